This is an optimization exercise on Yosys and OpenROAD, whose aim is a short achievable clock period and few clock cycles, not a production implementation.
In this exercise RTL edits were held to simulation tests only and were not proved equivalent to the original.
The runs stand in the order in which they began. Some may have run side by side, so a run need not build on the results above it, and the first need not be the original design.
Not every run is shown, and edits may drop behaviour that the tests do not exercise.
Power and IR drop assume default switching activity.

<file path="flow/run.sh">
#!/bin/bash
set -euo pipefail
bash standard.sh SETUP_SLACK_MARGIN=9.5 finish > standard_flow.log 2>&1
</file>
<file path="standard.sh">
#!/bin/bash
# synth_recipe.tcl (not shown) runs the flow's synth.tcl, then flattens the netlist and writes it again
# the make line also repeats each setting of config.mk as NAME=value (left out here)
make -C /OpenROAD-flow-scripts/flow DESIGN_CONFIG=/design/flow/config.mk WORK_HOME=/design/flow/orfs CLKGATE_MAP_FILE= SYNTH_SCRIPT=/design/flow/synth_recipe.tcl "${@:-finish}"
</file>
<file path="config.mk">
export PLATFORM = sky130hd
export DESIGN_NAME = CPU
export DESIGN_NICKNAME = CPU
export VERILOG_FILES = /design/flow/design.v
export SDC_FILE = /design/flow/constraint.sdc
export NUM_CORES = 4
export LEC_CHECK = 0
export CAP_MARGIN = 20
export CORE_MARGIN = 2
export CORE_UTILIZATION = 30
export PLACE_DENSITY = 0.45
export SLEW_MARGIN = 20
</file>
<file path="constraint.sdc">
create_clock -name core_clock -period 14.0 [get_ports {clk}]
set_input_delay 2.8000 -clock core_clock [delete_from_list [all_inputs] [get_ports {clk}]]
set_output_delay 2.8000 -clock core_clock [all_outputs]
set_load 0.01 [all_outputs]
</file>
<file path="design.v">
module CPU (
    input clk, reset,
    output wire [31:0] mem_addr,
    output wire        mem_wr,
    output wire [31:0] mem_wdata,
    input  wire [31:0] mem_rdata
);
    localparam RB = 4;       
    localparam BN = 16;      
    localparam K_NO = 3'd0, K_F = 3'd1, K_LD = 3'd2, K_SR = 3'd3, K_DM = 3'd4, K_EX = 3'd5;
    localparam PD_W = 14;
    localparam P_RS = 0, P_RT = 1, P_WD = 2, P_MEM = 3, P_SRAM = 4, P_DVC = 5, P_DIV = 6;
    function [PD_W-1:0] predec;
        input [31:0] w;
        reg [5:0] op, fn;
        reg isR, r_add, r_sub, r_and, r_slt, r_jr, r_brk, r_rte, r_sll, r_srl, r_sra, r_sllv, r_srav;
        reg r_div, r_mfhi, r_mflo, r_mult, r_divm, r_bad, i_known;
        reg i_load, i_st, wr_rd, wr_rt, i_br;
        begin
            op = w[31:26]; fn = w[5:0];
            isR    = op == 6'h00;
            r_add  = isR && fn == 6'h20;
            r_sub  = isR && fn == 6'h22;
            r_and  = isR && fn == 6'h24;
            r_slt  = isR && fn == 6'h2a;
            r_jr   = isR && fn == 6'h08;
            r_brk  = isR && fn == 6'h0d;
            r_rte  = isR && fn == 6'h13;
            r_sll  = isR && fn == 6'h00;
            r_srl  = isR && fn == 6'h02;
            r_sra  = isR && fn == 6'h03;
            r_sllv = isR && fn == 6'h04;
            r_srav = isR && fn == 6'h07;
            r_div  = isR && fn == 6'h1a;
            r_mfhi = isR && fn == 6'h10;
            r_mflo = isR && fn == 6'h12;
            r_mult = isR && fn == 6'h18;
            r_divm = isR && fn == 6'h05;
            i_load = op == 6'h20 || op == 6'h21 || op == 6'h23;
            i_st   = op == 6'h28 || op == 6'h29 || op == 6'h2b;
            i_br   = op == 6'h04 || op == 6'h05 || op == 6'h06 || op == 6'h07;
            i_known = isR || op == 6'h01 || op == 6'h02 || op == 6'h03 || i_br || op == 6'h08 ||
                      op == 6'h09 || op == 6'h0a || op == 6'h0f || i_load || i_st;
            wr_rd = r_add | r_sub | r_and | r_slt | r_sll | r_srl | r_sra | r_sllv | r_srav | r_mfhi | r_mflo;
            wr_rt = op == 6'h08 || op == 6'h09 || op == 6'h0a || op == 6'h0f || op == 6'h01 || i_load;
            predec[P_RS]   = r_add | r_sub | r_and | r_slt | r_sllv | r_srav | r_div | r_jr |
                             op == 6'h08 || op == 6'h09 || op == 6'h0a || i_br || i_load || i_st;
            predec[P_RT]   = r_add | r_sub | r_and | r_slt | r_sll | r_srl | r_sra | r_sllv | r_srav |
                             r_div | r_divm | i_br | i_st | op == 6'h01;
            predec[P_WD]   = wr_rd | wr_rt | op == 6'h03;
            predec[P_MEM]  = i_load | i_st | r_divm;
            predec[P_SRAM] = op == 6'h01;
            predec[P_DVC]  = r_div | r_divm | r_mfhi | r_mflo;
            predec[P_DIV]  = r_div;
            predec[11:7]   = (op == 6'h03) ? 5'd31 : wr_rt ? w[20:16] : w[15:11];
            predec[12]     = !i_known;
            predec[13]     = i_br || op == 6'h02 || op == 6'h03;
        end
    endfunction
    reg [31:0] ba, bwd;
    reg        bwr;
    assign mem_addr  = ba;
    assign mem_wr    = bwr;
    assign mem_wdata = bwd;
    reg [2:0]  k0, k1, k2;
    reg [1:0]  e0, e1, e2;       
    reg [31:0] p1, p2;           
    reg [4:0]  d0, d1, d2;       
    reg [1:0]  y0, y1, y2;       
    reg        u0, u1, u2;       
    reg        t0, t1, t2;       
    reg [31:0]     rb_i [0:RB-1];
    reg [31:0]     rb_p [0:RB-1];
    reg            rb_t [0:RB-1];
    reg [PD_W-1:0] rb_d [0:RB-1];
    reg [1:0]      rh, rtl;
    reg [2:0]      rn;
    reg            ofv, of_t;
    reg [31:0]     of_i, of_p;
    reg [PD_W-1:0] of_d;
    reg        bt_v [0:BN-1];
    reg [31:0] bt_pc [0:BN-1];
    reg [31:0] bt_tg [0:BN-1];
    reg [1:0]  epoch;            
    reg [31:0] fpc;
    reg        halted;
    reg        exc_req, exc_wait;
    reg [1:0]  exc_vec;          
    reg [31:0] HI, LO, EPC, MDR;
    reg        dctl;             
    reg [31:0] mu_addr, mu_data;
    reg        mu_byte;
    reg        dm_busy, dm_chk;
    reg [31:0] dm_pc;
    reg        dv_busy;
    reg [4:0]  dv_cnt;
    reg [31:0] dv_rem, dv_res, dv_by;
    reg        xv;
    reg [31:0] x_pc, x_A, x_B, x_Bop, x_k, x_tgt, x_rtg;
    reg        x_cin;
    reg [31:0] x_dsel;           
    reg [4:0]  x_dst;
    reg [4:0]  x_sha;
    reg [31:0] x_shv;
    reg        x_wr, x_ovw, x_ovx;
    reg        s_sum, s_and, s_lt, s_shl, s_shr, s_hi, s_lo, s_k;
    reg        x_ar, x_sram;
    reg        x_beq, x_bne, x_ble, x_bgt, x_jmp;
    reg        x_brk, x_bad, x_div, x_nz, x_divm;
    reg        x_ld, x_sw, x_smw, x_sb;
    reg [1:0]  x_lty;
    reg        x_wdv;            
    reg        x_pt, x_bt;       
    reg        bw_v, bw_tk;
    reg [31:0] bw_pc, bw_tg;
    reg        w_en;
    reg [31:0] w_dsel, w_res;
    reg [4:0]  w_dst;
    wire [31:0] rv [0:31];
    wire        we1, we2;
    wire [4:0]  wa2;
    wire [31:0] wd1, wd2;
    genvar gi;
    generate
        for (gi = 0; gi < 32; gi = gi + 1) begin : RF
            reg [31:0] q;
            assign rv[gi] = q;
            always @(posedge clk or posedge reset) begin
                if (reset)
                    q <= (gi == 29) ? 32'd227 : 32'd0;
                else if (we2 && wa2 == gi)
                    q <= wd2;
                else if (w_en && w_dsel[gi])
                    q <= w_res;
            end
        end
    endgenerate
    wire [31:0] I  = of_i;
    wire [31:0] pc = of_p;
    wire [5:0]  op = I[31:26];
    wire [4:0]  rs = I[25:21];
    wire [4:0]  rt = I[20:16];
    wire [4:0]  sa = I[10:6];
    wire [5:0]  fn = I[5:0];
    wire [15:0] imm = I[15:0];
    wire [31:0] simm = {{16{imm[15]}}, imm};
    wire isR    = (op == 6'h00);
    wire r_add  = isR && fn == 6'h20;
    wire r_sub  = isR && fn == 6'h22;
    wire r_and  = isR && fn == 6'h24;
    wire r_slt  = isR && fn == 6'h2a;
    wire r_jr   = isR && fn == 6'h08;
    wire r_brk  = isR && fn == 6'h0d;
    wire r_rte  = isR && fn == 6'h13;
    wire r_sll  = isR && fn == 6'h00;
    wire r_srl  = isR && fn == 6'h02;
    wire r_sra  = isR && fn == 6'h03;
    wire r_sllv = isR && fn == 6'h04;
    wire r_srav = isR && fn == 6'h07;
    wire r_div  = isR && fn == 6'h1a;
    wire r_mfhi = isR && fn == 6'h10;
    wire r_mflo = isR && fn == 6'h12;
    wire r_mult = isR && fn == 6'h18;
    wire r_divm = isR && fn == 6'h05;
    wire r_bad  = isR && !(r_add | r_sub | r_and | r_slt | r_jr | r_brk | r_rte | r_sll | r_srl |
                           r_sra | r_sllv | r_srav | r_div | r_mfhi | r_mflo | r_mult | r_divm);
    wire i_sram  = op == 6'h01;
    wire i_j     = op == 6'h02;
    wire i_jal   = op == 6'h03;
    wire i_beq   = op == 6'h04;
    wire i_bne   = op == 6'h05;
    wire i_ble   = op == 6'h06;
    wire i_bgt   = op == 6'h07;
    wire i_addi  = op == 6'h08;
    wire i_addiu = op == 6'h09;
    wire i_slti  = op == 6'h0a;
    wire i_lui   = op == 6'h0f;
    wire i_lb    = op == 6'h20;
    wire i_lh    = op == 6'h21;
    wire i_lw    = op == 6'h23;
    wire i_sb    = op == 6'h28;
    wire i_sh    = op == 6'h29;
    wire i_sw    = op == 6'h2b;
    wire i_load  = i_lb | i_lh | i_lw;
    wire i_smw   = i_sb | i_sh;
    wire i_br    = i_beq | i_bne | i_ble | i_bgt;
    wire [31:0] A, B;
    wire       wr_rd = r_add | r_sub | r_and | r_slt | r_sll | r_srl | r_sra | r_sllv | r_srav | r_mfhi | r_mflo;
    wire [4:0] dst = of_d[11:7];
    wire pl0 = (k0 == K_LD), pl1 = (k1 == K_LD), pl2 = (k2 == K_LD);
    wire xw  = xv && x_wdv;
    wire xl  = xv && x_ld;
    function pend_r;
        input [4:0] r;
        pend_r = (pl0 && d0 == r) || (pl1 && d1 == r) || (xl && x_dst == r);
    endfunction
    function pend_w;
        input [4:0] r;
        pend_w = (pl0 && d0 == r) || (xl && x_dst == r);
    endfunction
    wire hazard = (of_d[P_RS] && pend_r(rs)) || (of_d[P_RT] && pend_r(rt)) || (of_d[P_WD] && pend_w(dst));
    wire sr_01   = (k0 == K_SR) || (k1 == K_SR);
    wire mem_ok  = !sr_01 && !(xv && x_smw);
    wire mdr_ok  = !((pl0 && u0) || (pl1 && u1) || sr_01 || (xv && (x_ld || x_smw)));
    wire dv_last = dv_cnt == 5'd31;
    wire dv_ok   = !(dv_busy && !dv_last) && !(xv && x_div);
    wire dctl_e  = (xv && x_div) ? 1'b0 : dctl;
    wire hv = ofv && !exc_req && !exc_wait && !halted && !dm_busy && !dm_chk && !(xv && x_divm);
    wire ok = !hazard &&
              (!of_d[P_MEM] || mem_ok) &&
              (!of_d[P_SRAM] || mdr_ok) &&
              (!of_d[P_DVC] || dv_ok) &&
              (!of_d[P_DIV] || !dctl_e || rn != 3'd0);
    wire [31:0] sum = x_A + x_Bop + {31'd0, x_cin};
    wire ovf  = (x_A[31] == x_Bop[31]) && (sum[31] != x_A[31]);
    wire lt   = sum[31] ^ ovf;
    wire eq   = (x_A == x_B);
    wire gt   = !lt && !eq;
    wire [4:0]  sha = x_sram ? MDR[4:0] : x_sha;
    wire [31:0] shl = x_shv << sha;
    wire signed [32:0] shx = {x_ar & x_shv[31], x_shv};
    wire [32:0] shr_full = shx >>> sha;
    wire [31:0] shr = shr_full[31:0];
    wire [31:0] res = ({32{s_sum}} & sum) | ({32{s_and}} & (x_A & x_B)) | ({32{s_lt}} & {31'd0, lt}) |
                      ({32{s_shl}} & shl) | ({32{s_shr}} & shr) | ({32{s_hi}} & HI) |
                      ({32{s_lo}} & LO) | ({32{s_k}} & x_k);
    wire div0  = x_div && ((x_B == 32'd0) || x_nz);
    wire exc   = xv && ((x_ovx && ovf) || div0 || x_bad);
    wire [1:0] exc_v = x_bad ? 2'd0 : (x_div ? 2'd2 : 2'd1);
    wire tk    = (x_beq && eq) || (x_bne && !eq) || (x_ble && !gt) || (x_bgt && gt) || x_jmp;
    wire taken = xv && (tk != x_pt);         
    wire halt  = xv && x_brk;
    wire dm_exc = dm_chk && (MDR == 32'd0);
    wire flip  = taken || halt || exc || dm_exc;
    assign we1 = xv && x_wr && !(x_ovw && ovf);
    function [31:0] opnd;
        input [4:0] r;
        opnd = (xv && x_wr && x_dst == r) ? res :
               (w_en && w_dst == r)       ? w_res :
               (pl2 && d2 == r)           ? wd2 : rv[r];
    endfunction
    assign A = opnd(rs);
    assign B = opnd(rt);
    assign wd1 = res;
    wire go    = hv && ok;           
    wire issue = go && !flip;
    wire ld_ret = (k2 == K_LD);
    assign we2 = ld_ret;
    assign wa2 = d2;
    assign wd2 = (y2 == 2'd0) ? mem_rdata : (y2 == 2'd1) ? {16'd0, mem_rdata[15:0]} : {24'd0, mem_rdata[7:0]};
    wire push = (k2 == K_F) && (e2 == epoch);
    wire in_j = push && (mem_rdata[31:27] == 5'b00001) && !t2;
    wire [31:0] p2_4 = p2 + 32'd4;
    wire [31:0] jt_a = {p2_4[31:28], mem_rdata[25:0], 2'b00};
    wire [31:0] jt_a4 = jt_a + 32'd4;
    wire [PD_W-1:0] in_d = predec(mem_rdata);
    wire [2:0] fly_f = {2'd0, k0 == K_F} + {2'd0, k1 == K_F} + {2'd0, k2 == K_F};
    wire [3:0] held  = {1'b0, rn} + {3'd0, ofv} + {1'b0, fly_f};
    wire fetch_ok = !halted && !exc_req && !exc_wait && (held < RB + 1);
    wire take = go || !ofv;                   
    wire rb_any = rn != 3'd0;
    wire mv = take && (rb_any || push);       
    integer i;
    always @(posedge clk or posedge reset) begin
        if (reset) begin
            rh <= 2'd0; rtl <= 2'd0; rn <= 3'd0;
            ofv <= 1'b0; of_t <= 1'b0; of_i <= 32'd0; of_p <= 32'd0; of_d <= {PD_W{1'b0}};
            for (i = 0; i < RB; i = i + 1) begin
                rb_i[i] <= 32'd0; rb_p[i] <= 32'd0; rb_t[i] <= 1'b0; rb_d[i] <= {PD_W{1'b0}};
            end
        end else begin
            if (push) begin
                rb_i[rtl] <= mem_rdata; rb_p[rtl] <= p2; rb_t[rtl] <= t2 | in_j; rb_d[rtl] <= in_d;
            end
            if (take) begin
                if (rb_any) begin
                    of_i <= rb_i[rh]; of_p <= rb_p[rh]; of_t <= rb_t[rh]; of_d <= rb_d[rh];
                end else begin
                    of_i <= mem_rdata; of_p <= p2; of_t <= t2 | in_j; of_d <= in_d;
                end
            end
            if (flip) begin
                ofv <= 1'b0;
                rn <= 3'd0;
                rh <= 2'd0; rtl <= 2'd0;
            end else begin
                if (take) ofv <= rb_any || push;
                rtl <= rtl + {1'b0, push};
                rh  <= rh + {1'b0, mv};
                rn  <= rn + {2'd0, push} - {2'd0, mv};
            end
        end
    end
    wire [31:0] pc4  = pc + 32'd4;
    wire [31:0] btgt = pc4 + {simm[29:0], 2'b00};
    wire [31:0] jtgt = {pc4[31:28], I[25:0], 2'b00};
    wire [31:0] tgt  = r_jr ? A : r_rte ? EPC : (i_j | i_jal) ? jtgt : btgt;
    wire [31:0] nxt  = rb_i[rh];      
    always @(posedge clk or posedge reset) begin
        if (reset) begin
            xv <= 1'b0;
            x_pc <= 32'd0; x_A <= 32'd0; x_B <= 32'd0; x_Bop <= 32'd0; x_k <= 32'd0;
            x_tgt <= 32'd0; x_rtg <= 32'd0;
            x_cin <= 1'b0; x_dsel <= 32'd0; x_dst <= 5'd0; x_sha <= 5'd0; x_shv <= 32'd0;
            x_wr <= 1'b0; x_ovw <= 1'b0; x_ovx <= 1'b0;
            s_sum <= 1'b0; s_and <= 1'b0; s_lt <= 1'b0; s_shl <= 1'b0; s_shr <= 1'b0;
            s_hi <= 1'b0; s_lo <= 1'b0; s_k <= 1'b0;
            x_ar <= 1'b0; x_sram <= 1'b0;
            x_beq <= 1'b0; x_bne <= 1'b0; x_ble <= 1'b0; x_bgt <= 1'b0; x_jmp <= 1'b0;
            x_brk <= 1'b0; x_bad <= 1'b0; x_div <= 1'b0; x_nz <= 1'b0; x_divm <= 1'b0;
            x_ld <= 1'b0; x_sw <= 1'b0; x_smw <= 1'b0; x_sb <= 1'b0; x_lty <= 2'd0; x_wdv <= 1'b0;
            x_pt <= 1'b0; x_bt <= 1'b0;
        end else begin
            xv <= issue;
            x_pc <= pc;
            x_A <= A;
            x_B <= B;
            if (r_sub | r_slt | i_ble | i_bgt)
                x_Bop <= ~B;
            else if (i_slti)
                x_Bop <= ~simm;
            else if (r_add)
                x_Bop <= B;
            else
                x_Bop <= simm;
            x_cin <= r_sub | r_slt | i_slti | i_ble | i_bgt;
            x_k <= i_jal ? pc4 : {imm, 16'd0};
            x_tgt <= tgt;
            x_rtg <= of_t ? pc4 : tgt;       
            x_dsel <= 32'd1 << dst;
            x_dst <= dst;
            x_sha <= (r_sllv | r_srav) ? B[4:0] : sa;
            x_shv <= (r_sllv | r_srav) ? A : B;
            x_wr  <= wr_rd | i_addi | i_addiu | i_slti | i_lui | i_sram | i_jal;
            x_ovw <= r_sub | i_addi;
            x_ovx <= r_add | r_sub | i_addi;
            s_sum <= r_add | r_sub | i_addi | i_addiu;
            s_and <= r_and;
            s_lt  <= r_slt | i_slti;
            s_shl <= r_sll | r_sllv;
            s_shr <= r_srl | r_sra | r_srav | i_sram;
            s_hi  <= r_mfhi;
            s_lo  <= r_mflo;
            s_k   <= i_lui | i_jal;
            x_ar  <= r_sra | r_srav | i_sram;
            x_sram <= i_sram;
            x_beq <= i_beq; x_bne <= i_bne; x_ble <= i_ble; x_bgt <= i_bgt;
            x_jmp <= i_j | i_jal | r_jr | r_rte;
            x_brk <= r_brk | r_bad;
            x_bad <= of_d[12];
            x_div <= r_div;
            x_nz  <= dctl_e && (nxt == 32'd0);
            x_divm <= r_divm;
            x_ld  <= i_load;
            x_sw  <= i_sw;
            x_smw <= i_smw;
            x_sb  <= i_sb;
            x_lty <= i_lw ? 2'd0 : i_lh ? 2'd1 : 2'd2;
            x_wdv <= of_d[P_WD];
            x_pt  <= of_t;
            x_bt  <= of_d[13];
        end
    end
    wire sr_ret = (k2 == K_SR);
    wire [31:0] merged = mu_byte ? {mem_rdata[31:8], mu_data[7:0]} : {mem_rdata[31:16], mu_data[15:0]};
    wire x_mem = xv && (x_ld || x_sw || x_smw || x_divm);
    wire bhit = bt_v[fpc[5:2]] && (bt_pc[fpc[5:2]] == fpc);
    wire [31:0] btgt_f = bt_tg[fpc[5:2]];
    wire [31:0] dv_a = dm_chk ? MDR : x_A;
    wire [31:0] dv_b = dm_chk ? MDR : x_B;
    wire dv_start = (xv && x_div && !div0) || (dm_chk && !dm_exc);
    reg [4:0] dv_z;
    integer z;
    always @(*) begin
        dv_z = 5'd31;
        for (z = 0; z < 32; z = z + 1)
            if (dv_a[z]) dv_z = 5'd31 - z[4:0];
    end
    wire [32:0] dsub = {1'b0, dv_rem[30:0], dv_res[31]} - {1'b0, dv_by};
    wire [31:0] nrem = dsub[32] ? {dv_rem[30:0], dv_res[31]} : dsub[31:0];
    wire [31:0] nres = {dv_res[30:0], !dsub[32]};
    always @(posedge clk or posedge reset) begin
        if (reset) begin
            w_en <= 1'b0; w_dsel <= 32'd0; w_res <= 32'd0; w_dst <= 5'd0;
        end else begin
            w_en <= we1; w_dsel <= x_dsel; w_res <= wd1; w_dst <= x_dst;
        end
    end
    integer j;
    always @(posedge clk or posedge reset) begin
        if (reset) begin
            ba <= 32'd0; bwr <= 1'b0; bwd <= 32'd0;
            k0 <= K_F; k1 <= K_NO; k2 <= K_NO;
            e0 <= 2'd0; e1 <= 2'd0; e2 <= 2'd0;
            p1 <= 32'd0; p2 <= 32'd0;
            d0 <= 5'd0; d1 <= 5'd0; d2 <= 5'd0;
            y0 <= 2'd0; y1 <= 2'd0; y2 <= 2'd0;
            u0 <= 1'b0; u1 <= 1'b0; u2 <= 1'b0;
            t0 <= 1'b0; t1 <= 1'b0; t2 <= 1'b0;
            bw_v <= 1'b0; bw_tk <= 1'b0; bw_pc <= 32'd0; bw_tg <= 32'd0;
            for (j = 0; j < BN; j = j + 1) begin
                bt_v[j] <= 1'b0; bt_pc[j] <= 32'd0; bt_tg[j] <= 32'd0;
            end
            epoch <= 2'd0;
            fpc <= 32'd4;
            halted <= 1'b0;
            exc_req <= 1'b0; exc_wait <= 1'b0; exc_vec <= 2'd0;
            HI <= 32'd0; LO <= 32'd0; EPC <= 32'd0; MDR <= 32'd0;
            dctl <= 1'b0;
            mu_addr <= 32'd0; mu_data <= 32'd0; mu_byte <= 1'b0;
            dm_busy <= 1'b0; dm_chk <= 1'b0; dm_pc <= 32'd0;
            dv_busy <= 1'b0; dv_cnt <= 5'd0; dv_rem <= 32'd0; dv_res <= 32'd0; dv_by <= 32'd0;
        end else begin
            k1 <= k0; k2 <= k1;
            e1 <= e0; e2 <= e1;
            p1 <= ba; p2 <= p1;
            d1 <= d0; d2 <= d1;
            y1 <= y0; y2 <= y1;
            u1 <= u0; u2 <= u1;
            t1 <= t0; t2 <= t1;
            epoch <= epoch + {1'b0, flip | in_j};
            bwr <= 1'b0;
            k0 <= K_NO;
            u0 <= 1'b0;
            t0 <= 1'b0;
            if (sr_ret) begin
                ba <= mu_addr; bwr <= 1'b1; bwd <= merged;
                if (taken) fpc <= x_rtg;
                else if (in_j) fpc <= jt_a;
            end else if (exc_req) begin
                ba <= (exc_vec == 2'd0) ? 32'd253 : (exc_vec == 2'd1) ? 32'd254 : 32'd255;
                k0 <= K_EX;
                exc_req <= 1'b0;
                exc_wait <= 1'b1;
            end else if (x_mem) begin
                if (x_divm) begin
                    ba <= x_B; k0 <= K_DM;
                end else if (x_sw) begin
                    ba <= sum; bwr <= 1'b1; bwd <= x_B;
                end else if (x_smw) begin
                    ba <= sum; k0 <= K_SR;
                end else begin
                    ba <= sum; k0 <= K_LD; d0 <= x_dst; y0 <= x_lty; u0 <= 1'b1;
                end
                if (in_j) fpc <= jt_a;
            end else if (taken) begin
                ba <= x_rtg; k0 <= K_F; e0 <= epoch + 2'd1; fpc <= x_rtg + 32'd4;
            end else if (in_j && fetch_ok) begin
                ba <= jt_a; k0 <= K_F; e0 <= epoch + {1'b0, !flip}; fpc <= jt_a4;
            end else if (in_j) begin
                fpc <= jt_a;         
            end else if (fetch_ok) begin
                ba <= fpc; k0 <= K_F; e0 <= epoch; t0 <= bhit;
                fpc <= bhit ? btgt_f : fpc + 32'd4;
            end
            bw_v  <= xv && x_bt && (tk || x_pt);
            bw_tk <= tk;
            bw_pc <= x_pc;
            bw_tg <= x_tgt;
            if (bw_v) begin
                bt_v[bw_pc[5:2]] <= bw_tk; bt_pc[bw_pc[5:2]] <= bw_pc; bt_tg[bw_pc[5:2]] <= bw_tg;
            end
            if (xv && x_smw) begin
                mu_addr <= sum; mu_data <= x_B; mu_byte <= x_sb;
            end
            if (xv && x_sw) begin
                MDR <= x_B;
                u1 <= 1'b0; u2 <= 1'b0;
            end else if ((ld_ret && u2) || sr_ret || k2 == K_DM || k2 == K_EX) begin
                MDR <= mem_rdata;
            end
            if (exc) begin
                exc_req <= 1'b1; exc_vec <= exc_v; EPC <= x_pc;
            end
            if (k2 == K_EX) begin
                exc_wait <= 1'b0;
                fpc <= {24'd0, mem_rdata[7:0]};
            end
            if (halt) halted <= 1'b1;
            if (xv && x_divm) begin
                dm_busy <= 1'b1; dm_pc <= x_pc; dctl <= 1'b1;
            end
            if (k2 == K_DM) begin
                dm_busy <= 1'b0; dm_chk <= 1'b1;
            end
            if (dm_chk) begin
                dm_chk <= 1'b0;
                if (dm_exc) begin
                    exc_req <= 1'b1; exc_vec <= 2'd2; EPC <= dm_pc;
                end
            end
            if (xv && x_div) dctl <= 1'b0;
            if (dv_start) begin
                dv_busy <= 1'b1; dv_cnt <= dv_z;
                dv_rem <= 32'd0; dv_res <= dv_a << dv_z; dv_by <= dv_b;
            end else if (dv_busy) begin
                dv_rem <= nrem; dv_res <= nres;
                dv_cnt <= dv_cnt + 5'd1;
                if (dv_last) begin
                    dv_busy <= 1'b0;
                    HI <= nrem; LO <= nres;
                end
            end
        end
    end
endmodule
</file>
==> impl_metrics.csv, run 1 <==
group,metric,value,unit
power,p_leak,102,nW
floorplan,dieArea,606000,um^2
sta,setup_viol,0,
power,ir_drop,0.143,mV
sta,fmax,210,MHz
yosys,yosysUniqueCellTypes,95,
placement,hpwl,620000,um
sta,fin_crit,4.77,ns
yosys,netlist.area_leader.share,48.0,%
yosys,netlist_area,180000,um^2
yosys,synth.most_common_cell,"dfrtp_1",
sta,finalCritPeriodShare,34.1,%
yosys,ys_seq_elements,3457,
sta,tightestPinTransition,1.32,ns
floorplan,io_pins,99,
clock_network,cts_buffers,406,
clock_network,root_buffer,"clkbuf_16",
route,wl_per_cell,38.4,um
job,max-cap-violations,0,
yosys,yosysSeqAreaShare,48.1,%
sta,fin_worst_skew,0.0966,ns
yosys,avgSynthCellArea,10.1,um^2
status,outcome,"finished clean",
yosys,ys_warn_count,8,
yosys,synth_nets,17900,
final_layout,area_delta_synth_final,18.4,%
placement,port_buffers,98,
global_route,first_global_vias,150000,
route,ant_nets,0,
worst_setup_path,slowest_delay,0.48,ns
floorplan,die_height,778,um
worst_setup_path,worstPathCellList,"fa_2 -> a211oi_2 -> o21ai_2 -> nand3_2 -> a21oi_4 -> o21ai_4 -> a211oi_4 -> o31ai_2 -> mux2_4 -> nor3_4 -> a21oi_4 -> nor2_4 -> ha_4 -> and2_4 -> buf_12 -> or2_4 -> or3_4 -> buf_12 -> buf_16 -> nor2_4 -> a21oi_1",
global_route,grt.total_usage,31.6,%
worst_setup_path,cp-start-kind,"register",
yosys,synth_top_area_cell,"dfrtp_1",
clock_network,clkTransAtPathRegs,0.06,ns
worst_setup_path,worstSetupPathType,"register to register",
global_route,antenna_found_initial,110,
floorplan,core,598000,um^2
route,routed-via-count,159000,
final_layout,multi_input_area,91000,um^2
route,vias_per_cell,6.13,
final_layout,nets,17700,
worst_setup_path,critPathSlowestCell,"or3_4",
global_route,grt_pass1_wl,1340000,um
worst_setup_path,r2r_cells,21,
clock_network,cts_tree,"done",
floorplan,rows,284,
yosys,syn_inst,17700,
hold_path,hold_class,"register to register",
floorplan,die_x,778,um
power,powerDensity,238,nW/um^2
sta,tns,0,ns
yosys,netlist_top_cells_count,"dfrtp_1 (3450), mux2i_1 (1570), nor2_1 (1570)",
placement,gp_congestion,0.979,
yosys,ys.flop_type,"dfrtp_1",
clock_network,clock_latency,1.08,ns
worst_setup_path,r2r_slack,9.23,ns
yosys,synth-edff-count,0,
worst_setup_path,end_kind,"register",
worst_setup_path,cp_max_fo,7,
final_layout,fillCellCount,60300,
yosys,synthTopCellsByArea,"dfrtp_1 (48%), mux2i_1 (8.7%), mux2_2 (8.1%), a21oi_1 (3.9%), a22oi_1 (3.8%)",
global_route,grt-ovfl-total,0,
clock_network,clkSinkCount,3457,
hold_path,holdPathStages,0,
floorplan,start_util,30.1,%
yosys,ys_async_sr_fraction,100,%
clock_network,h-tree-depth,5,
route,drc,0,
route,drt_iter0_markers,20700,
route,drtPass1Iterations,8,
global_route,grt_max_degree,144,
sta,finalMaxSlewViolations,0,
worst_setup_path,required,14.94,ns
sta,whs,0.339,ns
route,routed_wl,994000,um
sta,rsz0062_at_grt,"true",
clock_network,clk_path_buf_depth,4,
sta,final-hold-violation-count,0,
final_layout,seq_area,86700,um^2
final_layout,drive_above_1_share,21.8,%
worst_setup_path,crit_arrival,5.71,ns
sta,max_slew_margin,12.2,%
[layer usage]
metal,wire length (um),global-route usage (%),vias to the layer above
li1,-,-,64000
met1,386000,40.1,81000
met2,422000,46.8,10400
met3,99000,8.27,3375
met4,86900,21.9,30
met5,210,0.141,-
[kinds of logic (layout without fill, tap and decap cells)]
family                   count (synthesis)  after routing  synth area share (%)
AO/OA/AOI/OAI                         4450           4451                  16.0
XOR/XNOR                               281            281                  1.37
adder cells (fa/ha/maj)                151            151                  1.08
buffers and inverters                 1856           1935                  3.97
flip-flops                            3457           3457                  48.1
multiplexers                          2975           2975                  18.2
other                                    0             89                     0
AND/OR/NAND/NOR                       4568           4573                  11.3
[registers in the layout, summed over array words and instances, names as in the netlist, 56 cells and up]
| name | cells |
|---|---|
| RF.q | 1024 |
| bt_pc | 512 |
| bt_tg | 512 |
| rb_d | 56 |
| rb_i | 128 |
| rb_p | 128 |
[cells in the final DEF, fill, tap and decap left out, types with 141 or more instances in the layout]
cell       instances
o21ai_0          751
mux2_2          1294
nand4_1          152
a21oi_1         1345
inv_1            172
mux2i_1         1550
a221oi_1         191
a22oi_1          905
nand2_1         1476
xnor2_1          141
nor2_1          1471
and3_1           231
a22o_1           170
clkbuf_16        423
dfrtp_1         3373
buf_4            640
nand3_1          323
[layout make-up]
type | instances | area share, %
repair buffers | 1010 | 5.01
clock buffers | 618 | 5.73
inverters | 187 | 0.341
diodes | 89 | 0.105
flip-flops and latches | 3457 | 40.7
repair inverters | 1 | 0.00235
clock inverters | 119 | 0.685
multi-input cells | 12400 | 42.7
well taps | 8008 | 4.70
[where the power goes]
part | internal (W) | switching, W
logic | 0.00810 | 0.0153
registers | 0.0125 | 0.00375
clock network | 0.00642 | 0.00474
[metrics by stage]
stage | area [um^2] | std cells | power, W | utilization (%) | worst slack (ns)
3_5_place_dp | 190000 | 24700 | 0.0360 | 31.8 | 6.61
6_report | 213000 | 25900 | 0.0508 | 35.6 | 9.23
5_1_grt | 213000 | 25800 | 0.0521 | 35.6 | 9.16
4_1_cts | 210000 | 25700 | 0.0492 | 35.2 | 9.20
3_3_place_gp | 190000 | 24700 | 0.0359 | 31.8 | 6.56
2_1_floorplan | 180000 | 17700 | 0.0259 | - | -36.94
[path summary, 6_finish.rpt]
check | endpoint | from
max | ba[2] | x_cin
min | w_dsel[16] | x_dsel[16]
min reg2reg | w_dsel[16] | x_dsel[16]
min in group asynchronous | bt_tg[13][21] | reset
max in group asynchronous | of_p[15] | reset
max reg2reg | ba[2] | x_cin
[worst max-delay path, delay by kind of cell (launching register included)]
family                     cells  cell delay (ns)
and+or+nand+nor                7             1.40
AOI/OAI and AO/OA              8             1.34
adders and majority gates      2             0.66
buffers and inverters          3             0.48
DFF                            1             0.40
muxes                          1             0.34
[timing repair]
item | in CTS | in global routing
hold buffers | 0 | 0
gates resized for setup | 1108 | 301
setup endpoints to repair | 2257 | 1035
buffers inserted | 215 | 93
pin swaps | 129 | 101
cloned | 46 | 7
Testbench counts, summed over its fixed seeds: cycles 51,523.
==> run 2: changes to the inputs <==
--- a/design.v
+++ b/design.v
@@ -250,6 +250,11 @@
     assign wd2 = (y2 == 2'd0) ? mem_rdata : (y2 == 2'd1) ? {16'd0, mem_rdata[15:0]} : {24'd0, mem_rdata[7:0]};
     wire push = (k2 == K_F) && (e2 == epoch);
     wire in_j = push && (mem_rdata[31:27] == 5'b00001) && !t2;
+    wire in_bk = push && (mem_rdata[31:28] == 4'b0001) && mem_rdata[15] && !t2;
+    reg        bk_p;
+    reg [31:0] bk_pc;
+    reg [15:0] bk_off;
+    wire [31:0] bk_tgt = bk_pc + 32'd4 + {{14{bk_off[15]}}, bk_off, 2'b00};
     wire [31:0] p2_4 = p2 + 32'd4;
     wire [31:0] jt_a = {p2_4[31:28], mem_rdata[25:0], 2'b00};
     wire [31:0] jt_a4 = jt_a + 32'd4;
@@ -270,13 +275,13 @@
             end
         end else begin
             if (push) begin
-                rb_i[rtl] <= mem_rdata; rb_p[rtl] <= p2; rb_t[rtl] <= t2 | in_j; rb_d[rtl] <= in_d;
+                rb_i[rtl] <= mem_rdata; rb_p[rtl] <= p2; rb_t[rtl] <= t2 | in_j | in_bk; rb_d[rtl] <= in_d;
             end
             if (take) begin
                 if (rb_any) begin
                     of_i <= rb_i[rh]; of_p <= rb_p[rh]; of_t <= rb_t[rh]; of_d <= rb_d[rh];
                 end else begin
-                    of_i <= mem_rdata; of_p <= p2; of_t <= t2 | in_j; of_d <= in_d;
+                    of_i <= mem_rdata; of_p <= p2; of_t <= t2 | in_j | in_bk; of_d <= in_d;
                 end
             end
             if (flip) begin
@@ -386,6 +391,23 @@
             w_en <= we1; w_dsel <= x_dsel; w_res <= wd1; w_dst <= x_dst;
         end
     end
+    wire redir = taken && !sr_ret && !exc_req && !x_mem;
+    wire [31:0] x_rtg4 = x_rtg + 32'd4;
+    reg [31:0] ba_o;
+    always @(*) begin
+        if (sr_ret)
+            ba_o = mu_addr;
+        else if (exc_req)
+            ba_o = (exc_vec == 2'd0) ? 32'd253 : (exc_vec == 2'd1) ? 32'd254 : 32'd255;
+        else if (x_mem)
+            ba_o = x_divm ? x_B : sum;
+        else if (in_j)
+            ba_o = jt_a;
+        else if (bk_p)
+            ba_o = bk_tgt;
+        else
+            ba_o = fpc;
+    end
     integer j;
     always @(posedge clk or posedge reset) begin
         if (reset) begin
@@ -402,6 +424,7 @@
                 bt_v[j] <= 1'b0; bt_pc[j] <= 32'd0; bt_tg[j] <= 32'd0;
             end
             epoch <= 2'd0;
+            bk_p <= 1'b0; bk_pc <= 32'd0; bk_off <= 16'd0;
             fpc <= 32'd4;
             halted <= 1'b0;
             exc_req <= 1'b0; exc_wait <= 1'b0; exc_vec <= 2'd0;
@@ -418,41 +441,50 @@
             y1 <= y0; y2 <= y1;
             u1 <= u0; u2 <= u1;
             t1 <= t0; t2 <= t1;
-            epoch <= epoch + {1'b0, flip | in_j};
+            epoch <= epoch + {1'b0, flip | in_j | in_bk};
+            bk_p <= in_bk && !flip;
+            bk_pc <= p2;
+            bk_off <= mem_rdata[15:0];
             bwr <= 1'b0;
             k0 <= K_NO;
             u0 <= 1'b0;
             t0 <= 1'b0;
+            ba <= redir ? x_rtg : ba_o;
             if (sr_ret) begin
-                ba <= mu_addr; bwr <= 1'b1; bwd <= merged;
-                if (taken) fpc <= x_rtg;
-                else if (in_j) fpc <= jt_a;
+                bwr <= 1'b1; bwd <= merged;
+                if (in_j) fpc <= jt_a;
+                else if (bk_p) fpc <= bk_tgt;
             end else if (exc_req) begin
-                ba <= (exc_vec == 2'd0) ? 32'd253 : (exc_vec == 2'd1) ? 32'd254 : 32'd255;
                 k0 <= K_EX;
                 exc_req <= 1'b0;
                 exc_wait <= 1'b1;
             end else if (x_mem) begin
                 if (x_divm) begin
-                    ba <= x_B; k0 <= K_DM;
+                    k0 <= K_DM;
                 end else if (x_sw) begin
-                    ba <= sum; bwr <= 1'b1; bwd <= x_B;
+                    bwr <= 1'b1; bwd <= x_B;
                 end else if (x_smw) begin
-                    ba <= sum; k0 <= K_SR;
+                    k0 <= K_SR;
                 end else begin
-                    ba <= sum; k0 <= K_LD; d0 <= x_dst; y0 <= x_lty; u0 <= 1'b1;
+                    k0 <= K_LD; d0 <= x_dst; y0 <= x_lty; u0 <= 1'b1;
                 end
                 if (in_j) fpc <= jt_a;
+                else if (bk_p) fpc <= bk_tgt;
             end else if (taken) begin
-                ba <= x_rtg; k0 <= K_F; e0 <= epoch + 2'd1; fpc <= x_rtg + 32'd4;
+                k0 <= K_F; e0 <= epoch + 2'd1;
             end else if (in_j && fetch_ok) begin
-                ba <= jt_a; k0 <= K_F; e0 <= epoch + {1'b0, !flip}; fpc <= jt_a4;
+                k0 <= K_F; e0 <= epoch + {1'b0, !flip}; fpc <= jt_a4;
             end else if (in_j) begin
                 fpc <= jt_a;         
+            end else if (bk_p && fetch_ok) begin
+                k0 <= K_F; e0 <= epoch; fpc <= bk_tgt + 32'd4;
+            end else if (bk_p) begin
+                fpc <= bk_tgt;
             end else if (fetch_ok) begin
-                ba <= fpc; k0 <= K_F; e0 <= epoch; t0 <= bhit;
+                k0 <= K_F; e0 <= epoch; t0 <= bhit;
                 fpc <= bhit ? btgt_f : fpc + 32'd4;
             end
+            if (taken) fpc <= sr_ret ? x_rtg : x_rtg4;
             bw_v  <= xv && x_bt && (tk || x_pt);
             bw_tk <= tk;
             bw_pc <= x_pc;
==> run 2 against run 1 <==
Net effect: combinational power barely moved; synthesized cell count grew 1.9%; die area increased by 2.2%; area after synthesis up 2.2%; sequential cell count is 49 higher; global-route usage shrank 1.2 points; cell area is 1.2% higher; maximum frequency increased by 0.15%.
==> impl_metrics.csv, run 2 <==
group,metric,value,unit
power,p_sw_share,47.3,%
sta,max_slew_margin,13.9,%
yosys,ys.flop_type,"dfrtp_1",
final_layout,fin_util,35.3,%
job,max-cap-violations,0,
final_layout,fillCellCount,61300,
worst_setup_path,required,14.90,ns
worst_setup_path,cp_max_fo,7,
power,ir_drop,0.388,mV
worst_setup_path,crit_arrival,5.66,ns
yosys,synth_top_area_cell,"dfrtp_1",
route,vias_per_cell,6.10,
sta,finalCritPeriodShare,34.0,%
yosys,synth.most_common_cell,"dfrtp_1",
final_layout,area_delta_synth_final,17.2,%
clock_network,clkSinkCount,3506,
final_layout,largestRegisters,"RF.q x1024, bt_pc x512, bt_tg x512",
clock_network,cts_tree,"done",
floorplan,die_x,787,um
yosys,synthTopCellsByArea,"dfrtp_1 (48%), mux2i_1 (8.8%), mux2_2 (7.7%), a21oi_1 (3.8%), a22oi_1 (3.6%)",
power,total_power,0.0513,W
yosys,ys_async_sr_fraction,100,%
clock_network,cts_buffers,409,
yosys,netlist.area_leader.share,47.6,%
power,p_leak,103,nW
floorplan,dieArea,619000,um^2
worst_setup_path,cp-start-kind,"register",
clock_network,clk_path_buf_depth,4,
worst_setup_path,end_kind,"register",
yosys,netlist_area,184000,um^2
clock_network,h-tree-depth,5,
yosys,ys_seq_elements,3506,
yosys,ys_warn_count,8,
worst_setup_path,slowest_delay,0.54,ns
sta,final-hold-violation-count,0,
worst_setup_path,r2r_slack,9.24,ns
clock_network,root_buffer,"clkbuf_16",
hold_path,hold_class,"register to register",
hold_path,holdPathStages,0,
sta,fin_worst_skew,0.112,ns
floorplan,die_height,787,um
final_layout,final_common_cell,"dfrtp_1",
placement,port_buffers,98,
sta,setup_viol,0,
floorplan,io_pins,99,
route,wl_per_cell,37.6,um
worst_setup_path,worstReg2RegStart,"x_A[14]",
global_route,grt-ovfl-total,0,
final_layout,largest_register_ffs,1024,
clock_network,hold_buffers,0,
route,drtPass1Iterations,9,
worst_setup_path,critPathSlowestCell,"ha_1",
global_route,grt_max_degree,167,
placement,gp_congestion,0.970,
worst_setup_path,crit_start,"x_A[14]",
final_layout,layout_common_cells,"dfrtp_1 (3427), nand2_1 (1581), mux2i_1 (1580)",
global_route,grt_pass1_wl,1330000,um
power,internal_power,0.0270,W
route,routed-via-count,160000,
yosys,syn_inst,18100,
yosys,yosysSeqAreaShare,47.7,%
sta,rsz0062_at_grt,"true",
sta,fin_ws,9.24,ns
clock_network,clock_latency,1.08,ns
final_layout,regMostFlops,"RF.q",
yosys,netlist_top_cells_count,"dfrtp_1 (3499), nand2_1 (1654), mux2i_1 (1620)",
floorplan,rows,287,
sta,fmax,210,MHz
global_route,grt.total_usage,30.4,%
power,share_seq_of_total_power,32.0,%
power,powerDensity,238,nW/um^2
clock_network,clkTransAtPathRegs,0.06,ns
global_route,antenna_found_initial,92,
yosys,synth-edff-count,0,
power,pwr-share-comb,46.2,%
placement,hpwl,620000,um
sta,finalMaxSlewViolations,0,
sta,whs,0.305,ns
final_layout,drive_above_1_share,20.7,%
floorplan,start_util,30.1,%
yosys,synth_nets,18300,
worst_setup_path,r2r_cells,18,
sta,fin_crit,4.76,ns
route,ant_nets,0,
power,p_switching,0.0243,W
route,drt_iter0_markers,22800,
power,clkPwrFrac,21.8,%
sta,tns,0,ns
worst_setup_path,worstSetupPathType,"register to register",
worst_setup_path,timing.rr.end,"fpc[8]",
final_layout,seq_area,87900,um^2
route,drc,0,
yosys,yosysUniqueCellTypes,102,
placement,dpl_worst_slack,6.70,ns
floorplan,core,611000,um^2
route,routed_wl,986000,um
status,outcome,"finished clean",
final_layout,multi_input_area,93400,um^2
global_route,first_global_vias,150000,
worst_setup_path,crit_end,"fpc[8]",
worst_setup_path,worstPathCellList,"ha_1 -> and4_1 -> and4_4 -> o21ai_4 -> a31o_4 -> o31ai_4 -> mux2i_2 -> nor4_2 -> mux2_4 -> ha_4 -> and2_4 -> buf_12 -> or3_4 -> nor2_4 -> buf_6 -> buf_16 -> a222oi_1 -> o21ai_1",
final_layout,nets,18000,
yosys,avgSynthCellArea,10.2,um^2
sta,tightestPinTransition,1.29,ns
[run 2: layout make-up]
| cell class | instances | share of cell area, % |
|---|---|---|
| Inverter | 227 | 0.406 |
| Clock buffer | 606 | 5.65 |
| Timing Repair Buffer | 944 | 4.34 |
| Antenna cell | 44 | 0.0511 |
| Multi-Input combinational cell | 12700 | 43.4 |
| Clock inverter | 141 | 0.728 |
| Tap cell | 8092 | 4.70 |
| Sequential cell | 3506 | 40.8 |
[run 2: timing repair]
action | in CTS | in global routing
hold endpoints to repair | 0 | 0
cloned | 15 | 13
resized for setup | 981 | 288
buffers inserted | 148 | 81
setup endpoints to repair | 1566 | 1766
pin swaps | 100 | 99
[run 2: power by group through the flow]
stage          Sequential, W  Combinational [W]  Clock (W)
6_report              0.0164             0.0237     0.0112
5_1_grt               0.0166             0.0243     0.0117
4_1_cts               0.0163             0.0223     0.0113
3_5_place_dp          0.0164             0.0207          0
3_3_place_gp          0.0164             0.0206          0
2_1_floorplan         0.0145             0.0120          0
[run 2: kinds of logic (layout without fill, tap and decap cells)]
kind of cell / count (synthesis) / after routing / synth area share, %
xor gates and xnor gates: 310 / 310 / 1.48
adders and majority gates: 211 / 211 / 1.47
and+or+nand+nor: 4616 / 4622 / 11.2
other: 0 / 44 / 0
DFF: 3506 / 3506 / 47.7
muxes: 3002 / 3002 / 18.0
buffers and inverters: 1881 / 1918 / 3.95
AOI/OAI and AO/OA: 4544 / 4544 / 16.1
[run 2: worst max-delay path, delay by kind of cell, from the launching register on]
| kind | cells | cell delay [ns] |
|---|---|---|
| AO/OA/AOI/OAI | 5 | 1.25 |
| adder cells (fa/ha/maj) | 2 | 0.83 |
| buffers and inverters | 3 | 0.41 |
| flip-flops | 1 | 0.46 |
| multiplexers | 2 | 0.60 |
| AND/OR/NAND/NOR | 6 | 1.05 |
[run 2: worst min path at each step]
stage                     startpoint    endpoint  slack [ns]
after detailed placement       p1[0]       p2[0]        0.33
after global routing      x_dsel[18]  w_dsel[18]        0.34
after floorplan             x_tgt[0]    bw_tg[0]        0.33
after CTS                 x_dsel[18]  w_dsel[18]        0.33
after global placement        p1[15]      p2[15]        0.33
final                     x_dsel[18]  w_dsel[18]        0.30
[run 2: metal layers]
layer,wire (um),vias to the layer above,GRT usage (%)
met5,344,-,0
met4,72400,52,17.4
met3,98200,2907,7.50
met2,408000,9894,43.8
met1,407000,82100,41.4
li1,-,65200,-
[run 2: through the flow]
| step | std cells | cell area (um^2) |
|---|---|---|
| after floorplan | 18100 | 184000 |
| after global placement | 25200 | 194000 |
| after detailed placement | 25200 | 195000 |
| after CTS | 26100 | 213000 |
| after global routing | 26200 | 215000 |
| final | 26200 | 215000 |
Testbench counts for the RTL of run 2, summed over its fixed seeds: cycles 51,108.
==> run 3: changes to the inputs <==
--- a/design.v
+++ b/design.v
@@ -82,6 +82,7 @@
     reg [31:0] bt_pc [0:BN-1];
     reg [31:0] bt_tg [0:BN-1];
     reg [1:0]  epoch;            
+    reg        flip_r;           
     reg [31:0] fpc;
     reg        halted;
     reg        exc_req, exc_wait;
@@ -111,6 +112,7 @@
     reg [1:0]  x_lty;
     reg        x_wdv;            
     reg        x_pt, x_bt;       
+    reg        x_ph2, x_gt;      
     reg        bw_v, bw_tk;
     reg [31:0] bw_pc, bw_tg;
     reg        w_en;
@@ -198,20 +200,23 @@
         input [4:0] r;
         pend_w = (pl0 && d0 == r) || (xl && x_dst == r);
     endfunction
-    wire hazard = (of_d[P_RS] && pend_r(rs)) || (of_d[P_RT] && pend_r(rt)) || (of_d[P_WD] && pend_w(dst));
+    wire jr_wait = r_jr && ((xv && x_wr && x_dst == rs) || (pl2 && d2 == rs));
+    wire hazard = (of_d[P_RS] && pend_r(rs)) || (of_d[P_RT] && pend_r(rt)) || (of_d[P_WD] && pend_w(dst)) ||
+                  jr_wait;
     wire sr_01   = (k0 == K_SR) || (k1 == K_SR);
     wire mem_ok  = !sr_01 && !(xv && x_smw);
     wire mdr_ok  = !((pl0 && u0) || (pl1 && u1) || sr_01 || (xv && (x_ld || x_smw)));
     wire dv_last = dv_cnt == 5'd31;
     wire dv_ok   = !(dv_busy && !dv_last) && !(xv && x_div);
     wire dctl_e  = (xv && x_div) ? 1'b0 : dctl;
-    wire hv = ofv && !exc_req && !exc_wait && !halted && !dm_busy && !dm_chk && !(xv && x_divm);
+    wire hv = ofv && !flip_r && !exc_req && !exc_wait && !halted && !dm_busy && !dm_chk && !(xv && x_divm);
     wire ok = !hazard &&
               (!of_d[P_MEM] || mem_ok) &&
               (!of_d[P_SRAM] || mdr_ok) &&
               (!of_d[P_DVC] || dv_ok) &&
               (!of_d[P_DIV] || !dctl_e || rn != 3'd0);
-    wire [31:0] sum = x_A + x_Bop + {31'd0, x_cin};
+    wire [32:0] sum_c = {x_A, 1'b1} + {x_Bop, x_cin};
+    wire [31:0] sum = sum_c[32:1];
     wire ovf  = (x_A[31] == x_Bop[31]) && (sum[31] != x_A[31]);
     wire lt   = sum[31] ^ ovf;
     wire eq   = (x_A == x_B);
@@ -227,8 +232,9 @@
     wire div0  = x_div && ((x_B == 32'd0) || x_nz);
     wire exc   = xv && ((x_ovx && ovf) || div0 || x_bad);
     wire [1:0] exc_v = x_bad ? 2'd0 : (x_div ? 2'd2 : 2'd1);
-    wire tk    = (x_beq && eq) || (x_bne && !eq) || (x_ble && !gt) || (x_bgt && gt) || x_jmp;
-    wire taken = xv && (tk != x_pt);         
+    wire hold  = xv && (x_ble || x_bgt) && !x_ph2;
+    wire tk    = (x_beq && eq) || (x_bne && !eq) || (x_ble && !x_gt) || (x_bgt && x_gt) || x_jmp;
+    wire taken = xv && !hold && (tk != x_pt);    
     wire halt  = xv && x_brk;
     wire dm_exc = dm_chk && (MDR == 32'd0);
     wire flip  = taken || halt || exc || dm_exc;
@@ -242,26 +248,34 @@
     assign A = opnd(rs);
     assign B = opnd(rt);
     assign wd1 = res;
-    wire go    = hv && ok;           
+    wire go    = hv && ok && !hold;  
     wire issue = go && !flip;
     wire ld_ret = (k2 == K_LD);
     assign we2 = ld_ret;
     assign wa2 = d2;
     assign wd2 = (y2 == 2'd0) ? mem_rdata : (y2 == 2'd1) ? {16'd0, mem_rdata[15:0]} : {24'd0, mem_rdata[7:0]};
-    wire push = (k2 == K_F) && (e2 == epoch);
+    wire push = (k2 == K_F) && (e2 == epoch) && !flip_r;
     wire in_j = push && (mem_rdata[31:27] == 5'b00001) && !t2;
     wire in_bk = push && (mem_rdata[31:28] == 4'b0001) && mem_rdata[15] && !t2;
-    reg        bk_p;
     reg [31:0] bk_pc;
     reg [15:0] bk_off;
-    wire [31:0] bk_tgt = bk_pc + 32'd4 + {{14{bk_off[15]}}, bk_off, 2'b00};
+    reg        pr_p, pr_j;
+    reg [31:0] pr_jt;
+    wire prv = pr_p && !flip_r;
+    wire [30:0] bk_s = {bk_pc[31:2], 1'b1} + {{14{bk_off[15]}}, bk_off, 1'b1};
+    wire [31:0] bk_tgt = {bk_s[30:1], bk_pc[1:0]};
+    wire [31:0] pr_tgt = pr_j ? pr_jt : bk_tgt;
     wire [31:0] p2_4 = p2 + 32'd4;
     wire [31:0] jt_a = {p2_4[31:28], mem_rdata[25:0], 2'b00};
-    wire [31:0] jt_a4 = jt_a + 32'd4;
     wire [PD_W-1:0] in_d = predec(mem_rdata);
-    wire [2:0] fly_f = {2'd0, k0 == K_F} + {2'd0, k1 == K_F} + {2'd0, k2 == K_F};
-    wire [3:0] held  = {1'b0, rn} + {3'd0, ofv} + {1'b0, fly_f};
-    wire fetch_ok = !halted && !exc_req && !exc_wait && (held < RB + 1);
+    wire f0 = (k0 == K_F), f1 = (k1 == K_F), f2 = (k2 == K_F);
+    wire ge1 = ofv | f0 | f1 | f2;
+    wire ge2 = (ofv & (f0 | f1 | f2)) | (f0 & (f1 | f2)) | (f1 & f2);
+    wire ge3 = (ofv & f0 & (f1 | f2)) | (ofv & f1 & f2) | (f0 & f1 & f2);
+    wire ge4 = ofv & f0 & f1 & f2;
+    wire room = (rn == 3'd0) | ((rn == 3'd1) & !ge4) | ((rn == 3'd2) & !ge3) |
+                ((rn == 3'd3) & !ge2) | ((rn == 3'd4) & !ge1);
+    wire fetch_ok = !halted && !exc_req && !exc_wait && room;
     wire take = go || !ofv;                   
     wire rb_any = rn != 3'd0;
     wire mv = take && (rb_any || push);       
@@ -284,7 +298,7 @@
                     of_i <= mem_rdata; of_p <= p2; of_t <= t2 | in_j | in_bk; of_d <= in_d;
                 end
             end
-            if (flip) begin
+            if (flip_r) begin
                 ofv <= 1'b0;
                 rn <= 3'd0;
                 rh <= 2'd0; rtl <= 2'd0;
@@ -297,9 +311,11 @@
         end
     end
     wire [31:0] pc4  = pc + 32'd4;
-    wire [31:0] btgt = pc4 + {simm[29:0], 2'b00};
+    wire [30:0] bt_s = {pc[31:2], 1'b1} + {simm[29:0], 1'b1};
+    wire [31:0] btgt = {bt_s[30:1], pc[1:0]};
     wire [31:0] jtgt = {pc4[31:28], I[25:0], 2'b00};
-    wire [31:0] tgt  = r_jr ? A : r_rte ? EPC : (i_j | i_jal) ? jtgt : btgt;
+    wire [31:0] A_jr = (w_en && w_dst == rs) ? w_res : rv[rs];
+    wire [31:0] tgt  = r_jr ? A_jr : r_rte ? EPC : (i_j | i_jal) ? jtgt : btgt;
     wire [31:0] nxt  = rb_i[rh];      
     always @(posedge clk or posedge reset) begin
         if (reset) begin
@@ -315,7 +331,12 @@
             x_brk <= 1'b0; x_bad <= 1'b0; x_div <= 1'b0; x_nz <= 1'b0; x_divm <= 1'b0;
             x_ld <= 1'b0; x_sw <= 1'b0; x_smw <= 1'b0; x_sb <= 1'b0; x_lty <= 2'd0; x_wdv <= 1'b0;
             x_pt <= 1'b0; x_bt <= 1'b0;
+            x_ph2 <= 1'b0; x_gt <= 1'b0;
+        end else if (hold) begin
+            x_ph2 <= 1'b1;
+            x_gt <= gt;
         end else begin
+            x_ph2 <= 1'b0;
             xv <= issue;
             x_pc <= pc;
             x_A <= A;
@@ -401,10 +422,8 @@
             ba_o = (exc_vec == 2'd0) ? 32'd253 : (exc_vec == 2'd1) ? 32'd254 : 32'd255;
         else if (x_mem)
             ba_o = x_divm ? x_B : sum;
-        else if (in_j)
-            ba_o = jt_a;
-        else if (bk_p)
-            ba_o = bk_tgt;
+        else if (prv)
+            ba_o = pr_tgt;
         else
             ba_o = fpc;
     end
@@ -424,7 +443,8 @@
                 bt_v[j] <= 1'b0; bt_pc[j] <= 32'd0; bt_tg[j] <= 32'd0;
             end
             epoch <= 2'd0;
-            bk_p <= 1'b0; bk_pc <= 32'd0; bk_off <= 16'd0;
+            pr_p <= 1'b0; pr_j <= 1'b0; pr_jt <= 32'd0; bk_pc <= 32'd0; bk_off <= 16'd0;
+            flip_r <= 1'b0;
             fpc <= 32'd4;
             halted <= 1'b0;
             exc_req <= 1'b0; exc_wait <= 1'b0; exc_vec <= 2'd0;
@@ -441,8 +461,11 @@
             y1 <= y0; y2 <= y1;
             u1 <= u0; u2 <= u1;
             t1 <= t0; t2 <= t1;
-            epoch <= epoch + {1'b0, flip | in_j | in_bk};
-            bk_p <= in_bk && !flip;
+            epoch <= epoch + {1'b0, flip_r | in_j | in_bk};
+            flip_r <= flip;
+            pr_p <= in_j | in_bk;
+            pr_j <= in_j;
+            pr_jt <= jt_a;
             bk_pc <= p2;
             bk_off <= mem_rdata[15:0];
             bwr <= 1'b0;
@@ -452,8 +475,7 @@
             ba <= redir ? x_rtg : ba_o;
             if (sr_ret) begin
                 bwr <= 1'b1; bwd <= merged;
-                if (in_j) fpc <= jt_a;
-                else if (bk_p) fpc <= bk_tgt;
+                if (prv) fpc <= pr_tgt;
             end else if (exc_req) begin
                 k0 <= K_EX;
                 exc_req <= 1'b0;
@@ -468,24 +490,19 @@
                 end else begin
                     k0 <= K_LD; d0 <= x_dst; y0 <= x_lty; u0 <= 1'b1;
                 end
-                if (in_j) fpc <= jt_a;
-                else if (bk_p) fpc <= bk_tgt;
+                if (prv) fpc <= pr_tgt;
             end else if (taken) begin
-                k0 <= K_F; e0 <= epoch + 2'd1;
-            end else if (in_j && fetch_ok) begin
-                k0 <= K_F; e0 <= epoch + {1'b0, !flip}; fpc <= jt_a4;
-            end else if (in_j) begin
-                fpc <= jt_a;         
-            end else if (bk_p && fetch_ok) begin
-                k0 <= K_F; e0 <= epoch; fpc <= bk_tgt + 32'd4;
-            end else if (bk_p) begin
-                fpc <= bk_tgt;
+                k0 <= K_F; e0 <= epoch + 2'd1 + {1'b0, in_j | in_bk};
+            end else if (prv && fetch_ok) begin
+                k0 <= K_F; e0 <= epoch; fpc <= pr_tgt + 32'd4;
+            end else if (prv) begin
+                fpc <= pr_tgt;
             end else if (fetch_ok) begin
-                k0 <= K_F; e0 <= epoch; t0 <= bhit;
+                k0 <= K_F; e0 <= epoch + {1'b0, flip_r}; t0 <= bhit;
                 fpc <= bhit ? btgt_f : fpc + 32'd4;
             end
             if (taken) fpc <= sr_ret ? x_rtg : x_rtg4;
-            bw_v  <= xv && x_bt && (tk || x_pt);
+            bw_v  <= xv && !hold && x_bt && (tk || x_pt);
             bw_tk <= tk;
             bw_pc <= x_pc;
             bw_tg <= x_tgt;
==> run 3 against run 2 <==
Net effect: still clean on timing, DRC and antenna; register-to-register slack got worse by 0.07 ns; count of clock-buffer cells in the layout rose by 21; cell area rose by 0.11%; maximum frequency fell by 1.4%; utilization fell by 0.19 points; sequential share of layout area rose by 0.14 points; routed wire length rose by 1.3%; power rose by 4.8%; via count rose by 2.0%; combinational power rose by 7%; sequential power rose by 4%; final cell count rose by 2.3%; critical endpoint is now EPC[22].
==> impl_metrics.csv, run 3 <==
group,metric,value,unit
route,ant_nets,0,
global_route,grt_max_degree,164,
final_layout,fillCellCount,62300,
placement,port_buffers,98,
final_layout,postLayoutCellArea,216000,um^2
yosys,synthSimpleGateAreaFrac,11.8,%
sta,finalMaxSlewViolations,0,
yosys,synthAdderAreaFrac,1.22,%
clock_network,cts_tree,"done",
floorplan,rows,288,
sta,fin_worst_skew,0.148,ns
clock_network,clkSinkCount,3524,
hold_path,hold_class,"register to register",
yosys,syn_inst,18700,
yosys,netlist_area,185000,um^2
global_route,grt-ovfl-total,0,
yosys,muxShareOfSynthArea,17.7,%
worst_setup_path,crit_arrival,5.64,ns
yosys,ys_seq_elements,3524,
floorplan,die_height,789,um
final_layout,nets,18500,
power,powerDensity,249,nW/um^2
yosys,synth.most_common_cell,"dfrtp_1",
floorplan,core,615000,um^2
worst_setup_path,required,14.82,ns
global_route,antenna_found_initial,73,
floorplan,die_x,789,um
hold_path,whs_endpoint,"p2[1]",
final_layout,final_common_cell,"dfrtp_1",
final_layout,fin_util,35.1,%
power,total_power,0.0538,W
yosys,netlist.area_leader.share,47.6,%
route,routed_wl,998000,um
sta,max_slew_margin,12.2,%
sta,finalCritPeriodShare,34.5,%
sta,rsz0062_at_grt,"true",
placement,hpwl,636000,um
route,vias_per_cell,6.08,
hold_path,min_from,"p1[1]",
yosys,yosysUniqueCellTypes,107,
worst_setup_path,worstSetupPathType,"register to register",
worst_setup_path,cp_max_fo,5,
yosys,synth_xor_area_share,1.30,%
yosys,synth_top_family_by_area,"multiplexers",
yosys,ys_warn_count,8,
worst_setup_path,timing.rr.end,"EPC[22]",
global_route,grt_pass1_wl,1350000,um
job,max-cap-violations,0,
clock_network,clkTransAtPathRegs,0.06,ns
clock_network,cts_buffers,412,
final_layout,regMostFlops,"RF.q",
power,p_leak,102,nW
sta,final-hold-violation-count,0,
route,drtPass1Iterations,12,
floorplan,start_util,30.1,%
yosys,synth-edff-count,0,
yosys,yosysSeqAreaShare,47.7,%
yosys,synth_compound_area_share,16.5,%
final_layout,drive_above_1_share,19.1,%
clock_network,clock_latency,1.10,ns
global_route,grt.total_usage,30.6,%
power,ir_drop,0.170,mV
sta,setup_viol,0,
yosys,synthTopCellsByArea,"dfrtp_1 (48%), mux2i_1 (8.7%), mux2_2 (7.7%), a22oi_1 (4.3%), nand2_1 (4.2%)",
final_layout,area_delta_synth_final,16.6,%
sta,whs,0.343,ns
final_layout,largest_register_ffs,1024,
worst_setup_path,r2r_slack,9.17,ns
floorplan,dieArea,623000,um^2
worst_setup_path,end_kind,"register",
worst_setup_path,r2r_cells,20,
final_layout,layout_common_cells,"dfrtp_1 (3482), nand2_1 (2005), nor2_1 (1717)",
clock_network,root_buffer,"clkbuf_16",
global_route,first_global_vias,153000,
clock_network,h-tree-depth,5,
yosys,synth_nets,18900,
yosys,ys_async_sr_fraction,100,%
yosys,netlist_top_cells_count,"dfrtp_1 (3517), nand2_1 (2079), nor2_1 (1803)",
yosys,synth_top_area_cell,"dfrtp_1",
worst_setup_path,worstReg2RegStart,"x_A[14]",
worst_setup_path,cp-start-kind,"register",
final_layout,largestRegisters,"RF.q x1024, bt_pc x512, bt_tg x512",
yosys,ys.flop_type,"dfrtp_1",
clock_network,clk_path_buf_depth,4,
sta,tns,0,ns
floorplan,io_pins,99,
status,outcome,"finished clean",
sta,fmax,207,MHz
yosys,avgSynthCellArea,9.91,um^2
placement,placed_area,196000,um^2
route,drc,0,
route,routed-via-count,163000,
route,wl_per_cell,37.2,um
sta,fin_crit,4.83,ns
placement,gp_congestion,0.996,
sta,tightestPinTransition,1.32,ns
route,drt_iter0_markers,22900,
hold_path,holdPathStages,0,
-- run 3: stage by stage --
step / instances / setup slack [ns]
after floorplan: 18700 / -37.87
after global placement: 25800 / 7.60
after detailed placement: 25800 / 7.64
after CTS: 26700 / 9.28
after global routing: 26800 / 9.09
final: 26800 / 9.17
-- run 3: worst max path at each step --
stage          depth (start not counted)      from  slack [ns]             to
6_report                              20   x_A[14]        9.17        EPC[22]
5_1_grt                               22  x_Bop[0]        9.09        EPC[11]
4_1_cts                               22    x_A[3]        9.28         EPC[8]
3_5_place_dp                           5     reset        7.64  bt_pc[14][15]
3_3_place_gp                          16    fpc[4]        7.60         fpc[9]
2_1_floorplan                          1     reset      -37.87         EPC[0]
-- run 3: power by group --
part | switching, W | internal, W | total [W]
registers | 0.00393 | 0.0132 | 0.0171
clock network | 0.00486 | 0.00653 | 0.0114
logic | 0.0167 | 0.00856 | 0.0253
total | 0.0255 | 0.0283 | 0.0538
-- run 3: cell type report --
class / count / area [um^2] / area share, %
tap: 8120 / 10200 / 4.71
inverter: 157 / 613 / 0.284
sequential: 3524 / 88300 / 40.9
clock buffer: 627 / 12200 / 5.68
clock inverter: 124 / 1670 / 0.774
antenna: 53 / 133 / 0.0615
multi-input combinational: 13300 / 93400 / 43.3
timing repair buffer: 943 / 9290 / 4.30
-- run 3: repair_timing --
action                     in CTS  in global routing
hold buffers                    0                  0
hold endpoints to repair        0                  0
buffers inserted              117                 97
setup endpoints to repair    2462               1527
gates cloned                   19                 22
pin swaps                      54                 71
resized for setup             682                287
-- run 3: cells by family after synthesis --
family                     count (synthesis)
adders and majority gates                177
and+or+nand+nor                         5081
xor gates and xnor gates                 274
AOI/OAI and AO/OA                       4789
DFF                                     3524
muxes                                   2977
buffers and inverters                   1852
-- run 3: worst max-delay path, cell delays in order, from the launching register on --
cell and delay [ns]:
dfrtp_1 0.58, ha_1 0.59, nand3_1 0.19, o31ai_4 0.35, buf_6 0.16, a21o_1 0.19, a311oi_2 0.12, o21bai_1 0.18
a21oi_1 0.11, o21bai_2 0.19, fa_2 0.52, nand3_2 0.13, o21ai_4 0.11, a221oi_4 0.31, nor2b_4 0.07, buf_12 0.13
buf_4 0.12, buf_6 0.11, buf_16 0.14, mux2i_1 0.14, o21ai_0 0.09
-- run 3: metal layers --
layer	part of all wire (%)	wire length [um]	GRT usage (%)	up-vias
met5	0.061	607	0.366	-
met4	7.2	71700	17.4	42
met3	11	106000	8.56	2877
met1	41	407000	41.4	83200
met2	41	413000	43.9	10200
li1	-	-	-	66900
Testbench counts for the RTL of run 3, summed over its fixed seeds: cycles 52,206.
==> run 4: changes to the inputs <==
--- a/design.v
+++ b/design.v
@@ -88,6 +88,8 @@
     reg        exc_req, exc_wait;
     reg [1:0]  exc_vec;          
     reg [31:0] HI, LO, EPC, MDR;
+    reg        exc_r;
+    reg [31:0] epc_c;
     reg        dctl;             
     reg [31:0] mu_addr, mu_data;
     reg        mu_byte;
@@ -257,16 +259,15 @@
     wire push = (k2 == K_F) && (e2 == epoch) && !flip_r;
     wire in_j = push && (mem_rdata[31:27] == 5'b00001) && !t2;
     wire in_bk = push && (mem_rdata[31:28] == 4'b0001) && mem_rdata[15] && !t2;
+    reg        bk_p;
     reg [31:0] bk_pc;
     reg [15:0] bk_off;
-    reg        pr_p, pr_j;
-    reg [31:0] pr_jt;
-    wire prv = pr_p && !flip_r;
+    wire bkv = bk_p && !flip_r;
     wire [30:0] bk_s = {bk_pc[31:2], 1'b1} + {{14{bk_off[15]}}, bk_off, 1'b1};
     wire [31:0] bk_tgt = {bk_s[30:1], bk_pc[1:0]};
-    wire [31:0] pr_tgt = pr_j ? pr_jt : bk_tgt;
     wire [31:0] p2_4 = p2 + 32'd4;
     wire [31:0] jt_a = {p2_4[31:28], mem_rdata[25:0], 2'b00};
+    wire [31:0] jt_a4 = jt_a + 32'd4;
     wire [PD_W-1:0] in_d = predec(mem_rdata);
     wire f0 = (k0 == K_F), f1 = (k1 == K_F), f2 = (k2 == K_F);
     wire ge1 = ofv | f0 | f1 | f2;
@@ -390,8 +391,18 @@
     wire sr_ret = (k2 == K_SR);
     wire [31:0] merged = mu_byte ? {mem_rdata[31:8], mu_data[7:0]} : {mem_rdata[31:16], mu_data[15:0]};
     wire x_mem = xv && (x_ld || x_sw || x_smw || x_divm);
-    wire bhit = bt_v[fpc[5:2]] && (bt_pc[fpc[5:2]] == fpc);
-    wire [31:0] btgt_f = bt_tg[fpc[5:2]];
+    reg        bhit;
+    reg [31:0] btgt_f;
+    integer bi;
+    always @(*) begin
+        bhit = 1'b0;
+        btgt_f = 32'd0;
+        for (bi = 0; bi < BN; bi = bi + 1)
+            if (bt_v[bi] && bt_pc[bi] == fpc) begin
+                bhit = 1'b1;
+                btgt_f = btgt_f | bt_tg[bi];
+            end
+    end
     wire [31:0] dv_a = dm_chk ? MDR : x_A;
     wire [31:0] dv_b = dm_chk ? MDR : x_B;
     wire dv_start = (xv && x_div && !div0) || (dm_chk && !dm_exc);
@@ -422,8 +433,10 @@
             ba_o = (exc_vec == 2'd0) ? 32'd253 : (exc_vec == 2'd1) ? 32'd254 : 32'd255;
         else if (x_mem)
             ba_o = x_divm ? x_B : sum;
-        else if (prv)
-            ba_o = pr_tgt;
+        else if (in_j)
+            ba_o = jt_a;
+        else if (bkv)
+            ba_o = bk_tgt;
         else
             ba_o = fpc;
     end
@@ -443,12 +456,13 @@
                 bt_v[j] <= 1'b0; bt_pc[j] <= 32'd0; bt_tg[j] <= 32'd0;
             end
             epoch <= 2'd0;
-            pr_p <= 1'b0; pr_j <= 1'b0; pr_jt <= 32'd0; bk_pc <= 32'd0; bk_off <= 16'd0;
+            bk_p <= 1'b0; bk_pc <= 32'd0; bk_off <= 16'd0;
             flip_r <= 1'b0;
             fpc <= 32'd4;
             halted <= 1'b0;
             exc_req <= 1'b0; exc_wait <= 1'b0; exc_vec <= 2'd0;
             HI <= 32'd0; LO <= 32'd0; EPC <= 32'd0; MDR <= 32'd0;
+            exc_r <= 1'b0; epc_c <= 32'd0;
             dctl <= 1'b0;
             mu_addr <= 32'd0; mu_data <= 32'd0; mu_byte <= 1'b0;
             dm_busy <= 1'b0; dm_chk <= 1'b0; dm_pc <= 32'd0;
@@ -463,9 +477,7 @@
             t1 <= t0; t2 <= t1;
             epoch <= epoch + {1'b0, flip_r | in_j | in_bk};
             flip_r <= flip;
-            pr_p <= in_j | in_bk;
-            pr_j <= in_j;
-            pr_jt <= jt_a;
+            bk_p <= in_bk;
             bk_pc <= p2;
             bk_off <= mem_rdata[15:0];
             bwr <= 1'b0;
@@ -475,7 +487,8 @@
             ba <= redir ? x_rtg : ba_o;
             if (sr_ret) begin
                 bwr <= 1'b1; bwd <= merged;
-                if (prv) fpc <= pr_tgt;
+                if (in_j) fpc <= jt_a;
+                else if (bkv) fpc <= bk_tgt;
             end else if (exc_req) begin
                 k0 <= K_EX;
                 exc_req <= 1'b0;
@@ -490,13 +503,18 @@
                 end else begin
                     k0 <= K_LD; d0 <= x_dst; y0 <= x_lty; u0 <= 1'b1;
                 end
-                if (prv) fpc <= pr_tgt;
+                if (in_j) fpc <= jt_a;
+                else if (bkv) fpc <= bk_tgt;
             end else if (taken) begin
                 k0 <= K_F; e0 <= epoch + 2'd1 + {1'b0, in_j | in_bk};
-            end else if (prv && fetch_ok) begin
-                k0 <= K_F; e0 <= epoch; fpc <= pr_tgt + 32'd4;
-            end else if (prv) begin
-                fpc <= pr_tgt;
+            end else if (in_j && fetch_ok) begin
+                k0 <= K_F; e0 <= epoch + 2'd1; fpc <= jt_a4;
+            end else if (in_j) begin
+                fpc <= jt_a;         
+            end else if (bkv && fetch_ok) begin
+                k0 <= K_F; e0 <= epoch; fpc <= bk_tgt + 32'd4;
+            end else if (bkv) begin
+                fpc <= bk_tgt;
             end else if (fetch_ok) begin
                 k0 <= K_F; e0 <= epoch + {1'b0, flip_r}; t0 <= bhit;
                 fpc <= bhit ? btgt_f : fpc + 32'd4;
@@ -518,9 +536,12 @@
             end else if ((ld_ret && u2) || sr_ret || k2 == K_DM || k2 == K_EX) begin
                 MDR <= mem_rdata;
             end
-            if (exc) begin
-                exc_req <= 1'b1; exc_vec <= exc_v; EPC <= x_pc;
+            if (exc) exc_req <= 1'b1;
+            if (xv) begin
+                exc_vec <= exc_v; epc_c <= x_pc;
             end
+            exc_r <= exc;
+            if (exc_r) EPC <= epc_c;
             if (k2 == K_EX) begin
                 exc_wait <= 1'b0;
                 fpc <= {24'd0, mem_rdata[7:0]};
==> run 4 against run 3 <==
Net effect: critical path type unchanged; combinational power fell by 6%; count of clock-buffer cells in the layout up 8; largest power group unchanged; sequential share of layout area is 0.16 points higher; clock skew decreased by 0.027 ns; die area increased by 1.3%; still clean; sequential power barely moved; via count is 1.0% lower; hold slack improved by 0.0024 ns; power down 2.7%.
==> impl_metrics.csv, run 4 <==
group,metric,value,unit
clock_network,cts_buffers,416,
clock_network,cts_tree,"done",
global_route,first_global_vias,151000,
final_layout,largest_register_ffs,1024,
floorplan,die_height,795,um
final_layout,regMostFlops,"RF.q",
global_route,grt_max_degree,188,
route,drc,0,
yosys,synth.most_common_cell,"dfrtp_1",
hold_path,hold_class,"register to register",
sta,max_slew_margin,14.1,%
global_route,grt_pass1_wl,1350000,um
sta,tightestPinTransition,1.29,ns
worst_setup_path,required,14.93,ns
floorplan,start_util,30.1,%
floorplan,io_pins,99,
sta,finalCritPeriodShare,34.1,%
sta,fmax,210,MHz
power,clkPwrFrac,21.7,%
sta,rsz0062_at_grt,"true",
power,powerDensity,242,nW/um^2
yosys,ys_async_sr_fraction,100,%
clock_network,hold_buffers,0,
route,wl_per_cell,37.5,um
global_route,grt-ovfl-total,0,
power,share_seq_of_total_power,33.1,%
global_route,grt.total_usage,30.5,%
worst_setup_path,worstSetupPathType,"register to register",
power,ir_drop,0.125,mV
power,p_sw_share,46.0,%
yosys,yosysSeqAreaShare,47.3,%
sta,tns,0,ns
worst_setup_path,cp_max_fo,22,
clock_network,root_buffer,"clkbuf_16",
clock_network,clk_path_buf_depth,4,
power,pwr-share-comb,45.3,%
final_layout,nets,18200,
clock_network,clkTransAtPathRegs,0.06,ns
yosys,yosysUniqueCellTypes,94,
sta,final-hold-violation-count,0,
yosys,avgSynthCellArea,10.2,um^2
worst_setup_path,cp-start-kind,"register",
clock_network,h-tree-depth,5,
yosys,synthTopCellsByArea,"dfrtp_1 (47%), mux2_2 (8.5%), mux2i_1 (7.6%), a21oi_1 (3.9%), a22oi_1 (3.6%)",
sta,fin_crit,4.77,ns
final_layout,final_common_cell,"dfrtp_1",
placement,port_buffers,98,
yosys,ys_seq_elements,3542,
yosys,ys.flop_type,"dfrtp_1",
route,vias_per_cell,6.05,
final_layout,area_delta_synth_final,15.3,%
power,internal_power,0.0282,W
power,total_power,0.0523,W
route,drtPass1Iterations,10,
worst_setup_path,end_kind,"register",
worst_setup_path,crit_arrival,5.70,ns
sta,setup_viol,0,
job,max-cap-violations,0,
yosys,synth_nets,18600,
power,p_leak,102,nW
route,drt_iter0_markers,22000,
clock_network,clock_latency,1.10,ns
power,p_switching,0.0241,W
yosys,netlist.area_leader.share,47.2,%
status,outcome,"finished clean",
yosys,netlist_area,188000,um^2
sta,finalMaxSlewViolations,0,
yosys,synth-edff-count,0,
yosys,syn_inst,18400,
final_layout,largestRegisters,"RF.q x1024, bt_pc x512, bt_tg x512",
placement,hpwl,635000,um
global_route,antenna_found_initial,108,
yosys,synth_top_area_cell,"dfrtp_1",
clock_network,clkSinkCount,3542,
final_layout,layout_common_cells,"dfrtp_1 (3442), nor2_1 (1659), nand2_1 (1442)",
route,routed-via-count,162000,
floorplan,die_x,795,um
final_layout,drive_above_1_share,19.8,%
floorplan,rows,290,
route,routed_wl,1000000,um
floorplan,dieArea,631000,um^2
route,ant_nets,0,
yosys,ys_warn_count,8,
placement,gp_congestion,0.969,
sta,fin_worst_skew,0.121,ns
yosys,netlist_top_cells_count,"dfrtp_1 (3535), nor2_1 (1704), nand2_1 (1514)",
final_layout,fillCellCount,63200,
floorplan,core,623000,um^2
## run 4: changes by cell type after synthesis, sizes merged, moves of 85 or more
cell   change
nand2    -565
xnor2    +366
mux2i    -181
a22oi    -167
xor2     +166
mux2     +153
nand4    +102
nor2      -99
a21oi     -90
o21ai     -85
## run 4: final timing paths
kind	startpoint	to	slack, ns	cells after the start
max reg2reg	of_i[24]	x_shv[23]	9.23	12
min	p1[25]	p2[25]	0.35	0
min reg2reg	p1[25]	p2[25]	0.35	0
max in group asynchronous	reset	RF[26].q[31]	9.69	6
max	of_i[24]	x_shv[23]	9.23	12
min in group asynchronous	reset	bt_tg[8][18]	2.33	4
## run 4: logic make-up (layout without fill, tap and decap cells)
kind of cell             Yosys count  count (layout)  share of synthesized area, %
multiplexers                    2974            2974                          17.7
flip-flops                      3542            3542                          47.3
adder cells (fa/ha/maj)          178             178                          1.21
buffers and inverters           1779            1704                          3.61
XOR/XNOR                         806             806                          3.76
AND/OR/NAND/NOR                 4722            4724                          11.3
AO/OA/AOI/OAI                   4411            4412                          15.1
other                              0              41                             0
## run 4: power by group through the flow
stage | registers (W) | logic, W | clock network [W]
3_3_place_gp | 0.0173 | 0.0220 | 0
5_1_grt | 0.0175 | 0.0247 | 0.0119
4_1_cts | 0.0172 | 0.0227 | 0.0115
6_report | 0.0173 | 0.0237 | 0.0113
3_5_place_dp | 0.0173 | 0.0221 | 0
2_1_floorplan | 0.0154 | 0.0134 | 0
## run 4: worst max-delay path, cell delays in order (launching register included)
cell and delay [ns]:
dfrtp_2 0.66, and3_1 0.62, and2_4 0.47, buf_6 0.56
a22oi_1 0.16, nand2_1 0.11, nor3_1 0.06, nand2_1 0.07
o32a_1 0.63, mux2i_1 0.15, o21ai_0 0.47, mux2i_1 0.34
a211oi_1 0.29
## run 4: through the flow
stage          cell area, um^2  setup WS, ns  cells  utilization [%]  hold WS, ns
6_report                216000          9.23  26700             34.7        0.345
5_1_grt                 216000          9.36  26700             34.7        0.345
4_1_cts                 215000          9.32  26600             34.5        0.343
3_5_place_dp            199000          5.98  25800             31.9        0.335
3_3_place_gp            199000          6.08  25800             31.9        0.331
2_1_floorplan           188000        -38.13  18400                -        0.331
## run 4: area by class of cell
type	instances	area, um^2	share of cell area [%]
well taps	8322	10400	4.82
clock inverters	125	1490	0.690
clock buffers	635	12400	5.72
multi-input cells	13100	94800	43.8
repair inverters	2	22.5	0.0104
repair buffers	819	7740	3.58
inverters	123	509	0.236
diodes	41	103	0.0475
flip-flops and latches	3542	88800	41.1
## run 4: what timing repair did
action / in CTS / in global routing
gates resized for setup: 751 / 198
pin swaps: 33 / 37
gates cloned: 9 / 6
endpoints found under the setup margin: 1591 / 1403
buffers inserted: 67 / 35
## run 4: routing by layer
metal / track usage (%) / share of wire (%) / up-vias
li1: - / - / 65800
met4: 16.7 / 6.9 / 52
met3: 8.06 / 10 / 2792
met2: 44.4 / 42 / 9507
met1: 41.1 / 41 / 83400
met5: 0.121 / 0.040 / -
Testbench counts for the RTL of run 4, summed over its fixed seeds: cycles 51,833.

[port drivers added, routing unchanged]
The results above use ideal ports. As a check the final layouts listed here were re-extracted and re-timed, cells and wires unchanged.
Step 1, drivers: a clkbuf_16 drives clk and a buf_2 each remaining input, both assumed.
Step 2 times the ports against the registers' clock, not the clock port: input delays grow and output delays shrink by t, the midpoint of the rising clock arrivals with the driver on.
a / b / c = ideal / step 1 / step 2; a / b = the first two.
run | shift t [ns] | setup slack, ns | hold slack, ns | worst setup path at the end | clock arrival spread, ns
run 1 | 1.167 | 9.233 / 9.209 / 8.219 | 0.339 / 0.339 / 0.339 | input to register | 0.098 / 0.098
run 2 | 1.170 | 9.240 / 9.240 / 8.203 | 0.305 / 0.305 / 0.305 | input to register | 0.120 / 0.120
run 3 | 1.161 | 9.173 / 9.173 / 8.340 | 0.343 / 0.343 / 0.343 | input to register | 0.154 / 0.154
run 4 | 1.165 | 9.231 / 9.231 / 8.398 | 0.345 / 0.345 / 0.345 | input to register | 0.142 / 0.141
After both steps setup and hold are still met in every run listed. The setup slack of run 2, which loses most, moves by 0.000 ns with the drivers and by -1.037 ns with both steps.
